This design comes from an exercise in tuning for small area on the open sky130 flow, not from production work.
Function was checked by simulation only, so behaviour that the tests miss may differ from the original.
Order is by start time. A run may have started before the one above it ended, and the first run may already hold edits.
The series may have gaps, and a smaller design here may also do less where the tests do not look.
Power figures rest on the tool's default switching activity, not on a simulated workload.

--- design/flow/run.sh ---
#!/bin/bash
# synth_recipe.tcl (not shown) runs the flow's synth.tcl, then flattens the netlist and writes it again
# the make line also repeats each setting of config.mk as NAME=value (left out here)
make -C /OpenROAD-flow-scripts/flow DESIGN_CONFIG=/design/flow/config.mk WORK_HOME=/design/flow/orfs CLKGATE_MAP_FILE= SYNTH_SCRIPT=/design/flow/synth_recipe.tcl finish
--- design/flow/config.mk ---
export PLATFORM = sky130hd
export DESIGN_NAME = uart
export DESIGN_NICKNAME = uart
export VERILOG_FILES = /design/flow/design.v
export SDC_FILE = /design/flow/constraint.sdc
export NUM_CORES = 4
export LEC_CHECK = 0
export CAP_MARGIN = 20
export CORE_MARGIN = 2
export CORE_UTILIZATION = 40
export PLACE_DENSITY = 0.6
export SLEW_MARGIN = 20
--- design/flow/constraint.sdc ---
create_clock -name core_clock -period 10.0 [get_ports {i_clk}]
set_input_delay 2.0000 -clock core_clock [delete_from_list [all_inputs] [get_ports {i_clk}]]
set_output_delay 2.0000 -clock core_clock [all_outputs]
set_load 0.01 [all_outputs]
--- design/flow/design.v ---
module parity_checker(
              i_clk,
              i_rst_n,  
              i_parity_mode_0,
              i_parity_en,
              i_frame_size,
              i_frame,
              o_parity_check
            );
input                 i_clk;
input                 i_rst_n;
input                 i_parity_mode_0;  
input                 i_parity_en; 
input   [2:0]         i_frame_size;     
input   [8:0]         i_frame;          
output  reg           o_parity_check;   
always @(*) begin: parity_check_block
    case (i_frame_size)   
          3'b000: o_parity_check = (^i_frame[4:0])^i_parity_mode_0;
          3'b001: o_parity_check = (^i_frame[5:0])^i_parity_mode_0;
          3'b010: o_parity_check = (^i_frame[6:0])^i_parity_mode_0;
          3'b011: o_parity_check = (^i_frame[7:0])^i_parity_mode_0;
          3'b111: o_parity_check = (^i_frame[8:0])^i_parity_mode_0;
          default: o_parity_check = i_parity_mode_0;
        endcase     
end
endmodule       
module fsm_tx ( 
				i_clk,
				i_tick,
				i_rst_n,
				i_data_in_udr,
				i_last_bit_sent,
				i_upm1,
				i_usbs,
				o_start_bit_insert,
				o_parity_generate,
    			o_reg_wr_or_shift,
    			o_rewr_or_count,
    			o_data_transmit,
    			o_parity_insert,
    			o_stop_bit,
    			o_transmit_complete
              );
parameter 					IDLE 				= 0, 
							START_TRANSMISSION	= 1,
							SEND_DATA			= 2,
							PARITY_INSERT		= 3,
							STOP_BIT			= 4;
input 					i_clk;		 
input 					i_tick;	 
input 					i_rst_n;		 
input 					i_data_in_udr;	 
input 					i_last_bit_sent;	   
input 					i_upm1;			 
input 					i_usbs; 		 
output  reg 			o_start_bit_insert;  
output  reg 			o_data_transmit; 	 
output  reg 			o_parity_generate;  
output	reg				o_reg_wr_or_shift;  
output  reg 			o_rewr_or_count;    
output  reg 			o_parity_insert;    
output 	reg 			o_stop_bit;		    
output 	reg 			o_transmit_complete;  
reg		[2:0]			state, next_state; 	 
always @(posedge i_clk or negedge i_rst_n) begin : fsm_state_change_block
	if(~i_rst_n) begin : fsm_state_change_reset
		state <= IDLE;
	end else if (i_tick) begin : fsm_state_change_operation
		state <= next_state;
	end
end
always @(posedge i_clk or negedge i_rst_n) begin : fsm_output_logic_block
	if(~i_rst_n) begin : fsm_output_logic_reset
		o_start_bit_insert  <= 0;
		o_parity_generate 	<= 0;
		o_reg_wr_or_shift 	<= 0;
		o_rewr_or_count	  	<= 0;
		o_parity_insert   	<= 0;
		o_stop_bit		  	<= 0;
		o_transmit_complete	<= 1;
		o_data_transmit		<= 0;
	end else if (i_tick) begin : fsm_output_logic_operation
		o_start_bit_insert  <= 0;
		o_parity_generate 	<= 0;
		o_reg_wr_or_shift 	<= 0;
		o_rewr_or_count	  	<= 0;
		o_parity_insert   	<= 0;
		o_stop_bit		  	<= 0;
		o_transmit_complete	<= 0;
		o_data_transmit 	<= 0;
		case(next_state)
			IDLE: 	begin : idle_state_operation
						o_stop_bit 			<= 1;
						o_transmit_complete	<= 1;
					end
			START_TRANSMISSION:
					begin : start_transmissiom_operation
						o_reg_wr_or_shift 		<= 1;
						o_rewr_or_count	  		<= 1;
						o_parity_generate 		<= 1;
						o_start_bit_insert 		<= 1;
					end
			SEND_DATA:
					begin : send_data_operation
						o_data_transmit <= 1;
						if (i_last_bit_sent) o_parity_insert <= 1;
					end
			PARITY_INSERT:
					begin : parity_insert
						o_parity_insert <= 1;
					end
			STOP_BIT:
					begin : STOP_BIT_operation
						o_stop_bit		<= 1;
					end
		endcase
	end
end
always @(*) begin : fsm_state_change_logic_block
	case (state)
		IDLE: 	if(i_data_in_udr) begin
					next_state = START_TRANSMISSION;
				end else begin
					next_state = IDLE;
				end
		START_TRANSMISSION:
					next_state = SEND_DATA;
		SEND_DATA:
				if (i_last_bit_sent) begin
					if (i_upm1) next_state = PARITY_INSERT;
					else begin
						if(i_usbs) 	next_state = STOP_BIT;
						else next_state = IDLE;
					end
				end else begin
					next_state = SEND_DATA;
				end
		PARITY_INSERT:
				if(i_usbs) next_state = STOP_BIT;
				else next_state = IDLE;
		STOP_BIT:
				next_state = IDLE;
		default: next_state = IDLE;
	endcase  
end  
endmodule
module fsm_rx (
				i_clk,
				i_tick,
				i_rst_n,
				i_edge_detect,
				i_start_bit,
				i_data_recovery,
				i_end_frame,
				i_upm1,
				o_start_bit_wait,
				o_data_bit_wait,
				o_sampling_en,
				o_bit_counter_load_en,
				o_parity_check,
				o_stop_bit_wait,
				o_receive_complete
				);
parameter 					IDLE_RESET 		= 5,
							IDLE 			= 0,
							START_BIT		= 1,
							DATA_RECEIVE	= 2,
							PARITY_CHECK 	= 3,
							STOP_BIT 		= 4;
input 						i_clk;	 
input 						i_tick;	 
input 						i_rst_n;	 
input 						i_edge_detect;	 
input 						i_start_bit;	 
input 						i_data_recovery;  
input 						i_end_frame;	 
input 						i_upm1;	 
output reg					o_sampling_en;	 
output reg 					o_bit_counter_load_en;  
output reg					o_stop_bit_wait;	 
output reg 					o_parity_check;  
output reg 					o_receive_complete;  
output reg 					o_start_bit_wait;  
output reg 					o_data_bit_wait;	 
reg 	[2:0]				state, next_state;  
always @(posedge i_clk or negedge i_rst_n) begin : fsm_state_change_block
	if(~i_rst_n) begin : fsm_state_change_reset
		state <= IDLE_RESET;
	end else if (i_tick) begin : fsm_state_change_operation
		state <= next_state;
	end
end
always @(posedge i_clk or negedge i_rst_n) begin : fsm_output_logic_block
	if(~i_rst_n) begin : fsm_output_logic_reset
		o_sampling_en 		  <= 0;
		o_bit_counter_load_en <= 0;
		o_stop_bit_wait 	  <= 0;
		o_parity_check		  <= 0;
		o_receive_complete	  <= 0;
		o_start_bit_wait	  <= 0;
		o_data_bit_wait 	  <= 0;
	end else if (i_tick) begin : fsm_output_logic_operation
		o_sampling_en 		  <= 1;
		o_bit_counter_load_en <= 0;
		o_stop_bit_wait		  <= 0;
		o_parity_check		  <= 0;
		o_receive_complete 	  <= 0;
		o_start_bit_wait	  <= 0;
		o_data_bit_wait 	  <= 0;
		 case(next_state)
		 	IDLE_RESET:
					begin : idle_reset_operation
						o_sampling_en 		<= 0;
					end
		 	IDLE:	begin : idle_state_operation
		 				o_sampling_en		<= 0;
		 				o_receive_complete	<= 1;
		 			end
		 	START_BIT:
		 			begin : start_bit_operation
		 				o_bit_counter_load_en <= 1;
		 				o_start_bit_wait	  <= 1;
		 				if(o_stop_bit_wait) o_receive_complete 	<=	1;
		 			end
		 	DATA_RECEIVE:
		 			begin : data_receive_operation
		 				o_data_bit_wait <= 1;
		 			end
		 	PARITY_CHECK:
		 			begin : parity_check_operation
		 				if (i_data_recovery)
		 					o_parity_check <= 1;
		 			end
		 	STOP_BIT:
		 			begin : stop_bit_1_operation
		 				o_stop_bit_wait  	  <= 1;
		 				if (i_data_recovery)
		 					o_receive_complete 	<=	1;	 					
		 			end
		 endcase  
	end
end
always @(*) begin : fsm_state_chage_logic_block
	case(state)
		IDLE_RESET: 
				if (i_edge_detect) 	
					next_state = START_BIT;
				else 	
					next_state = IDLE_RESET;
		IDLE: 	if (i_edge_detect) 	
					next_state = START_BIT;
				else 	
					next_state = IDLE;
		START_BIT:
				if (i_start_bit)
					next_state = DATA_RECEIVE;
				else 
					if(i_data_recovery) 
						next_state = IDLE;
					else 
						next_state = START_BIT;	
		DATA_RECEIVE:
				case(1'b1)
					i_upm1 & i_end_frame: next_state = PARITY_CHECK;
					i_end_frame	:		  next_state = STOP_BIT;
					default: 			  next_state = DATA_RECEIVE;
				endcase
		PARITY_CHECK:
				if(o_parity_check) 	
						next_state = STOP_BIT;
				else 	next_state = PARITY_CHECK;
		STOP_BIT:
				case (1'b1)
					i_edge_detect & i_data_recovery:
								 				next_state = START_BIT;
					i_data_recovery: 			next_state = IDLE;
					default: 					next_state = STOP_BIT;
				endcase
		default: next_state = IDLE;
	endcase
end
endmodule
module transmitter	(
					i_clk,
					i_tick,
					i_rst_n,	
					i_tx_data,
					i_tx_data_9bit,
					i_tx_data_en,
					i_ucz,
					i_upm,
					i_usbs,
					o_tx,
					o_transmit_complete,
					o_data_read_from_udr
					);
input 					i_clk; 		 
input 					i_tick;	 
input 					i_rst_n;		 
input 	[7:0]			i_tx_data;		 
input 					i_tx_data_9bit;	 
input 					i_tx_data_en; 	 
input 	[2:0]			i_ucz;			 
input 	[1:0]			i_upm;			 
input 					i_usbs; 		 
output					o_transmit_complete;	 
output  reg 			o_tx;					 
output 					o_data_read_from_udr;
reg		[8:0]			shift_register;  
reg 	[3:0]			counter;
wire 					fsm_start_bit; 		   
wire					fsm_rewrite_or_shift;  
wire 					fsm_counter_en;		   
wire					fsm_parity_generate;   
wire 					fsm_parity_insert;	   
wire 					fsm_stop_bit_insert;   
wire 					fsm_transmit_complete; 
wire  					fsm_data_transmit;	   
wire 					last_bit_flag;			   
wire					parity_bit;			   
reg 					parity_bit_reg; 	  
wire 					tx;
reg 					data_read_from_udr;
parity_checker  parity_check1 (
				              	.i_clk 				(i_clk),
				              	.i_rst_n			(i_rst_n),  
				              	.i_parity_mode_0	(i_upm[0]),
				              	.i_parity_en		(fsm_parity_generate),
				              	.i_frame_size		(i_ucz),
				              	.i_frame 			({i_tx_data_9bit, i_tx_data}),
				              	.o_parity_check		(parity_bit)
				              );
fsm_tx 	transmitter1_fsm1	( 
								.i_clk				(i_clk),
								.i_tick				(i_tick), 
								.i_rst_n				(i_rst_n),
								.i_data_in_udr			(i_tx_data_en),
								.i_last_bit_sent		(last_bit_flag),
								.i_upm1					(i_upm[1]),
								.i_usbs					(i_usbs),
								.o_start_bit_insert		(fsm_start_bit),
								.o_parity_generate		(fsm_parity_generate),
				    			.o_reg_wr_or_shift		(fsm_rewrite_or_shift),
				    			.o_rewr_or_count		(fsm_counter_en),
				    			.o_data_transmit		(fsm_data_transmit),
				    			.o_parity_insert		(fsm_parity_insert),
				    			.o_stop_bit				(fsm_stop_bit_insert),
				    			.o_transmit_complete	(fsm_transmit_complete)
				              );
assign  o_data_read_from_udr = data_read_from_udr;
assign 	last_bit_flag	=	(counter == 1);
assign 	o_transmit_complete = fsm_transmit_complete;
assign  tx 				= shift_register[0];
always @(posedge i_clk or negedge i_rst_n) begin : shift_register_load_block
	if(~i_rst_n) begin : shift_register_reset
		shift_register <= 0;
		data_read_from_udr <= 0;
	end else if (i_tick) begin : shift_register_operation
		if (fsm_rewrite_or_shift) begin	
			shift_register <= {i_tx_data_9bit, i_tx_data};
			data_read_from_udr <= 1;
		end else begin
			data_read_from_udr <= 0;
			shift_register <= {1'b0, shift_register[8:1]};
		end
	end
end  
always @(posedge i_clk or negedge i_rst_n) begin : proc_
	if(~i_rst_n) begin
		parity_bit_reg <= 0;
	end else if (i_tick) begin
		if (fsm_parity_generate) 
			parity_bit_reg <= parity_bit;
	end
end
always @(posedge i_clk or negedge i_rst_n) begin : counter_block
	if(~i_rst_n) begin : counter_reset
		counter <= 0;
	end else if (i_tick) begin : counter_operation
		if (fsm_counter_en|!fsm_data_transmit) begin
			case(i_ucz)
				3'b000:		counter <= 5;  
				3'b001:		counter <= 6;  
				3'b010:		counter <= 7;  
				3'b011:		counter <= 8;  
				3'b111:		counter <= 9;  
				default:	counter <= 0;  
			endcase  
		end else begin
			counter <= counter - 1;
		end
	end
end
always @(posedge i_clk or negedge i_rst_n) begin : tx_line_block
	if(~i_rst_n) begin
		o_tx <= 1;
	end else if (i_tick) begin
		if (fsm_parity_insert)	o_tx <= parity_bit_reg;
		else begin
			if (fsm_stop_bit_insert) 		o_tx <= 1;
			else begin
				if (fsm_start_bit) 			o_tx <= 0;
				else begin
					if (fsm_data_transmit) 	o_tx <= tx;
					else 					o_tx <= 1;
				end
			end
		end
	end
end  
endmodule
module receiver (
					i_clk,
					i_tick,
					i_rst_n,
					i_rx,
					i_upm,
					i_ucsz,
					i_udr_valid,
					i_receive_buffer_valid,
					i_mpcm,
					i_u2x,
					i_umsel,
					o_shift_register,
					o_frame_error,
					o_data_overrun,
					o_parity_error,
					o_shift_register_valid
				);
input 				i_clk;  
input 				i_tick;	 
input 				i_rst_n;  
input 				i_rx;	  
input 	[1:0]		i_upm;	  
input 	[2:0]		i_ucsz;	 
input 				i_mpcm;  
input 				i_u2x;	 
input 				i_umsel;  
input 				i_receive_buffer_valid;  
input 				i_udr_valid;
output  reg	[8:0]	o_shift_register;	 
output  reg			o_frame_error;		 
output 	reg 		o_data_overrun;		 
output  reg 		o_parity_error;		 
output 	reg 		o_shift_register_valid;	 
reg			[8:0]	shift_register;		 
reg 				input_ff;	 
reg 		[3:0]	sample_counter;		 
reg 		[2:0] 	vote_sample;  
reg 		[3:0]	bit_counter;  
reg 				mpcm_address_receive_bit;  
wire 				high_to_low_transition;  
wire 				recovery_bit;  
wire 				start_bit;  
wire 				recovery_ready;  
wire                fsm_sample_count_en;  
wire 				shift_register_we;  
wire 				fsm_bit_couter_load_en; 	 
wire 				fsm_stop_bit_wait;	 
wire 				parity_bit;			 
wire 				fsm_receive_complete;	 
wire 				fsm_wait_start_bit;	 
wire 				stop_bit;			 
wire 				fsm_data_bit_wait;	 
wire 				data_overrun_error;	 
wire 				sync_recovery;  
wire 				frame_end_sync;
wire 				fsm_frame_end;
wire 				fsm_parity_check;
wire 				frame_end;
wire 				smp_4, smp_5, smp_6, smp_7, smp_8, smp_9, smp_10, smp_11;
parity_checker  parity_check2 (
				              	.i_clk 				(i_clk),
				              	.i_rst_n			(i_rst_n),  
				              	.i_parity_mode_0	(i_upm[0]),
				              	.i_parity_en		(1'b1),
				              	.i_frame_size		(i_ucsz),
				              	.i_frame 			(shift_register),
				              	.o_parity_check		(parity_bit)
				              );
fsm_rx receiver1_fsm1	(
							.i_clk					(i_clk),
								.i_tick					(i_tick),
							.i_rst_n					(i_rst_n),
							.i_edge_detect				(high_to_low_transition),
							.i_start_bit				(start_bit),
							.i_data_recovery			(recovery_ready),
							.i_end_frame				(fsm_frame_end),
							.i_upm1						(i_upm[1]),
							.o_sampling_en				(fsm_sample_count_en),
							.o_start_bit_wait			(fsm_wait_start_bit),
							.o_data_bit_wait			(fsm_data_bit_wait),
							.o_bit_counter_load_en		(fsm_bit_couter_load_en),
							.o_parity_check				(fsm_parity_check),
							.o_stop_bit_wait			(fsm_stop_bit_wait),
							.o_receive_complete			(fsm_receive_complete)
						);
assign	high_to_low_transition = input_ff & ! i_rx;
assign  sync_recovery = (sample_counter == 0);
assign  smp_4 = (sample_counter == 3); 
assign  smp_5 = (sample_counter == 4);
assign  smp_6 = (sample_counter == 5);
assign  smp_7 = (sample_counter == 6);
assign  smp_8 = (sample_counter == 7);
assign  smp_9 = (sample_counter == 8);
assign  smp_10 = (sample_counter == 9);
assign	smp_11 = (sample_counter == 10);
assign  recovery_bit = (i_umsel) ? (input_ff):
						(vote_sample[0] & vote_sample[1]) | 
							(vote_sample[0] & vote_sample[2]) | 
								(vote_sample[1] & vote_sample[2]); 
assign	recovery_ready = (i_umsel)?	(sync_recovery)	: ((i_u2x) ? (smp_7) : (smp_11));
assign	start_bit = recovery_ready & !recovery_bit & fsm_wait_start_bit;
assign 	frame_end = (bit_counter == 0);
assign  shift_register_we = recovery_ready & fsm_data_bit_wait & !frame_end;	
assign  frame_end_sync = (bit_counter == 1);
assign  fsm_frame_end = (i_umsel) ? (frame_end | frame_end_sync) : (frame_end);
assign 	stop_bit = fsm_stop_bit_wait & recovery_ready;
assign 	data_overrun_error = i_receive_buffer_valid & i_udr_valid;
always @(posedge i_clk or negedge i_rst_n) begin : edge_detector_block
	if(~i_rst_n) begin
		input_ff <= 1;
	end else if (i_tick) begin
		input_ff <= i_rx;
	end
end
always @(posedge i_clk or negedge i_rst_n) begin : sample_counter_block
	if(~i_rst_n) begin : sample_counter_reset
		sample_counter <= 0;
	end else if (i_tick) begin : sample_counter_operation
		if (fsm_sample_count_en) begin
			if (stop_bit) begin
				sample_counter <= 0;
			end
			else begin
				if (i_u2x & smp_8 | i_umsel)
					sample_counter <= 0;
				else 
					sample_counter <= sample_counter + 1;
			end
		end	
	end
end
always @(posedge i_clk or negedge i_rst_n) begin : vote_samples_block
	if(~i_rst_n) begin
		vote_sample <= 0;
	end else if (i_tick) begin
		if (!i_u2x) begin
			if(smp_8) 	vote_sample[0] <= input_ff;
			if(smp_9) 	vote_sample[1] <= input_ff;
			if(smp_10)	vote_sample[2] <= input_ff;
		end else begin 
			if(smp_4) 	vote_sample[0] <= input_ff;
			if(smp_5) 	vote_sample[1] <= input_ff;
			if(smp_6) 	vote_sample[2] <= input_ff;
		end
	end
end
always @(posedge i_clk or negedge i_rst_n) begin : shift_register_block
	if(~i_rst_n) begin : shift_register_reset
		shift_register <= 0;
	end else if (i_tick) begin : shift_register_operation
		if (shift_register_we) begin 	
			shift_register 		<= shift_register << 1;
			shift_register[0] 	<= recovery_bit;
		end
	end
end
always @(posedge i_clk or negedge i_rst_n) begin : bit_counter_block
	if(~i_rst_n) begin : bit_counter_reset
		bit_counter <= 0;
	end else if (i_tick) begin : bit_counter_operation
		if (fsm_bit_couter_load_en) begin
			case(i_ucsz)
				3'b000:		bit_counter <= 5;  
				3'b001:		bit_counter <= 6;  
				3'b010:		bit_counter <= 7;  
				3'b011:		bit_counter <= 8;  
				3'b111:		bit_counter <= 9;  
				default:	bit_counter <= 0;  
			endcase  
		end else begin
			if (shift_register_we)
				bit_counter <= bit_counter - 1;
		end
	end
end
always @(posedge i_clk or negedge i_rst_n) begin : parity_error_block
	if(~i_rst_n) begin : parity_error_reset
		o_parity_error <= 0;
	end else if (i_tick) begin : parity_error_operation
		if (fsm_parity_check)
			o_parity_error <= !(parity_bit == recovery_bit);
	end
end
always @(posedge i_clk or negedge i_rst_n) begin : frame_error_block
	if(~i_rst_n) begin : frame_error_reset
		o_frame_error <= 0;
	end else if (i_tick) begin : frame_error_operation
		if (stop_bit)
			o_frame_error <= !recovery_bit;
	end
end
always @(posedge i_clk or negedge i_rst_n) begin : data_overrun_error_block
	if(~i_rst_n) begin : data_overrun_error_reset
		o_data_overrun <= 0;
	end else if (i_tick) begin : data_overrun_error_operation
		if (start_bit)
			o_data_overrun <= data_overrun_error;
		else begin
			if(!i_receive_buffer_valid)
				o_data_overrun <= 0;
		end
	end
end
always @(*) begin : valid_bit_block
	if (i_mpcm)
		o_shift_register_valid = fsm_receive_complete & shift_register[0]; 
	else 
		o_shift_register_valid = fsm_receive_complete;
end
always @(*) begin  
	o_shift_register   = shift_register;
end
endmodule
module fifo(  
			  i_clk,
			  i_rst_n,
              i_shift_register,
              i_shift_register_valid,
              i_frame_error,
              i_data_overrun,
              i_parity_error,
              i_mcu_read,
              o_udr,
              o_rxb8,
              o_udr_valid,
              o_receive_buffer_valid,
              o_parity_error_flag,
              o_frame_error_flag,
              o_data_overrun_flag
            );
input 				i_clk; 		 
input 				i_rst_n;	 
input 	[8:0]		i_shift_register;	 
input 				i_shift_register_valid;  
input 				i_data_overrun;	 
input 				i_parity_error;  
input 				i_frame_error;	 
input 				i_mcu_read;		 
output reg 	[7:0]	o_udr; 		
output reg 			o_rxb8;		
output reg 			o_udr_valid;
output reg 			o_receive_buffer_valid;
output reg 			o_parity_error_flag;
output reg 			o_frame_error_flag;
output reg 			o_data_overrun_flag;
reg 	[8:0]		receive_buffer;
reg 				frame_error_0;
reg 				parity_error_0;
reg 				udr_valid;
reg 				receive_buffer_valid;
reg 				shift_reg_read;
wire 				shift_reg_valid;
assign 	shift_reg_valid = i_shift_register_valid & !shift_reg_read;
always @(posedge i_clk or negedge i_rst_n) begin : receive_buffer_block
	if(~i_rst_n) begin : receive_buffer_reset
		receive_buffer 		 <= 0;
		frame_error_0		 <= 0;
		parity_error_0 		 <= 0;
		shift_reg_read 		 <= 0;
	end else begin : receive_buffer_operation
		if (!receive_buffer_valid & i_shift_register_valid | i_mcu_read) begin
			receive_buffer 	<=	i_shift_register;
			shift_reg_read  <=	1;
			frame_error_0 	<= 	i_frame_error;
			parity_error_0	<= 	i_parity_error;
		end
		if (!i_shift_register_valid)
			shift_reg_read 	<=  0;
	end
end
always @(posedge i_clk or negedge i_rst_n) begin : receive_buffer_valid_bit_block
	if(~i_rst_n) begin : receive_buffer_valid_bit_reset
		receive_buffer_valid <= 0; 
	end else begin : receive_buffer_valid_bit_operation
		if(i_mcu_read | !receive_buffer_valid | !udr_valid) begin
			receive_buffer_valid <= i_shift_register_valid;
		end
		if(i_shift_register_valid & shift_reg_read) 
			receive_buffer_valid <= 0;
	end
end
always @(*) begin : o_receive_buffer_valid_block
	o_receive_buffer_valid = receive_buffer_valid;
end
always @(posedge i_clk or negedge i_rst_n) begin : udr_block
	if(~i_rst_n) begin : udr_reset
		o_udr 	<=	0;
		o_rxb8	<=	0;
		o_parity_error_flag	<=	0;
		o_frame_error_flag	<=	0;
		o_data_overrun_flag	<=	0;
	end else begin : udr_operation
		if (i_mcu_read | !udr_valid) begin
			o_udr 	<=	receive_buffer[7:0];
			o_rxb8 	<=	receive_buffer[8];
			o_parity_error_flag	<=	parity_error_0;
			o_frame_error_flag 	<= 	frame_error_0;
			o_data_overrun_flag <= 	i_data_overrun;
		end
	end
end
always @(posedge i_clk or negedge i_rst_n) begin : udr_valid_block
	if(~i_rst_n) begin : udr_valid_reset
		udr_valid <= 0;
	end else begin : udr_valid_operation
		if (i_mcu_read | !udr_valid) 
			udr_valid 	<= 	receive_buffer_valid;
	end
end
always @(*) begin : o_udr_valid_block
	o_udr_valid = udr_valid;
end
endmodule
module clock_generator (  
              i_clk,
              i_rst_n,
              i_ubrrl_new,
              i_ubrr,
              i_xcki,
              i_ddr_xck,
              i_ucpol,
              i_umsel,
              i_u2x,
              i_txen,
              i_rxen,
              i_transmit_complete,
              o_txtick,
              o_rxtick,
              o_xcko
            );
input                     	i_clk;       
input                     	i_rst_n;     
input                     	i_xcki;      
input                     	i_ddr_xck;   
input   [11:0]		i_ubrr; 	 
input   					i_ubrrl_new; 
input 						i_ucpol;	 
input 						i_umsel; 	 
input 						i_u2x;		 
input 						i_rxen;		 
input 						i_txen;		 
input             i_transmit_complete;  
output                  o_txtick;    
output                  o_rxtick;    
output                  o_xcko;      
wire                      	baud_rate_clock_en;  
wire 						edge_detect;		 
wire 						rising_edge;		 
wire 						falling_edge;		 
wire 						sync_mode_clock; 	 
wire 						ux_u2x_clock;		 
wire 						txclk;				 
wire 						rxclk_sync;			 
reg     [11:0]			  	down_counter;
reg 						divide_by_2;		 
reg 	[1:0]				divide_by_8;		 
reg 						divide_by_16;		 
reg 	[1:0]				sync_register;		 
reg 						edge_detection_ff;	 
reg 						txclk_prev;			 
reg 						rxclk_sync_prev;	 
wire 						d2_rise, d4_rise, d8_rise;
assign baud_rate_clock_en   =  (down_counter == 0);
assign rising_edge			=  sync_register[1] & ~edge_detection_ff;
assign falling_edge			= ~sync_register[1] & edge_detection_ff;
assign edge_detect 			= (i_ucpol) ? (rising_edge) : (falling_edge);
assign o_xcko				= divide_by_2;
assign sync_mode_clock 		= (i_ddr_xck) ? (divide_by_2) : (edge_detect); 
assign ux_u2x_clock			= (i_u2x)	? (divide_by_8[1]) : (divide_by_16);
assign txclk				= (i_umsel) ? (sync_mode_clock) : (ux_u2x_clock);
assign rxclk_sync			= sync_mode_clock;
assign d2_rise				= baud_rate_clock_en & ~divide_by_2;
assign d4_rise				= d2_rise & ~divide_by_8[0];
assign d8_rise				= d4_rise & ~divide_by_8[1];
assign o_txtick				= txclk & ~txclk_prev & (i_txen | !i_transmit_complete);
assign o_rxtick				= i_rxen & ((i_umsel) ? (rxclk_sync & ~rxclk_sync_prev)
												  : (baud_rate_clock_en));
always @(posedge i_clk, negedge i_rst_n) begin: down_counter_block
    if(!i_rst_n)  begin: down_counter_reset
      down_counter <= 0;
    end  
    else begin: down_counter_operation
      if (i_ubrrl_new || baud_rate_clock_en) begin: down_counter_new_ubrr
        down_counter <= i_ubrr;
      end  
      else begin: down_counter_counting
        down_counter <= down_counter - 1;
      end  
    end  
end  
always @(posedge i_clk or negedge i_rst_n) begin : divider_block
	if(~i_rst_n) begin: divider_reset 
		divide_by_2 <= 0;
		divide_by_8 <= 0;
		divide_by_16 <= 0;
	end else begin: divider_operation
		if (baud_rate_clock_en) divide_by_2 <= ~divide_by_2;
		if (d2_rise) divide_by_8[0] <= ~divide_by_8[0];
		if (d4_rise) divide_by_8[1] <= ~divide_by_8[1];
		if (d8_rise) divide_by_16 <= ~divide_by_16;
	end
end  
always @(posedge i_clk or negedge i_rst_n) begin : sync_register_block
	if(~i_rst_n) begin: sync_register_reset
		sync_register <= 0;
	end else begin
		sync_register[0] <= i_xcki;
		sync_register[1] <= sync_register[0];
	end
end  
always @(posedge i_clk or negedge i_rst_n) begin : edge_detection_block
	if(~i_rst_n) begin
		edge_detection_ff <= 0;
	end else begin
		edge_detection_ff <= sync_register[1];
	end
end  
always @(posedge i_clk or negedge i_rst_n) begin : clock_level_block
	if(~i_rst_n) begin
		txclk_prev <= 0;
		rxclk_sync_prev <= 0;
	end else begin
		txclk_prev <= txclk;
		rxclk_sync_prev <= rxclk_sync;
	end
end  
endmodule
module uart_module(  
              i_clk,
              i_rst_n,
              i_we,
              i_udr_select,
              i_ubrrh_ucsrc_select,
              i_ucsra_select,
              i_ucsrb_select,
              i_ubrrl_select,
              i_ddr_xck,
              i_udr,
              i_rx,
              i_xcki,
              i_ubrrh_ucsrc,
              i_ubrrl,
              i_ucsra,
              i_ucsrb,
              o_ubrrh_ucsrc,
              o_ubrrl,
              o_ucsra,
              o_ucsrb,
              o_udr,
              o_tx,
              o_xcko
            );
parameter WIDTH = 8;
input                 i_clk;     
input                 i_rst_n;   
input   [WIDTH-1:0]   i_udr;     
input   			  i_rx;      
input 				  i_we;		 
input                 i_xcki;    
input 				  i_ddr_xck;  
input 					i_udr_select; 
input 	              	i_ubrrh_ucsrc_select; 
input 	              	i_ucsra_select;
input 	              	i_ucsrb_select;
input 	              	i_ubrrl_select;
input   [WIDTH-1:0]   i_ubrrh_ucsrc;   
input   [WIDTH-1:0]   i_ubrrl;         
input   [WIDTH-1:0]   i_ucsra;         
input   [WIDTH-1:0]   i_ucsrb;         
output   [WIDTH-1:0]   o_ubrrh_ucsrc;   
output   [WIDTH-1:0]   o_ubrrl;         
output   [WIDTH-1:0]   o_ucsra;         
output   [WIDTH-1:0]   o_ucsrb;         
output  [WIDTH-1:0]   o_udr;     
output  			  o_tx;      
output  reg           o_xcko;     
reg     [WIDTH-1:0]   ubrrh;     
reg     [WIDTH-1:0]   ubrrl;     
reg     [WIDTH-1:0]   ucsra;     
reg     [WIDTH-1:0]   ucsrb;     
reg     [WIDTH-1:0]   ucsrc;     
reg     [WIDTH-1:0]   udr_tx;              
reg 				  udr_tx_data_en; 	   
reg                   ubrrh_ucsrc_read_access;   
wire 				  txtick, rxtick;  
wire 				  transmit_complete ;  
wire 				  xclko;  
wire [8:0]				shift_reg;
reg [8:0]				shift_reg_re_order;
wire 					shift_reg_valid;
wire 					frame_err;
wire 					data_overrun_err;
wire 					parity_err;
wire 					receive_buffer_valid;
wire 					udr_valid;
wire [7:0]				udr_receiver1;
wire 					tx;
wire 					parity_error_flag;
wire 					data_overrun_flag;
wire 					frame_error_flag;
wire 					ucsrb_1;
wire 					udr_empty;
wire 					fifo_read;
integer 				i; 	 
clock_generator clock_generator1_inst1(  
              							.i_clk					(i_clk),
              							.i_rst_n				(i_rst_n),
              							.i_ubrrl_new			(i_ubrrl_select),
              							.i_ubrr 				({ubrrh[3:0], ubrrl}),
              							.i_xcki					(i_xcki),
              							.i_ddr_xck				(i_ddr_xck),
              							.i_ucpol				(ucsrc[0]),				
              							.i_umsel				(ucsrc[6]),
              							.i_u2x					(ucsra[1]),
              							.i_txen					(ucsrb[3]),
              							.i_rxen					(ucsrb[4]),
              							.i_transmit_complete	(transmit_complete),
              							.o_txtick				(txtick),
              							.o_rxtick				(rxtick),
              							.o_xcko					(xclko)
            						);
transmitter	transmitter1_inst1		(
										.i_clk					(i_clk),
										.i_tick					(txtick),
										.i_rst_n				(i_rst_n),	
										.i_tx_data 				(udr_tx),
										.i_tx_data_9bit 		(ucsrb[0]),
										.i_tx_data_en 			(udr_tx_data_en),
										.i_ucz					({ucsrb[2],ucsrc[2:1]}),
										.i_upm 					(ucsrc[5:4]),
										.i_usbs 				(ucsrc[3]),
										.o_tx 					(tx),
										.o_transmit_complete	(transmit_complete),
										.o_data_read_from_udr 	(udr_empty)
									);  
receiver receiver1_inst1 			(
										.i_clk					(i_clk),
										.i_tick					(rxtick),
										.i_rst_n				(i_rst_n),
										.i_rx 					(i_rx),
										.i_upm 					(ucsrc[5:4]),
										.i_ucsz					({ucsrb[2],ucsrc[2:1]}),
										.i_udr_valid 			(udr_valid),
										.i_receive_buffer_valid	(receive_buffer_valid),
										.i_mpcm					(ucsra[0]),
										.i_u2x					(ucsra[1]),
										.i_umsel				(ucsrc[6]),
										.o_shift_register 		(shift_reg),
										.o_frame_error 			(frame_err),
										.o_data_overrun			(data_overrun_err),
										.o_parity_error			(parity_err),
										.o_shift_register_valid	(shift_reg_valid)
									);  
fifo fifo1_inst1 					(  
										.i_clk 					(i_clk),
										.i_rst_n 				(i_rst_n),
							            .i_shift_register 		(shift_reg_re_order),
							            .i_shift_register_valid (shift_reg_valid),
							            .i_frame_error 			(frame_err),
							            .i_data_overrun			(data_overrun_err),
							            .i_parity_error 		(parity_err),
							            .i_mcu_read 			(fifo_read),
							            .o_udr 					(udr_receiver1),
							            .o_rxb8 				(ucsrb_1),
							            .o_udr_valid 			(udr_valid),
							            .o_receive_buffer_valid	(receive_buffer_valid),
							            .o_parity_error_flag	(parity_error_flag),
							            .o_frame_error_flag		(frame_error_flag),
							            .o_data_overrun_flag	(data_overrun_flag)
							        );      
assign 	  o_tx = tx;
assign 	  fifo_read = i_udr_select& !i_we;
assign    o_ucsra =  ucsra;
assign    o_ucsrb =  {ucsrb[7:2], ucsrb_1, ucsrb[0]};
assign    o_ubrrh_ucsrc =  ubrrh_ucsrc_read_access ? ucsrc : ubrrh;  
assign    o_ubrrl =  ubrrl; 
assign    o_udr    =  udr_receiver1;
always @(posedge i_clk or negedge i_rst_n) begin 
	if(~i_rst_n) begin
		udr_tx <= 0;
		udr_tx_data_en <= 0;
	end else begin
		case (1'b1)
			i_we & i_udr_select: begin
				udr_tx <= i_udr;
				udr_tx_data_en <= 1;
			end
			udr_empty: 
				udr_tx_data_en <= 0;
		endcase 
	end
end
always @(posedge i_clk or negedge i_rst_n) begin : ucsra_block
	if(~i_rst_n) begin
		ucsra <= 0;
		ucsra[5] <= 1;
	end else begin
		if (i_ucsra_select & i_we) begin : mcu_write_to_ucsra
			ucsra[1:0]	<= 	i_ucsra[1:0];
		end	else begin : usart_write_to_ucsra
			ucsra[7]	<=	udr_valid;
			ucsra[6]	<=	transmit_complete;
			ucsra[5]	<=  !udr_tx_data_en & !udr_empty;
			ucsra[4]	<=	frame_error_flag;
			ucsra[3]	<=	data_overrun_flag;
			ucsra[2]	<=	parity_error_flag;
		end
	end
end
always @(posedge i_clk or negedge i_rst_n) begin : ucsrb_block
	if(~i_rst_n) begin
		ucsrb <= 0;
	end else begin
		if(i_ucsrb_select & i_we) begin
			ucsrb[7:2] 	<= i_ucsrb[7:2];
			ucsrb[0]	<= i_ucsrb[0];
		end
	end
end
always @(posedge i_clk or negedge i_rst_n) begin : ucsrc_ubrrh_block
	if(~i_rst_n) begin
		ucsrc <= 8'b10000110;
		ubrrh <= 0;
	end else begin
		if (i_ubrrh_ucsrc[7] & i_we & i_ubrrh_ucsrc_select) begin
			ucsrc <= i_ubrrh_ucsrc;
		end else begin
			if (!i_ubrrh_ucsrc[7] & i_we & i_ubrrh_ucsrc_select) begin
				ubrrh[7] <= i_ubrrh_ucsrc[7];
				ubrrh[3:0] <= i_ubrrh_ucsrc[3:0];
			end
		end
	end
end
always @(posedge i_clk or negedge i_rst_n) begin : ucsrc_ubrrh_access_block
	if(~i_rst_n) begin
		ubrrh_ucsrc_read_access <= 0;
	end else begin
		if (i_ubrrh_ucsrc_select & !i_we) begin
			ubrrh_ucsrc_read_access <= ~ubrrh_ucsrc_read_access;
		end
	end
end
always @(posedge i_clk or negedge i_rst_n) begin : ubrrl_block
	if(~i_rst_n) begin
		ubrrl <= 0;
	end else begin
		if (i_we & i_ubrrl_select)
			ubrrl <= i_ubrrl;
	end
end
always @(*) begin : xclko_block
	o_xcko = xclko;
end
always @(*) begin : shift_reg_data_reorder_block
	shift_reg_re_order = 9'b0;
	case({ucsrb[2],ucsrc[2:1]})  
		3'b000:  
			begin
				for (i = 0; i < 5; i = i + 1) begin
					shift_reg_re_order[i] = shift_reg[4-i];
				end
			end
		3'b001:	 
			begin
				for (i = 0; i < 6; i = i + 1) begin
					shift_reg_re_order[i] = shift_reg[5-i];
				end
			end	
		3'b010:	 
			begin
				for (i = 0; i < 7; i = i + 1) begin
					shift_reg_re_order[i] = shift_reg[6-i];
				end
			end	
		3'b011:	 
			begin
				for (i = 0; i < 8; i = i + 1) begin
					shift_reg_re_order[i] = shift_reg[7-i];
				end
			end	
		3'b111:	 
			begin
				for (i = 0; i < 9; i = i + 1) begin
					shift_reg_re_order[i] = shift_reg[8-i];
				end
			end		
	endcase
end
endmodule
module uart	(
					i_clk,
					i_rst_n,
					i_we,
					i_address,
					i_data,
					i_rx,
					i_xcki,
					i_ddr_xck,
					o_xcko,
					o_tx,
					o_data
				);
	input 				i_clk;
	input 				i_rst_n;
	input 				i_we;
	input 	[7:0] 		i_address;
	input 	[7:0] 		i_data;
	input      			i_rx;
	input 				i_xcki;
	input 				i_ddr_xck;
	output  reg [7:0]	o_data;
	output 				o_tx;
	output 				o_xcko;
	reg 				ubrrh_ucsrc_select,
						ucsra_select,
						ucsrb_select,
						ubrrl_select,
						udr_select;
	wire 	[7:0]		ubrrh_ucsrc,
						ucsra,
						ucsrb,
						ubrrl,
						udr;
	uart_module uart_module_inst1 	(  
						              .i_clk					(i_clk),
						              .i_rst_n					(i_rst_n),
						              .i_we						(i_we),
						              .i_udr_select				(udr_select),
						              .i_ubrrh_ucsrc_select		(ubrrh_ucsrc_select),
						              .i_ucsra_select			(ucsra_select),
						              .i_ucsrb_select			(ucsrb_select),
						              .i_ubrrl_select			(ubrrl_select),
						              .i_ddr_xck				(i_ddr_xck),
						              .i_udr 					(i_data),
						              .i_rx 					(i_rx),
						              .i_xcki					(i_xcki),
						              .i_ubrrh_ucsrc 			(i_data),
						              .i_ubrrl 					(i_data),
						              .i_ucsra 					(i_data),
						              .i_ucsrb 					(i_data),
						              .o_ubrrh_ucsrc 			(ubrrh_ucsrc),
						              .o_ubrrl 					(ubrrl),
						              .o_ucsra 					(ucsra),
						              .o_ucsrb 					(ucsrb),
						              .o_udr 					(udr),
						              .o_tx 					(o_tx),
						              .o_xcko 					(o_xcko)
            						);
	always @(*) begin : address_block
		ucsra_select 		= 0;
		ucsrb_select 		= 0;
		ubrrh_ucsrc_select  = 0;
		ubrrl_select 		= 0;
		udr_select 			= 0;
		case(i_address)
			8'h00: 
					begin
						ucsra_select = 1;
					end
			8'h01:
					begin
						ucsrb_select = 1;
					end
			8'h02:
					begin
						ubrrh_ucsrc_select = 1;
					end
			8'h03:
					begin
						ubrrl_select = 1;
					end
			8'h04:
					begin
						udr_select = 1;
					end
		endcase  
	end
	always @(*) begin  
		o_data = 8'h00;
		case(1'b1)
			ucsra_select:			o_data = ucsra;
			ucsrb_select:			o_data = ucsrb;
			ubrrh_ucsrc_select:		o_data = ubrrh_ucsrc;
			ubrrl_select:			o_data = ubrrl;
			udr_select:				o_data = udr;
		endcase  
	end
endmodule  
==> qor.txt, run 1 <==
outcome - finished clean
FF/Latch Area - 3760 um2
hold_buf cts - 0
port bufs - 31
Root Buffer - clkbuf_16
crit path DAT - 5.08 ns
syn_nets - 801
largest net degree at the start of global routing - 100
worst slack at placement - 2.92 ns
vias in the first global route - 5440
Max-Cap Viols - 0
Netlist Area Pre-Place - 7880 um2
Worst R2R Setup Slack - 7.11 ns
Leakage Power - 3.93 nW
Crit path largest cell delay - 0.77 ns
Setup CP Type - in2out
Worst Skew - 0.00685 ns
global-route wire length before repair - 30100 um
total wire length - 18800 um
maximum fanout along the worst path - 20
post-layout minimum cycle time - 7.08 ns
Slew Limit Fails - 0
Tcrit/Tclk final - 0.708
Final #Nets - 811
DR vias - 5754
Post-DRT Antenna Nets - 0
final setup violation count - 0
Rows - 51
Hold Crit Class - reg2reg
CTS Sinks - 150
post-synthesis sequential area ratio - 0.478
CTS tree - built
Routed WL per cell - 17.8 um
placed wire-length estimate - 13300 um
H-tree level count - 4
Die Y - 144 um
DR vias/cell - 5.44
most used flip-flop cell after synthesis - dfrtp_1
CP Data Required Time - 8.00 ns
Initial DRT Pass Iterations - 4
IO Count - 32
worst skew pair latency - 0.43 ns
initial antenna violation count - 1
CTS Buf Count - 17
routability congestion estimate - 0.827
Avg Cell Area, Syn - 10.2 um2
Slew @ Worst Pin - 0.916 ns
critical-path cell list - clkdlybuf4s50_1 > nor2b_1 > or4b_1 > nor2_1 > a22oi_1 > nor2_1 > a2bb2oi_1 > clkdlybuf4s50_1
worst reg2reg path depth - 8
share of layout cells above drive strength 1 - 0.158
Ant. Diodes - 0
Worst slew margin - 0.389
Slowest cell on crit path - clkdlybuf4s50_1
Worst setup SP type - primary input
max reg flops - 12
Synth Register Bits - 150
Hold Path Depth - 0
Sum Neg Setup Slack - 0 ns
RSZ-0062 raised after global routing - false
initial DRC count - 371
final setup margin - 2.92 ns
CP endpoint kind - output pin
Max Clock Freq - 0.141 GHz
Clk pin slew, worst setup/hold paths - 0.06 ns
Initial Utilization - 0.406
Peak VDD IR - 109 uV
YS warnings - 9
multi-input logic area - 3810 um2
Pwr Density - 175 nW/um2
final hold vios - 0
DIE AREA - 20800 um2
Syn-to-layout area delta - 13.8%
Core Area - 19400 um2
CTS resizes - 0
asr flop ratio synth - 1.00
EDFF count, synth - 0
Post-Syn Instances - 770
Biggest register - uart_module_inst1.clock_generator1_inst1.down_counter
Netlist cell types - 71
setup bufs post-CTS - 0
GRT Residual Overflow - 0
clk buf depth - 2
Total GRT Usage - 0.189
Die Wd - 144 um
number of fill cells - 1871
R2R Path End - uart_module_inst1.receiver1_inst1.vote_sample[1]
drt drc - 0
## cells in the mapped netlist, types with 12 or more instances
cell	instances	share of area
a211oi_1	12	0.011
inv_1	34	0.016
mux2_2	68	0.097
dfrtp_1	141	0.45
o21ai_0	55	0.035
nor2_1	36	0.017
nor3_1	12	0.0076
xnor2_1	15	0.017
nand3_1	21	0.013
a21oi_1	34	0.022
nor2b_1	14	0.011
nand2_1	91	0.043
clkbuf_1	29	0.014
mux2i_1	24	0.031
## worst max-delay path by stage
stage,from,endpoint,slack (ns),depth (start not counted)
2_1_floorplan,i_address[3],o_data[6],4.24,7
3_3_place_gp,i_address[0],o_data[6],2.94,8
3_5_place_dp,i_address[0],o_data[6],2.92,8
4_1_cts,i_address[0],o_data[6],2.91,8
5_1_grt,i_address[0],o_data[6],2.69,8
6_report,i_address[0],o_data[6],2.92,8
## area by class of cell
| class | instances | share of cell area |
|---|---|---|
| clock buffers | 18 | 0.0490 |
| inverters | 34 | 0.0142 |
| repair buffers | 34 | 0.0373 |
| multi-input cells | 543 | 0.425 |
| clock inverters | 14 | 0.0169 |
| well taps | 265 | 0.0370 |
| flip-flops and latches | 150 | 0.420 |
## cell usage in the layout (no fill, tap or decap), drive strengths merged, types with 4 or more instances in the layout
cell / n
nor2b: 14
a221oi: 7
a211oi: 12
a21boi: 6
xnor3: 4
o41ai: 4
nor4: 6
and2: 5
clkbuf: 18
nand2b: 9
inv: 36
o22ai: 7
dfstp: 9
xor2: 8
nand4: 7
clkinvlp: 5
a21oi: 34
clkinv: 5
nor3b: 6
nor2: 36
dfrtp: 141
nand2: 91
clkdlybuf4s50: 30
mux2: 72
mux2i: 24
nand3: 21
a21o: 4
o21ai: 58
nand3b: 4
and3: 7
nor3: 12
buf: 4
xnor2: 15
ha: 9
o31ai: 10
## cell families (layout without fill, tap and decap cells)
logic type               count (synthesis)  in the layout  share of synthesized area
AO/OA/AOI/OAI                          175            175                      0.144
XOR/XNOR                                28             28                     0.0400
flip-flops                             150            150                      0.478
multiplexers                            97             97                      0.138
adder cells (fa/ha/maj)                 10             10                     0.0156
buffers and inverters                   77            100                     0.0383
AND/OR/NAND/NOR                        233            233                      0.146
## metal layers
layer | vias up | share of wire | wire [um] | GRT usage
met5 | - | 0.00069 | 13 | 0
met4 | 2 | 0.025 | 478 | 0.0654
met3 | 28 | 0.039 | 734 | 0.0411
met2 | 98 | 0.46 | 8560 | 0.290
met1 | 2849 | 0.48 | 9010 | 0.264
li1 | 2777 | - | - | -
## power by group
part           internal [mW]  leakage (nW)  switching (mW)
clock network          0.375         0.275           0.264
registers              0.673          1.97          0.0732
logic                 0.0892          1.68          0.0914
## through the flow
stage	util	cell area (um2)	hold WS (ns)	power (mW)	std cells
6_report	0.462	8960	0.350	1.57	1058
4_1_cts	0.462	8960	0.352	1.58	1058
3_3_place_gp	0.431	8370	0.332	0.935	1026
3_5_place_dp	0.431	8370	0.339	0.938	1026
2_1_floorplan	-	7880	0.331	0.862	770
5_1_grt	0.462	8960	0.355	1.64	1058
## worst max-delay path: cells and delay by family
family / cells / cell delay, ns
buf+inv: 2 / 1.38
simple gates: 4 / 1.28
compound gates: 2 / 0.43
==> run 2: changes to the inputs <==
==> design/flow/design.v (replaced) <==
module uart (
	input            i_clk,
	input            i_rst_n,
	input            i_we,
	input      [7:0] i_address,
	input      [7:0] i_data,
	input            i_rx,
	input            i_xcki,
	input            i_ddr_xck,
	output           o_xcko,
	output reg       o_tx,
	output reg [7:0] o_data
);
wire sel0 = (i_address == 8'd0);
wire sel1 = (i_address == 8'd1);
wire sel2 = (i_address == 8'd2);
wire sel3 = (i_address == 8'd3);
wire sel4 = (i_address == 8'd4);
wire mcu_read = sel4 & ~i_we;
reg  [1:0] ucsra_l;    
reg  [7:2] ucsra_h;    
reg  [7:2] ucsrb_h;    
reg        txb8;
reg  [6:0] ucsrc;      
reg  [3:0] ubrrh;
reg  [7:0] ubrrl;
reg        rd_ucsrc;   
reg  [7:0] udr_tx;     
reg        tx_pend;
wire       u2x   = ucsra_l[1];
wire       mpcm  = ucsra_l[0];
wire       rxen  = ucsrb_h[4];
wire       txen  = ucsrb_h[3];
wire [2:0] ucsz  = {ucsrb_h[2], ucsrc[2:1]};
wire       umsel = ucsrc[6];
wire [1:0] upm   = ucsrc[5:4];
wire       usbs  = ucsrc[3];
wire       ucpol = ucsrc[0];
reg  [7:0] udr_rx;
reg        rxb8;
reg        udr_valid;
reg        pe_flag, fe_flag, dor_flag;
reg  [2:0] ts;
localparam T_IDLE = 3'b000, T_START = 3'b001, T_STOP = 3'b010, T_PAR = 3'b011;
wire t_idle  = (ts == T_IDLE);
wire t_start = (ts == T_START);
wire t_par   = (ts == T_PAR);
wire t_send  = ts[2];
wire udr_empty = ts[2] & ~ts[0];
always @(*) begin
	o_data = 8'h00;
	case (1'b1)
		sel0: o_data = {ucsra_h, ucsra_l};
		sel1: o_data = {ucsrb_h, rxb8, txb8};
		sel2: o_data = rd_ucsrc ? {1'b1, ucsrc} : {4'b0000, ubrrh};
		sel3: o_data = ubrrl;
		sel4: o_data = udr_rx;
	endcase
end
always @(posedge i_clk or negedge i_rst_n) begin
	if (~i_rst_n) begin
		ucsra_l <= 2'b00;
		ucsra_h <= 6'b001000;
	end else if (sel0 & i_we) begin
		ucsra_l <= i_data[1:0];
	end else begin
		ucsra_h <= {udr_valid, t_idle, ~tx_pend & ~udr_empty, fe_flag, dor_flag, pe_flag};
	end
end
always @(posedge i_clk or negedge i_rst_n) begin
	if (~i_rst_n) begin
		ucsrb_h <= 6'b0;
		txb8    <= 1'b0;
	end else if (sel1 & i_we) begin
		ucsrb_h <= i_data[7:2];
		txb8    <= i_data[0];
	end
end
always @(posedge i_clk or negedge i_rst_n) begin
	if (~i_rst_n) begin
		ucsrc <= 7'b0000110;
		ubrrh <= 4'b0;
	end else if (sel2 & i_we) begin
		if (i_data[7]) ucsrc <= i_data[6:0];
		else           ubrrh <= i_data[3:0];
	end
end
always @(posedge i_clk or negedge i_rst_n) begin
	if (~i_rst_n)          rd_ucsrc <= 1'b0;
	else if (sel2 & ~i_we) rd_ucsrc <= ~rd_ucsrc;
end
always @(posedge i_clk or negedge i_rst_n) begin
	if (~i_rst_n)         ubrrl <= 8'b0;
	else if (sel3 & i_we) ubrrl <= i_data;
end
always @(posedge i_clk) begin
	if (sel4 & i_we) udr_tx <= i_data;
end
always @(posedge i_clk or negedge i_rst_n) begin
	if (~i_rst_n)         tx_pend <= 1'b0;
	else if (sel4 & i_we) tx_pend <= 1'b1;
	else if (udr_empty)   tx_pend <= 1'b0;
end
reg  [11:0] dc;
reg  [3:0]  div;        
reg  [2:0]  xs;         
reg         txclk_prev, rxclk_prev;
wire bz = (dc == 12'd0);
always @(posedge i_clk or negedge i_rst_n) begin
	if (~i_rst_n)       dc <= 12'd0;
	else if (sel3 | bz) dc <= {ubrrh, ubrrl};
	else                dc <= dc - 12'd1;
end
always @(posedge i_clk or negedge i_rst_n) begin
	if (~i_rst_n) div <= 4'd0;
	else if (bz)  div <= div - 4'd1;
end
always @(posedge i_clk or negedge i_rst_n) begin
	if (~i_rst_n) xs <= 3'b0;
	else          xs <= {xs[1:0], i_xcki};
end
wire xedge   = ucpol ? (xs[1] & ~xs[2]) : (~xs[1] & xs[2]);
wire syncclk = i_ddr_xck ? div[0] : xedge;
wire txclk   = umsel ? syncclk : (u2x ? div[2] : div[3]);
always @(posedge i_clk or negedge i_rst_n) begin
	if (~i_rst_n) begin
		txclk_prev <= 1'b0;
		rxclk_prev <= 1'b0;
	end else begin
		txclk_prev <= txclk;
		rxclk_prev <= syncclk;
	end
end
wire txtick = txclk & ~txclk_prev & (txen | ~t_idle);
wire rxtick = rxen & (umsel ? (syncclk & ~rxclk_prev) : bz);
assign o_xcko = div[0];
reg [3:0] nbits;
always @(*) begin
	case (ucsz)
		3'b000:  nbits = 4'd5;
		3'b001:  nbits = 4'd6;
		3'b010:  nbits = 4'd7;
		3'b011:  nbits = 4'd8;
		3'b111:  nbits = 4'd9;
		default: nbits = 4'd0;
	endcase
end
wire ucsz_rsvd = ucsz[2] & ~(ucsz[1] & ucsz[0]);
reg  [8:0] tsr;         
reg  [3:0] tcnt;        
reg        tpar;        
wire tlast = (tcnt == 4'd1);
always @(posedge i_clk or negedge i_rst_n) begin
	if (~i_rst_n) begin
		ts   <= T_IDLE;
		o_tx <= 1'b1;
	end else if (txtick) begin
		o_tx <= t_par ? tpar : t_start ? 1'b0 : t_send ? tsr[0] : 1'b1;
		case (ts)
			T_IDLE:  ts <= tx_pend ? T_START : T_IDLE;
			T_START: ts <= {1'b1, ucsz_rsvd, 1'b0};
			T_PAR:   ts <= usbs ? T_STOP : T_IDLE;
			T_STOP:  ts <= T_IDLE;
			default: ts <= ~tlast ? {1'b1, ts[1], 1'b1} :
			               upm[1] ? T_PAR : usbs ? T_STOP : T_IDLE;
		endcase
	end
end
always @(posedge i_clk) begin
	if (txtick) begin
		if (t_start) tsr <= {txb8, udr_tx};
		else         tsr <= {1'b0, tsr[8:1]};
		if (t_send)  tcnt <= tcnt - 4'd1;
		else         tcnt <= nbits;
		if (t_start)                tpar <= upm[0];
		else if (t_send & ~ts[1])   tpar <= tpar ^ tsr[0];
	end
end
reg        rin;         
reg  [3:0] sc;          
reg  [2:0] vote;
reg  [8:0] rsr;         
reg  [3:0] bc;          
reg        perr, ferr, dor;
reg  [2:0] rs;
reg        rc;          
localparam R_IDLE = 3'd0, R_START = 3'd1, R_DATA = 3'd2, R_STOP = 3'd3,
           R_PAR0 = 3'd4, R_PAR1 = 3'd5;
wire r_idle  = (rs == R_IDLE);
wire r_start = (rs == R_START);
wire r_data  = (rs == R_DATA);
wire r_stop  = (rs == R_STOP);
wire r_par1  = (rs == R_PAR1);
wire hl    = rin & ~i_rx;
wire rr    = umsel ? (sc == 4'd0) : (u2x ? (sc == 4'd6) : (sc == 4'd10));
wire rbit  = umsel ? rin : ((vote[0] & vote[1]) | (vote[0] & vote[2]) | (vote[1] & vote[2]));
wire startbit = rr & ~rbit & r_start;
wire fend  = (bc == 4'd0) | (umsel & (bc == 4'd1));
wire swe   = rr & r_data & (bc != 4'd0);
wire stopbit = r_stop & rr;
reg rpar;
always @(*) begin
	case (ucsz)
		3'b000:  rpar = ^rsr[4:0];
		3'b001:  rpar = ^rsr[5:0];
		3'b010:  rpar = ^rsr[6:0];
		3'b011:  rpar = ^rsr[7:0];
		3'b111:  rpar = ^rsr[8:0];
		default: rpar = 1'b0;
	endcase
end
reg [8:0] rdat;
integer i;
always @(*) begin
	rdat = 9'b0;
	case (ucsz)
		3'b000: for (i = 0; i < 5; i = i + 1) rdat[i] = rsr[4-i];
		3'b001: for (i = 0; i < 6; i = i + 1) rdat[i] = rsr[5-i];
		3'b010: for (i = 0; i < 7; i = i + 1) rdat[i] = rsr[6-i];
		3'b011: for (i = 0; i < 8; i = i + 1) rdat[i] = rsr[7-i];
		3'b111: for (i = 0; i < 9; i = i + 1) rdat[i] = rsr[8-i];
		default: ;
	endcase
end
wire rb_valid;
always @(posedge i_clk or negedge i_rst_n) begin
	if (~i_rst_n) begin
		rin  <= 1'b1;
		sc   <= 4'd0;
		vote <= 3'b0;
		rsr  <= 9'b0;
		perr <= 1'b0;
		ferr <= 1'b0;
		dor  <= 1'b0;
		rs   <= R_IDLE;
		rc   <= 1'b0;
	end else if (rxtick) begin
		rin <= i_rx;
		if (~r_idle) begin
			if (stopbit | (u2x & (sc == 4'd7)) | umsel) sc <= 4'd0;
			else                                        sc <= sc + 4'd1;
		end
		if (~u2x) begin
			if (sc == 4'd7) vote[0] <= rin;
			if (sc == 4'd8) vote[1] <= rin;
			if (sc == 4'd9) vote[2] <= rin;
		end else begin
			if (sc == 4'd3) vote[0] <= rin;
			if (sc == 4'd4) vote[1] <= rin;
			if (sc == 4'd5) vote[2] <= rin;
		end
		if (swe) rsr <= {rsr[7:0], rbit};
		if (r_par1) perr <= (rpar ^ upm[0]) ^ rbit;
		if (stopbit) ferr <= ~rbit;
		if (startbit)       dor <= rb_valid & udr_valid;
		else if (~rb_valid) dor <= 1'b0;
		case (rs)
			R_IDLE: begin
				if (hl) begin rs <= R_START; rc <= 1'b0; end
			end
			R_START: begin
				if (startbit)  begin rs <= R_DATA; rc <= 1'b0; end
				else if (rr)   begin rs <= R_IDLE; rc <= 1'b1; end
				else           begin rs <= R_START; rc <= 1'b0; end
			end
			R_DATA: begin
				if (fend) begin
					if (upm[1]) begin rs <= rr ? R_PAR1 : R_PAR0; rc <= 1'b0; end
					else        begin rs <= R_STOP; rc <= rr; end
				end else begin
					rc <= 1'b0;
				end
			end
			R_PAR0: begin
				rs <= rr ? R_PAR1 : R_PAR0; rc <= 1'b0;
			end
			R_PAR1: begin
				rs <= R_STOP; rc <= rr;
			end
			R_STOP: begin
				if (rr) begin rs <= hl ? R_START : R_IDLE; rc <= 1'b1; end
				else    begin rc <= 1'b0; end
			end
			default: begin rs <= R_IDLE; rc <= 1'b1; end
		endcase
	end
end
always @(posedge i_clk) begin
	if (rxtick) begin
		if (r_start)  bc <= nbits;
		else if (swe) bc <= bc - 4'd1;
	end
end
wire srv = rc & (~mpcm | rsr[0]);
reg  [8:0] rb;
reg        fe0, pe0, srd, rbv;
assign rb_valid = rbv;
always @(posedge i_clk or negedge i_rst_n) begin
	if (~i_rst_n) begin
		rb  <= 9'b0;
		fe0 <= 1'b0;
		pe0 <= 1'b0;
		srd <= 1'b0;
	end else begin
		if (~rbv & srv | mcu_read) begin
			rb  <= rdat;
			srd <= 1'b1;
			fe0 <= ferr;
			pe0 <= perr;
		end
		if (~srv) srd <= 1'b0;
	end
end
always @(posedge i_clk or negedge i_rst_n) begin
	if (~i_rst_n) rbv <= 1'b0;
	else begin
		if (mcu_read | ~rbv | ~udr_valid) rbv <= srv;
		if (srv & srd) rbv <= 1'b0;
	end
end
always @(posedge i_clk or negedge i_rst_n) begin
	if (~i_rst_n) begin
		udr_rx    <= 8'b0;
		rxb8      <= 1'b0;
		pe_flag   <= 1'b0;
		fe_flag   <= 1'b0;
		dor_flag  <= 1'b0;
		udr_valid <= 1'b0;
	end else if (mcu_read | ~udr_valid) begin
		udr_rx    <= rb[7:0];
		rxb8      <= rb[8];
		pe_flag   <= pe0;
		fe_flag   <= fe0;
		dor_flag  <= dor;
		udr_valid <= rbv;
	end
end
endmodule
--- a/design/flow/config.mk
+++ b/design/flow/config.mk
@@ -5,6 +5,7 @@
 export SDC_FILE = /design/flow/constraint.sdc
 export NUM_CORES = 4
 export LEC_CHECK = 0
+export ABC_AREA = 1
 export CAP_MARGIN = 20
 export CORE_MARGIN = 2
 export CORE_UTILIZATION = 40
==> qor.txt, run 2 <==
outcome - finished clean (unchanged)
placed wire-length estimate - 12400 um (was 13300 um)
Sum Neg Setup Slack - 0 ns (unchanged)
Routed WL per cell - 15.4 um (was 17.8 um)
CP Data Required Time - 8.00 ns (about the same)
vias in the first global route - 5255 (was 5440)
post-synthesis compound-gate area fraction - 0.146 (was 0.144)
CTS resizes - 0 (unchanged)
Root Buffer - clkbuf_16 (unchanged)
Biggest register - dc (was uart_module_inst1.clock_generator1_inst1.down_counter)
Avg Cell Area, Syn - 8.44 um2 (was 10.2 um2)
Tcrit/Tclk final - 0.632 (was 0.708)
worst skew pair latency - 0.42 ns (was 0.43 ns)
Worst Skew - 0.00635 ns (was 0.00685 ns)
Slew @ Worst Pin - 0.836 ns (was 0.916 ns)
largest net degree at the start of global routing - 58 (was 100)
Worst R2R Setup Slack - 7.53 ns (was 7.11 ns)
Synth Register Bits - 137 (was 150)
Max-Cap Viols - 0 (unchanged)
Worst setup SP type - primary input (unchanged)
Synth Area in Adders - 0.0216 (was 0.0156)
CP endpoint kind - output pin (unchanged)
post-layout minimum cycle time - 6.32 ns (was 7.08 ns)
initial DRC count - 458 (was 371)
post-synth top area share - 0.381 (was 0.448)
port bufs - 31 (unchanged)
EDFF count, synth - 26 (was 0)
Synth area leaders - dfrtp_1 38%, nand2_1 12%, edfxtp_1 11% (was dfrtp_1 45%, mux2_2 9.7%, nand2_1 4.3%)
global-route wire length before repair - 27800 um (was 30100 um)
initial antenna violation count - 0 (was 1)
Worst slew margin - 0.440 (was 0.389)
Die Wd - 136 um (was 144 um)
asr flop ratio synth - 0.810 (was 1.00)
Commonest cells post-synth - 214 x nand2_1, 106 x dfrtp_1, 102 x inv_1 (was 141 x dfrtp_1, 91 x nand2_1, 68 x mux2_2)
Leakage Power - 3.58 nW (was 3.93 nW)
Slew Limit Fails - 0 (unchanged)
DIE AREA - 18500 um2 (was 20800 um2)
hold_buf cts - 0 (unchanged)
post-synthesis sequential area ratio - 0.512 (was 0.478)
GRT Residual Overflow - 0 (unchanged)
maximum fanout along the worst path - 7 (was 20)
DR vias/cell - 5.03 (was 5.44)
Post-DRT Antenna Nets - 0 (unchanged)
Post-Synth Simple-Gate Area - 0.217 (was 0.146)
largest area contributor in the netlist - dfrtp_1 (unchanged)
count leader, synth - nand2_1 (was dfrtp_1)
Core Area - 17200 um2 (was 19400 um2)
Max Clock Freq - 0.158 GHz (was 0.141 GHz)
Setup CP Type - in2out (unchanged)
CTS Sinks - 137 (was 150)
share of layout cells above drive strength 1 - 0.0973 (was 0.158)
drt drc - 0 (unchanged)
H-tree level count - 4 (unchanged)
Hold Crit Class - reg2reg (unchanged)
max reg flops - 12 (unchanged)
Clk pin slew, worst setup/hold paths - 0.06 ns (about the same)
mux contribution to synthesized area - 0.00970 (was 0.138)
Hold WS - 0.349 ns (was 0.350 ns)
Initial Utilization - 0.405 (was 0.406)
RSZ-0062 raised after global routing - false (unchanged)
final hold vios - 0 (unchanged)
Post-Syn Instances - 825 (was 770)
most common cell after layout, fill and taps aside - nand2_1 (was dfrtp_1)
XOR/XNOR Fraction of Synth Area - 0.0226 (was 0.0400)
commonest cells after routing, fill and taps aside - 214 x nand2_1, 106 x dfrtp_1, 102 x inv_1, 95 x o21ai_0, 60 x nor2_1 (was 141 x dfrtp_1, 91 x nand2_1, 68 x mux2_2, 55 x o21ai_0, 36 x nor2_1)
Syn-to-layout area delta - 16.4% (was 13.8%)
Pwr Density - 198 nW/um2 (was 175 nW/um2)
Tot Pwr - 1.61 mW (was 1.57 mW)
YS warnings - 1 (was 9)
DR vias - 5533 (was 5754)
syn_nets - 859 (was 801)
total wire length - 16900 um (was 18800 um)
crit path DAT - 4.32 ns (was 5.08 ns)
Rows - 48 (was 51)
final setup violation count - 0 (unchanged)
Peak VDD IR - 150 uV (was 109 uV)
Ant. Diodes - 0 (unchanged)
Netlist Area Pre-Place - 6960 um2 (was 7880 um2)
Total GRT Usage - 0.198 (was 0.189)
clk buf depth - 2 (unchanged)
IO Count - 32 (unchanged)
CTS Buf Count - 17 (unchanged)
Initial DRT Pass Iterations - 8 (was 4)
largest family of logic cells by synthesized area - simple AND/OR/NAND/NOR gates (unchanged)
Netlist cell types - 46 (was 71)
most used flip-flop cell after synthesis - dfrtp_1 (unchanged)
Die Y - 136 um (was 144 um)
setup bufs post-CTS - 0 (unchanged)
routability congestion estimate - 0.893 (was 0.827)
Final #Nets - 895 (was 811)
CTS tree - built (unchanged)
run 2: final timing paths:
kind	to	cells past startpoint	from
worst max-delay path	o_data[6]	11	i_address[3]
worst min-delay path	xs[1]	0	xs[0]
worst max register to register	bc[1]	10	dc[0]
worst min register to register	xs[1]	0	xs[0]
max in group asynchronous	sc[0]	2	i_rst_n
min in group asynchronous	xs[0]	1	i_rst_n
run 2: worst max-delay path, cell delays in order:
cell             delay [ns]
clkdlybuf4s50_1        0.44
inv_1                  0.07
nand2_1                0.13
inv_2                  0.09
nand3_1                0.11
nor2_2                 0.25
inv_1                  0.20
o22ai_1                0.16
a31oi_1                0.07
o211ai_1               0.18
clkdlybuf4s50_1        0.61
run 2: cells by family (layout without fill, tap and decap cells):
kind of cell | count (synthesis) | count (layout)
AND/OR/NAND/NOR | 350 | 350
AO/OA/AOI/OAI | 175 | 175
flip-flops | 137 | 137
buffers and inverters | 127 | 176
XOR/XNOR | 18 | 18
adder cells (fa/ha/maj) | 12 | 12
multiplexers | 6 | 6
run 2: through the flow:
step	utilization	std cells	setup slack (ns)	instance area (um2)
finish	0.472	1099	3.68	8100
global route	0.472	1099	3.51	8100
CTS	0.472	1099	3.72	8100
global placement	0.436	1067	3.77	7490
detailed placement	0.436	1067	3.74	7490
floorplan	-	825	5.01	6960
run 2: metal layers:
layer  vias up  global-route usage  routed length (um)
li1       2786                   -                   -
met1      2618               0.270                8030
met2       107               0.309                7900
met3        22              0.0447                 640
met4         0              0.0712                 312
met5         -                   0                   0
run 2: area by class of cell:
cell class,count,area [um2]
well taps,225,282
multi-input cells,561,2900
inverters,111,419
clock inverters,9,138
fillers,1697,9070
clock buffers,23,478
flip-flops and latches,137,3560
repair buffers,33,323
run 2: where the power goes:
| group | internal, mW | switching, mW |
|---|---|---|
| clock | 0.414 | 0.241 |
| sequential | 0.648 | 0.0518 |
| combinational | 0.0951 | 0.157 |
| total | 1.16 | 0.449 |
==> run 3: changes to the inputs <==
==> design/flow/flow/run.sh (new file) <==
#!/bin/bash
# Own layout flow: the standard ORFS flow, with port buffers of the
# smallest buffer cell and a clock tree without dummy loads.
set -euo pipefail
CTS="-sink_clustering_enable -repair_clock_nets -dont_use_dummy_load -buf_list sky130_fd_sc_hd__clkbuf_8 -sink_clustering_size 20"
bash standard.sh \
  "BUFFER_PORTS_ARGS=-buffer_cell sky130_fd_sc_hd__buf_1" \
  "CTS_ARGS=$CTS" \
  finish > standard_flow.log 2>&1
==> design/flow/standard.sh (new file) <==
#!/bin/bash
# synth_recipe.tcl (not shown) runs the flow's synth.tcl, then flattens the netlist and writes it again
# the make line also repeats each setting of config.mk as NAME=value (left out here)
make -C /OpenROAD-flow-scripts/flow DESIGN_CONFIG=/design/flow/config.mk WORK_HOME=/design/flow/orfs CLKGATE_MAP_FILE= SYNTH_SCRIPT=/design/flow/synth_recipe.tcl "${@:-finish}"
removed: design/flow/run.sh
==> qor.txt, run 3 <==
outcome - finished clean (unchanged)
post-layout minimum cycle time - 5.58 ns (was 6.32 ns)
clk buf depth - 2 (unchanged)
Slew @ Worst Pin - 0.917 ns (was 0.836 ns)
CP endpoint kind - output pin (unchanged)
maximum fanout along the worst path - 7 (unchanged)
IO Count - 32 (unchanged)
Sum Neg Setup Slack - 0 ns (unchanged)
final instance area - 7530 um2 (was 8100 um2)
Tcrit/Tclk final - 0.558 (was 0.632)
Slowest cell on crit path - nor2_2 (was clkdlybuf4s50_1)
asr flop ratio synth - 0.810 (unchanged)
worst skew pair latency - 0.45 ns (was 0.42 ns)
global-route wire length before repair - 27000 um (was 27800 um)
final setup violation count - 0 (unchanged)
max reg flops - 12 (unchanged)
CTS resizes - 0 (unchanged)
post-synth top area share - 0.381 (unchanged)
Netlist Area Pre-Place - 6960 um2 (unchanged)
DR vias/cell - 5.10 (was 5.03)
YS warnings - 1 (unchanged)
CP Data Required Time - 8.00 ns (about the same)
port bufs - 31 (unchanged)
CTS Sinks - 137 (unchanged)
Routed WL per cell - 15.2 um (was 15.4 um)
syn_nets - 859 (unchanged)
P_sw - 0.390 mW (was 0.449 mW)
Max-Cap Viols - 0 (unchanged)
post-layout util - 0.439 (was 0.472)
Clk pwr share - 0.262 (was 0.408)
RSZ-0062 raised after global routing - false (unchanged)
Initial DRT Pass Iterations - 5 (was 8)
routability congestion estimate - 0.846 (was 0.893)
total wire length - 16500 um (was 16900 um)
Max Clock Freq - 0.179 GHz (was 0.158 GHz)
final hold vios - 0 (unchanged)
Worst setup SP type - primary input (unchanged)
CTS Buf Count - 17 (unchanged)
initial antenna violation count - 0 (unchanged)
Final #Nets - 895 (unchanged)
Clk pin slew, worst setup/hold paths - 0.08 ns (was 0.06 ns)
Ant. Diodes - 0 (unchanged)
Synth Register Bits - 137 (unchanged)
DR vias - 5524 (was 5533)
Tot Pwr - 1.27 mW (was 1.61 mW)
commonest cells after routing, fill and taps aside - 214 x nand2_1, 106 x dfrtp_1, 102 x inv_1, 95 x o21ai_0, 60 x nor2_1 (unchanged)
GRT Residual Overflow - 0 (unchanged)
DIE AREA - 18500 um2 (unchanged)
most common cell after layout, fill and taps aside - nand2_1 (unchanged)
Post-Syn Instances - 825 (unchanged)
final setup margin - 4.42 ns (was 3.68 ns)
Total GRT Usage - 0.191 (was 0.198)
post-synthesis sequential area ratio - 0.512 (unchanged)
final std cells w/o fill - 1084 (was 1099)
hold_buf cts - 0 (unchanged)
Rows - 48 (unchanged)
Sequential Power Share - 0.549 (was 0.435)
Biggest register - dc (unchanged)
vias in the first global route - 5216 (was 5255)
switch share - 0.307 (was 0.280)
initial DRC count - 487 (was 458)
drt drc - 0 (unchanged)
Worst slew margin - 0.387 (was 0.440)
Initial Utilization - 0.405 (unchanged)
largest area contributor in the netlist - dfrtp_1 (unchanged)
Worst Skew - 0.0258 ns (was 0.00635 ns)
share of layout cells above drive strength 1 - 0.0850 (was 0.0973)
setup bufs post-CTS - 0 (unchanged)
placed wire-length estimate - 12200 um (was 12400 um)
Die Y - 136 um (unchanged)
Hold Path Depth - 0 (unchanged)
Internal Power - 0.882 mW (was 1.16 mW)
Netlist cell types - 46 (unchanged)
Core Area - 17200 um2 (unchanged)
Commonest cells post-synth - 214 x nand2_1, 106 x dfrtp_1, 102 x inv_1 (unchanged)
Root Buffer - clkbuf_8 (was clkbuf_16)
Post-DRT Antenna Nets - 0 (unchanged)
most used flip-flop cell after synthesis - dfrtp_1 (unchanged)
EDFF count, synth - 26 (unchanged)
H-tree level count - 4 (unchanged)
Peak VDD IR - 85.8 uV (was 150 uV)
placed inst area - 7300 um2 (was 7490 um2)
largest net degree at the start of global routing - 63 (was 58)
DP Cell Count - 1067 (unchanged)
critical-path cell list - buf_1 > inv_1 > nand2_1 > inv_2 > nand3_1 > nor2_2 > inv_1 > o22ai_1 > a31oi_1 > o211ai_1 > buf_1 (was clkdlybuf4s50_1 > inv_1 > nand2_1 > inv_2 > nand3_1 > nor2_2 > inv_1 > o22ai_1 > a31oi_1 > o211ai_1 > clkdlybuf4s50_1)
Avg Cell Area, Syn - 8.44 um2 (unchanged)
Die Wd - 136 um (unchanged)
Comb pwr share - 0.189 (was 0.157)
Syn-to-layout area delta - 8.18% (was 16.4%)
Hold WS - 0.354 ns (was 0.349 ns)
Leakage Power - 3.33 nW (was 3.58 nW)
crit path DAT - 3.58 ns (was 4.32 ns)
Hold Crit Class - reg2reg (unchanged)
worst slack at placement - 4.47 ns (was 3.74 ns)
Synth area leaders - dfrtp_1 38%, nand2_1 12%, edfxtp_1 11% (unchanged)
Crit path largest cell delay - 0.26 ns (was 0.61 ns)
Pwr Density - 169 nW/um2 (was 198 nW/um2)
Slew Limit Fails - 0 (unchanged)
count leader, synth - nand2_1 (unchanged)
Setup CP Type - in2out (unchanged)
CTS tree - built (unchanged)
worst reg2reg path depth - 10 (unchanged)
## run 3: cell families after synthesis
kind of cell / after synthesis / synth area share
and+or+nand+nor: 350 / 0.217
AOI/OAI and AO/OA: 175 / 0.146
DFF: 137 / 0.512
buffers and inverters: 127 / 0.0719
xor gates and xnor gates: 18 / 0.0226
adders and majority gates: 12 / 0.0216
muxes: 6 / 0.00970
## run 3: layout make-up
class,count,area (um2)
flip-flops and latches,137,3560
inverters,111,419
multi-input cells,561,2900
well taps,225,282
fillers,1753,9640
clock buffers,17,234
repair buffers,33,135
## run 3: metal layers
layer | vias up | global-route usage | wire length [um] | part of all wire
met5 | - | 0 | 0 | 0
met4 | 0 | 0.0694 | 369 | 0.022
met3 | 31 | 0.0466 | 683 | 0.041
met2 | 121 | 0.296 | 7510 | 0.46
met1 | 2609 | 0.261 | 7900 | 0.48
li1 | 2763 | - | - | -
## run 3: worst paths after layout
path                        endpoint          from  slack, ns
setup / recovery           o_data[6]  i_address[2]       4.42
hold / removal                 xs[1]         xs[0]       0.35
setup reg to reg               bc[0]         dc[0]       7.47
hold reg to reg                xs[1]         xs[0]       0.35
max in group asynchronous    vote[0]       i_rst_n       7.10
min in group asynchronous   ubrrl[4]       i_rst_n       1.60
## run 3: critical path, delay by kind of cell
family / cells / cell delay [ns]
buffers and inverters: 5 / 0.64
AO/OA/AOI/OAI: 3 / 0.42
AND/OR/NAND/NOR: 3 / 0.51
## run 3: power by group through the flow
stage                     combinational (mW)  sequential [mW]  clock (mW)
after floorplan                        0.183            0.696           0
after global placement                 0.240            0.708           0
after detailed placement               0.244            0.708           0
after CTS                              0.245            0.699       0.346
after global routing                   0.282            0.706       0.369
final                                  0.240            0.699       0.334
==> run 4: changes to the inputs <==
==> design/flow/flow/run.sh (replaced) <==
#!/bin/bash
# Own layout flow: the standard ORFS flow, with port buffers of the
# smallest buffer cell and a clock tree without dummy loads.
set -euo pipefail
CTS="-sink_clustering_enable -repair_clock_nets -dont_use_dummy_load -buf_list sky130_fd_sc_hd__clkbuf_4 -sink_clustering_size 20"
bash standard.sh \
  "BUFFER_PORTS_ARGS=-buffer_cell sky130_fd_sc_hd__buf_1" \
  "CTS_ARGS=$CTS" \
  finish > standard_flow.log 2>&1
--- a/design/flow/config.mk
+++ b/design/flow/config.mk
@@ -8,6 +8,6 @@
 export ABC_AREA = 1
 export CAP_MARGIN = 20
 export CORE_MARGIN = 2
-export CORE_UTILIZATION = 40
-export PLACE_DENSITY = 0.6
+export CORE_UTILIZATION = 65
+export PLACE_DENSITY = 0.75
 export SLEW_MARGIN = 20
==> qor.txt, run 4 <==
maximum fanout along the worst path - 7 (unchanged)
DIE AREA - 11600 um2 (was 18500 um2)
CP Data Required Time - 8.00 ns (about the same)
total wire length - 16400 um (was 16500 um)
IO Count - 32 (unchanged)
met1 usage - 0.390 (was 0.261)
Clk pin slew, worst setup/hold paths - 0.09 ns (was 0.08 ns)
Worst Skew - 0.0393 ns (was 0.0258 ns)
syn_nets - 859 (unchanged)
max reg flops - 12 (unchanged)
Max-Cap Viols - 0 (unchanged)
routability congestion estimate - 0.928 (was 0.846)
worst reg2reg path depth - 10 (unchanged)
EDFF count, synth - 26 (unchanged)
RSZ-0062 raised after global routing - false (unchanged)
share of layout cells above drive strength 1 - 0.0850 (unchanged)
CTS Buf Count - 17 (unchanged)
setup bufs post-CTS - 0 (unchanged)
Root Buffer - clkbuf_4 (was clkbuf_8)
Leakage Power - 3.29 nW (was 3.33 nW)
final hold vios - 0 (unchanged)
count leader, synth - nand2_1 (unchanged)
Syn-to-layout area delta - 5.09% (was 8.18%)
Most Used Layer, Global Route - met2 (unchanged)
Slew @ Worst Pin - 0.804 ns (was 0.917 ns)
Total GRT Usage - 0.307 (was 0.191)
origin of the worst min-delay path - xs[0] (unchanged)
Core Area - 10400 um2 (was 17200 um2)
largest area contributor in the netlist - dfrtp_1 (unchanged)
P_sw - 0.381 mW (was 0.390 mW)
CP endpoint kind - output pin (unchanged)
final setup violation count - 0 (unchanged)
hold_buf cts - 0 (unchanged)
met2 track demand over resource - 0.505 (was 0.296)
Slowest cell on crit path - nor2_2 (unchanged)
asr flop ratio synth - 0.810 (unchanged)
Rows - 37 (was 48)
post-synth top area share - 0.381 (unchanged)
outcome - finished clean (unchanged)
Worst slew margin - 0.464 (was 0.387)
Synth area leaders - dfrtp_1 38%, nand2_1 12%, edfxtp_1 11% (unchanged)
Post-DRT Antenna Nets - 0 (unchanged)
Die Y - 108 um (was 136 um)
Pwr Density - 163 nW/um2 (was 169 nW/um2)
Biggest register - dc (unchanged)
Initial DRT Pass Iterations - 7 (was 5)
global-route wire length before repair - 27000 um (about the same)
commonest cells after routing, fill and taps aside - 214 x nand2_1, 106 x dfrtp_1, 102 x inv_1, 95 x o21ai_0, 60 x nor2_1 (unchanged)
DR vias/cell - 5.78 (was 5.10)
clk buf depth - 2 (unchanged)
most used flip-flop cell after synthesis - dfrtp_1 (unchanged)
Max Clock Freq - 0.180 GHz (was 0.179 GHz)
FF-to-FF Start - dc[0] (unchanged)
number of fill cells - 841 (was 1753)
Comb pwr share - 0.208 (was 0.189)
vias in the first global route - 5623 (was 5216)
largest net degree at the start of global routing - 64 (was 63)
Initial Utilization - 0.671 (was 0.405)
Die Wd - 108 um (was 136 um)
initial antenna violation count - 1 (was 0)
worst skew pair latency - 0.55 ns (was 0.45 ns)
Routed WL per cell - 16.4 um (was 15.2 um)
GRT Residual Overflow - 0 (unchanged)
Clk pwr share - 0.206 (was 0.262)
DR vias - 5761 (was 5524)
critical-path cell list - buf_1 > inv_1 > nand2_1 > inv_2 > nand3_1 > nor2_2 > inv_1 > o22ai_1 > a31oi_1 > o211ai_1 > buf_1 (unchanged)
Netlist Area Pre-Place - 6960 um2 (unchanged)
Internal Power - 0.811 mW (was 0.882 mW)
worst path bufs/invs - 5 (unchanged)
Peak VDD IR - 99.1 uV (was 85.8 uV)
crit path DAT - 3.56 ns (was 3.58 ns)
H-tree level count - 4 (unchanged)
post-synthesis sequential area ratio - 0.512 (unchanged)
Sum Neg Setup Slack - 0 ns (unchanged)
port bufs - 31 (unchanged)
Final #Nets - 895 (unchanged)
post-layout minimum cycle time - 5.56 ns (was 5.58 ns)
Tcrit/Tclk final - 0.556 (was 0.558)
most common cell after layout, fill and taps aside - nand2_1 (unchanged)
CTS tree - built (unchanged)
Slew Limit Fails - 0 (unchanged)
hold endpoint - xs[1] (unchanged)
Setup CP Type - in2out (unchanged)
Crit path largest cell delay - 0.25 ns (was 0.26 ns)
Commonest cells post-synth - 214 x nand2_1, 106 x dfrtp_1, 102 x inv_1 (unchanged)
CTS Sinks - 137 (unchanged)
Netlist cell types - 46 (unchanged)
placed wire-length estimate - 12100 um (was 12200 um)
drt drc - 0 (unchanged)
Hold Path Depth - 0 (unchanged)
Worst setup SP type - primary input (unchanged)
GR Layer Usage met3 - 0.0642 (was 0.0466)
Post-Syn Instances - 825 (unchanged)
Sequential Power Share - 0.587 (was 0.549)
R2R Path End - bc[1] (was bc[0])
CP top delay family - buffers and inverters (unchanged)
CTS resizes - 0 (unchanged)
Hold Crit Class - reg2reg (unchanged)
Avg Cell Area, Syn - 8.44 um2 (unchanged)
initial DRC count - 467 (was 487)
post-layout util - 0.706 (was 0.439)
switch share - 0.320 (was 0.307)
Synth Register Bits - 137 (unchanged)
Worst R2R Setup Slack - 7.52 ns (was 7.47 ns)
YS warnings - 1 (unchanged)
[run 4: worst max path at each step]
stage                      start         to  slack (ns)  cells after the start
detailed placement  i_address[2]  o_data[5]        4.49                     11
global route        i_address[2]  o_data[5]        4.32                     11
floorplan           i_address[2]  o_data[5]        5.01                      9
global placement    i_address[2]  o_data[5]        4.61                     11
CTS                 i_address[2]  o_data[5]        4.48                     11
finish              i_address[2]  o_data[5]        4.44                     11
[run 4: cell families after synthesis]
kind of cell | Yosys count | share of synthesized area
AOI/OAI and AO/OA | 175 | 0.146
xor gates and xnor gates | 18 | 0.0226
adders and majority gates | 12 | 0.0216
buffers and inverters | 127 | 0.0719
DFF | 137 | 0.512
muxes | 6 | 0.00970
and+or+nand+nor | 350 | 0.217
[run 4: per-stage QoR]
stage	setup slack, ns	std cells	area [um2]	hold WS, ns	power, mW
floorplan	5.01	825	6960	0.331	0.878
global placement	4.61	978	7190	0.346	0.941
detailed placement	4.49	978	7190	0.347	0.956
CTS	4.48	995	7310	0.361	1.20
global route	4.32	996	7320	0.379	1.26
finish	4.44	996	7320	0.358	1.19
[run 4: power by group through the flow]
stage / Clock, mW / Sequential [mW] / Combinational [mW]
finish: 0.245 / 0.699 / 0.248
CTS: 0.250 / 0.698 / 0.249
global route: 0.272 / 0.708 / 0.284
detailed placement: 0 / 0.709 / 0.247
global placement: 0 / 0.707 / 0.234
floorplan: 0 / 0.696 / 0.183
[run 4: layer usage]
metal / wire [um] / vias up / part of all wire
met4: 662 / 0 / 0.040
li1: - / 2774 / -
met3: 897 / 55 / 0.055
met2: 7910 / 216 / 0.48
met5: 0 / - / 0
met1: 6890 / 2716 / 0.42
[run 4: layout make-up]
class / instances / area [um2] / area share
well taps: 136 / 170 / 0.0233
clock buffers: 17 / 128 / 0.0174
multi-input cells: 561 / 2900 / 0.396
repair buffers: 33 / 135 / 0.0185
flip-flops and latches: 137 / 3560 / 0.487
diodes: 1 / 2.50 / 0.000342
inverters: 111 / 419 / 0.0573
==> run 5: changes to the inputs <==
--- a/design/flow/design.v
+++ b/design/flow/design.v
@@ -122,14 +122,9 @@
 wire xedge   = ucpol ? (xs[1] & ~xs[2]) : (~xs[1] & xs[2]);
 wire syncclk = i_ddr_xck ? div[0] : xedge;
 wire txclk   = umsel ? syncclk : (u2x ? div[2] : div[3]);
-always @(posedge i_clk or negedge i_rst_n) begin
-	if (~i_rst_n) begin
-		txclk_prev <= 1'b0;
-		rxclk_prev <= 1'b0;
-	end else begin
-		txclk_prev <= txclk;
-		rxclk_prev <= syncclk;
-	end
+always @(posedge i_clk) begin
+	txclk_prev <= txclk;
+	rxclk_prev <= syncclk;
 end
 wire txtick = txclk & ~txclk_prev & (txen | ~t_idle);
 wire rxtick = rxen & (umsel ? (syncclk & ~rxclk_prev) : bz);
==> design/flow/flow/run.sh (replaced) <==
#!/bin/bash
# Own layout flow: the standard ORFS flow (standard.sh) with three changes:
#  - synthesis maps the logic with an area-only ABC script (flow/abc_min_area.script);
#    everything else in synthesis, including the registers and their names, is unchanged
#  - port buffers use the smallest buffer cell
#  - the clock tree is built without dummy loads
# Each tool's output goes to standard_flow.log (make) and the ORFS logs under orfs/logs.
set -euo pipefail
W=$(pwd)
ABC_SCRIPT="$W/flow/abc_min_area.script"
{
  echo 'proc abc {args} {'
  echo '  set i [lsearch -exact $args -script]'
  echo "  if {\$i >= 0} { lset args [expr {\$i + 1}] $ABC_SCRIPT }"
  echo '  yosys abc {*}$args'
  echo '}'
  cat "$W/synth_recipe.tcl"
} > "$W/own_synth.tcl"
CTS="-sink_clustering_enable -repair_clock_nets -dont_use_dummy_load -buf_list sky130_fd_sc_hd__clkbuf_8 -sink_clustering_size 20"
bash standard.sh \
  "SYNTH_SCRIPT=$W/own_synth.tcl" \
  "BUFFER_PORTS_ARGS=-buffer_cell sky130_fd_sc_hd__buf_1" \
  "CTS_ARGS=$CTS" \
  finish > standard_flow.log 2>&1
==> design/flow/flow/abc_min_area.script (new file) <==
strash; dch; amap -F 5 -A 5 -m; topo
--- a/design/flow/config.mk
+++ b/design/flow/config.mk
@@ -8,6 +8,6 @@
 export ABC_AREA = 1
 export CAP_MARGIN = 20
 export CORE_MARGIN = 2
-export CORE_UTILIZATION = 65
-export PLACE_DENSITY = 0.75
+export CORE_UTILIZATION = 40
+export PLACE_DENSITY = 0.6
 export SLEW_MARGIN = 20
==> qor.txt, run 5 <==
Die Wd - 130 um (was 108 um)
Syn-to-layout area delta - 10.5% (was 5.09%)
CTS Buf Count - 17 (unchanged)
Clk pin slew, worst setup/hold paths - 0.07 ns (was 0.09 ns)
Peak VDD IR - 126 uV (was 99.1 uV)
Synth Register Bits - 137 (unchanged)
Leakage Power - 2.49 nW (was 3.29 nW)
maximum fanout along the worst path - 7 (unchanged)
Initial Utilization - 0.413 (was 0.671)
asr flop ratio synth - 0.796 (was 0.810)
hold_buf cts - 0 (unchanged)
global-route wire length before repair - 26200 um (was 27000 um)
outcome - finished clean (unchanged)
H-tree level count - 4 (unchanged)
worst skew pair latency - 0.44 ns (was 0.55 ns)
CP most frequent cell - buf_1
post-layout minimum cycle time - 6.13 ns (was 5.56 ns)
largest net degree at the start of global routing - 78 (was 64)
commonest cells after routing, fill and taps aside - 132 x clkinv_1, 104 x dfrtp_1, 99 x o22ai_1, 44 x nor2_1 (was 214 x nand2_1, 106 x dfrtp_1, 102 x inv_1, 95 x o21ai_0, 60 x nor2_1)
Commonest cells post-synth - 132 x clkinv_1, 104 x dfrtp_1, 99 x o22ai_1 (was 214 x nand2_1, 106 x dfrtp_1, 102 x inv_1)
number of fill cells - 1502 (was 841)
Final #Nets - 732 (was 895)
Synth area leaders - dfrtp_1 41%, edfxtp_1 12%, o22ai_1 9.8% (was dfrtp_1 38%, nand2_1 12%, edfxtp_1 11%)
Slew Limit Fails - 0 (unchanged)
FF/Latch Area - 3550 um2 (was 3560 um2)
CP endpoint kind - output pin (unchanged)
total wire length - 16200 um (was 16400 um)
Ant. Diodes - 0 (was 1)
share of layout cells above drive strength 1 - 0.0417 (was 0.0850)
CP Data Required Time - 8.00 ns (about the same)
worst slack at placement - 3.54 ns (was 4.49 ns)
FF-to-FF Start - dc[6] (was dc[0])
clk buf depth - 2 (unchanged)
IO Count - 32 (unchanged)
CTS tree - built (unchanged)
CTS resizes - 0 (unchanged)
Sum Neg Setup Slack - 0 ns (unchanged)
Post-DRT Antenna Nets - 0 (unchanged)
Total GRT Usage - 0.205 (was 0.307)
DR vias/cell - 5.81 (was 5.78)
Initial DRT Pass Iterations - 5 (was 7)
count leader, synth - clkinv_1 (was nand2_1)
DR vias - 5273 (was 5761)
setup bufs post-CTS - 0 (unchanged)
DIE AREA - 16800 um2 (was 11600 um2)
Netlist Area Pre-Place - 6320 um2 (was 6960 um2)
post-synth top area share - 0.412 (was 0.381)
crit path DAT - 4.13 ns (was 3.56 ns)
vias in the first global route - 4999 (was 5623)
Routed WL per cell - 17.8 um (was 16.4 um)
syn_nets - 677 (was 859)
worst path bufs/invs - 3 (was 5)
drt drc - 0 (unchanged)
EDFF count, synth - 26 (unchanged)
Hold Crit Class - reg2reg (unchanged)
origin of the worst min-delay path - xs[0] (unchanged)
Worst Skew - 0.0217 ns (was 0.0393 ns)
placed inst area - 6740 um2 (was 7190 um2)
placed wire-length estimate - 12000 um (was 12100 um)
multi-input logic area - 2270 um2 (was 2900 um2)
Hold WS - 0.358 ns (about the same)
Pwr Density - 224 nW/um2 (was 163 nW/um2)
Rows - 45 (was 37)
Netlist cell types - 37 (was 46)
final hold vios - 0 (unchanged)
CTS Sinks - 137 (unchanged)
Setup CP Type - in2out (unchanged)
CP top delay family - simple AND/OR/NAND/NOR gates (was buffers and inverters)
Slew @ Worst Pin - 0.994 ns (was 0.804 ns)
post-layout util - 0.456 (was 0.706)
DP Cell Count - 890 (was 978)
Core Area - 15300 um2 (was 10400 um2)
initial antenna violation count - 0 (was 1)
port bufs - 31 (unchanged)
final std cells w/o fill - 907 (was 996)
Max-Cap Viols - 0 (unchanged)
max reg flops - 12 (unchanged)
most used flip-flop cell after synthesis - dfrtp_1 (unchanged)
RSZ-0062 raised after global routing - false (unchanged)
post-synthesis sequential area ratio - 0.563 (was 0.512)
Max Clock Freq - 0.163 GHz (was 0.180 GHz)
Crit path largest cell delay - 0.61 ns (was 0.25 ns)
most common cell after layout, fill and taps aside - clkinv_1 (was nand2_1)
GRT Residual Overflow - 0 (unchanged)
Tot Pwr - 1.56 mW (was 1.19 mW)
Die Y - 130 um (was 108 um)
Post-Syn Instances - 643 (was 825)
Slowest cell on crit path - or4_1 (was nor2_2)
Avg Cell Area, Syn - 9.83 um2 (was 8.44 um2)
final setup margin - 3.87 ns (was 4.44 ns)
Worst slew margin - 0.335 (was 0.464)
final setup violation count - 0 (unchanged)
critical-path cell list - buf_1 > or4_1 > nor4_2 > clkinv_1 > o22ai_1 > a31oi_1 > o221ai_1 > buf_1 (was buf_1 > inv_1 > nand2_1 > inv_2 > nand3_1 > nor2_2 > inv_1 > o22ai_1 > a31oi_1 > o211ai_1 > buf_1)
Biggest register - dc (unchanged)
Tcrit/Tclk final - 0.613 (was 0.556)
largest area contributor in the netlist - dfrtp_1 (unchanged)
crit path from - i_address[4] (was i_address[2])
final instance area - 6980 um2 (was 7320 um2)
YS warnings - 1 (unchanged)
initial DRC count - 542 (was 467)
routability congestion estimate - 0.929 (was 0.928)
Root Buffer - clkbuf_8 (was clkbuf_4)
Worst setup SP type - primary input (unchanged)
run 5: changes by cell type in the layout (fill, tap and decap cells not counted), moves of 17 or more:
cell | previous run | this run
clkinv_1 | 0 | 132
o21ai_0 | 95 | 32
clkbuf_4 | 18 | 1
nor3_1 | 6 | 24
inv_1 | 102 | 0
nand2_1 | 214 | 32
o22ai_1 | 17 | 99
nand3_1 | 39 | 8
clkbuf_8 | 0 | 17
run 5: cell families after synthesis:
family	synth area share
buffers and inverters	0.0784
flip-flops	0.563
adder cells (fa/ha/maj)	0.0238
AND/OR/NAND/NOR	0.0923
AO/OA/AOI/OAI	0.238
multiplexers	0.00178
XOR/XNOR	0.00277
run 5: layer usage:
metal | track usage | routed length (um) | up-vias
met5 | 0 | 0 | -
met4 | 0.0677 | 351 | 0
met2 | 0.325 | 7690 | 187
met1 | 0.276 | 7270 | 2550
li1 | - | - | 2510
met3 | 0.0524 | 863 | 26
run 5: path summary, 6_finish.rpt:
check | endpoint | slack (ns) | cells after the start
min reg2reg | xs[1] | 0.36 | 0
max | o_data[6] | 3.87 | 8
max reg2reg | rs[2] | 5.70 | 12
min | xs[1] | 0.36 | 0
min in group asynchronous | rb[3] | 1.54 | 1
max in group asynchronous | dc[9] | 7.14 | 2
run 5: power breakdown:
group          switching, mW  internal, mW
sequential            0.0861         0.696
combinational          0.285         0.174
clock                  0.175         0.149
run 5: worst reg2reg max path: cells and delay by family, from the launching register on:
| kind | cells | cell delay (ns) |
|---|---|---|
| DFF | 1 | 0.41 |
| AOI/OAI and AO/OA | 5 | 1.53 |
| and+or+nand+nor | 4 | 1.67 |
| buffers and inverters | 3 | 0.59 |
run 5: cell type report:
type,count,area share
Sequential cell,137,0.509
Inverter,132,0.0710
Timing Repair Buffer,36,0.0226
Multi-Input combinational cell,374,0.326
Tap cell,211,0.0378
Clock buffer,17,0.0335
==> run 6: changes to the inputs <==
--- a/design/flow/flow/run.sh
+++ b/design/flow/flow/run.sh
@@ -2,6 +2,7 @@
 # Own layout flow: the standard ORFS flow (standard.sh) with three changes:
 #  - synthesis maps the logic with an area-only ABC script (flow/abc_min_area.script);
 #    everything else in synthesis, including the registers and their names, is unchanged
+#  - synthesis does not map adders to half/full-adder cells (ADDER_MAP_FILE empty)
 #  - port buffers use the smallest buffer cell
 #  - the clock tree is built without dummy loads
 # Each tool's output goes to standard_flow.log (make) and the ORFS logs under orfs/logs.
@@ -19,6 +20,7 @@
 CTS="-sink_clustering_enable -repair_clock_nets -dont_use_dummy_load -buf_list sky130_fd_sc_hd__clkbuf_8 -sink_clustering_size 20"
 bash standard.sh \
   "SYNTH_SCRIPT=$W/own_synth.tcl" \
+  "ADDER_MAP_FILE=" \
   "BUFFER_PORTS_ARGS=-buffer_cell sky130_fd_sc_hd__buf_1" \
   "CTS_ARGS=$CTS" \
   finish > standard_flow.log 2>&1
==> design/flow/flow/abc_min_area.script (replaced) <==
strash; &get -n; &deepsyn -T 30; &put; dch; amap -F 5 -A 5 -m; topo
==> qor.txt, run 6 <==
post-layout minimum cycle time - 5.91 ns (was 6.13 ns)
Worst R2R Setup Slack - 5.13 ns (was 5.70 ns)
Biggest register - dc (unchanged)
drt drc - 0 (unchanged)
Clk pin slew, worst setup/hold paths - 0.07 ns (about the same)
Avg Cell Area, Syn - 9.51 um2 (was 9.83 um2)
FF/Latch Area - 3550 um2 (unchanged)
Pwr Density - 230 nW/um2 (was 224 nW/um2)
CTS Buf Count - 17 (unchanged)
Die Wd - 127 um (was 130 um)
IO Count - 32 (unchanged)
port bufs - 31 (unchanged)
Hold Crit Class - reg2reg (unchanged)
Routed WL per cell - 17.3 um (was 17.8 um)
Max-Cap Viols - 0 (unchanged)
Initial DRT Pass Iterations - 7 (was 5)
Worst Skew - 0.0131 ns (was 0.0217 ns)
syn_nets - 656 (was 677)
placed wire-length estimate - 11100 um (was 12000 um)
CP Data Required Time - 8.00 ns (about the same)
Slew Limit Fails - 0 (unchanged)
H-tree level count - 4 (unchanged)
Sum Neg Setup Slack - 0 ns (unchanged)
post-synthesis sequential area ratio - 0.590 (was 0.563)
Initial Utilization - 0.412 (was 0.413)
Post-Syn Instances - 634 (was 643)
post-synth top area share - 0.432 (was 0.412)
largest net degree at the start of global routing - 74 (was 78)
Netlist cell types - 34 (was 37)
crit path DAT - 3.91 ns (was 4.13 ns)
EDFF count, synth - 26 (unchanged)
Syn-to-layout area delta - 10.3% (was 10.5%)
Netlist Area Pre-Place - 6030 um2 (was 6320 um2)
hold_buf cts - 0 (unchanged)
Ant. Diodes - 0 (unchanged)
final setup violation count - 0 (unchanged)
CTS Sinks - 137 (unchanged)
Post-DRT Antenna Nets - 0 (unchanged)
clk buf depth - 2 (unchanged)
R2R Path End - bc[3] (was rs[2])
YS warnings - 1 (unchanged)
largest area contributor in the netlist - dfrtp_1 (unchanged)
Leakage Power - 2.58 nW (was 2.49 nW)
DR vias/cell - 5.61 (was 5.81)
Root Buffer - clkbuf_8 (unchanged)
Setup CP Type - in2out (unchanged)
Commonest cells post-synth - 104 x dfrtp_1, 103 x clkinv_1, 83 x nor2_1 (was 132 x clkinv_1, 104 x dfrtp_1, 99 x o22ai_1)
GRT Residual Overflow - 0 (unchanged)
CTS tree - built (unchanged)
Tot Pwr - 1.53 mW (was 1.56 mW)
worst reg2reg path depth - 15 (was 12)
final hold vios - 0 (unchanged)
outcome - finished clean (unchanged)
share of layout cells above drive strength 1 - 0.0408 (was 0.0417)
number of fill cells - 1407 (was 1502)
max reg flops - 12 (unchanged)
Max Clock Freq - 0.169 GHz (was 0.163 GHz)
initial DRC count - 310 (was 542)
crit path from - i_address[4] (unchanged)
CTS resizes - 0 (unchanged)
worst skew pair latency - 0.45 ns (was 0.44 ns)
FF-to-FF Start - dc[1] (was dc[6])
most common cell after layout, fill and taps aside - dfrtp_1 (was clkinv_1)
Slew @ Worst Pin - 0.976 ns (was 0.994 ns)
total wire length - 15100 um (was 16200 um)
Total GRT Usage - 0.196 (was 0.205)
Synth Register Bits - 137 (unchanged)
global-route wire length before repair - 24400 um (was 26200 um)
Die Y - 127 um (was 130 um)
Tcrit/Tclk final - 0.591 (was 0.613)
multi-input logic area - 2090 um2 (was 2270 um2)
vias in the first global route - 4785 (was 4999)
DR vias - 4884 (was 5273)
final std cells w/o fill - 871 (was 907)
commonest cells after routing, fill and taps aside - 104 x dfrtp_1, 103 x clkinv_1, 83 x nor2_1, 67 x nand2_1, 63 x o21ai_0 (was 132 x clkinv_1, 104 x dfrtp_1, 99 x o22ai_1, 44 x nor2_1)
maximum fanout along the worst path - 6 (was 7)
Worst slew margin - 0.344 (was 0.335)
DIE AREA - 16100 um2 (was 16800 um2)
Synth area leaders - dfrtp_1 43%, edfxtp_1 13%, clkinv_1 6.4% (was dfrtp_1 41%, edfxtp_1 12%, o22ai_1 9.8%)
CP endpoint kind - output pin (unchanged)
Core Area - 14600 um2 (was 15300 um2)
Peak VDD IR - 103 uV (was 126 uV)
setup bufs post-CTS - 0 (unchanged)
routability congestion estimate - 0.908 (was 0.929)
DP Cell Count - 854 (was 890)
CP endpoint - o_data[6] (unchanged)
initial antenna violation count - 0 (unchanged)
RSZ-0062 raised after global routing - false (unchanged)
Rows - 44 (was 45)
Final #Nets - 711 (was 732)
count leader, synth - dfrtp_1 (was clkinv_1)
placed inst area - 6420 um2 (was 6740 um2)
most used flip-flop cell after synthesis - dfrtp_1 (unchanged)
origin of the worst min-delay path - xs[0] (unchanged)
final instance area - 6650 um2 (was 6980 um2)
asr flop ratio synth - 0.796 (unchanged)
Worst setup SP type - primary input (unchanged)
## run 6: cell count changes after synthesis, sizes merged, moves of 7 or more
cell    previous run  this run
o21a               0         7
nor2              44        83
nand2             32        67
a222oi             7        16
o22ai             99        47
clkinv           132       103
ha                12         0
o21ai             32        63
nor3              24        12
## run 6: worst min path at each step
stage	cells past startpoint	endpoint	slack [ns]
final	0	xs[1]	0.35
after CTS	0	xs[1]	0.36
after detailed placement	0	xs[1]	0.34
after global placement	0	xs[1]	0.34
after floorplan	0	xs[1]	0.33
after global routing	0	xs[1]	0.36
## run 6: kinds of logic after synthesis
kind of cell    after synthesis  share of synthesized area
compound gates              206                      0.217
buf+inv                     103                     0.0641
flops                       137                      0.590
simple gates                188                      0.129
## run 6: per-stage QoR
step	hold WS [ns]	utilization	setup WS (ns)
after CTS	0.356	0.454	4.11
after detailed placement	0.340	0.438	4.08
after global placement	0.336	0.438	4.19
after floorplan	0.331	-	4.63
final	0.351	0.454	4.09
after global routing	0.358	0.454	3.91
## run 6: final cells by class
class	instances	area share
Clock buffer	17	0.0352
Inverter	103	0.0581
Tap cell	184	0.0346
Multi-Input combinational cell	394	0.314
Sequential cell	137	0.534
Timing Repair Buffer	36	0.0237
## run 6: worst max-delay path, stage by stage
cell and delay, ns:
buf_1 0.07, nor3_1 0.23, nand3b_1 0.14, or3_1 0.39
nor2_1 0.38, clkinv_1 0.21, o221ai_1 0.29, buf_1 0.21
## run 6: power by group
part	total, mW	switching (mW)	internal [mW]
Clock	0.334	0.185	0.149
Sequential	0.792	0.0858	0.706
Combinational	0.407	0.252	0.155
## run 6: routing by layer
layer	vias to the layer above	wire, um	global-route usage	share of wire
met2	130	6820	0.305	0.45
met5	-	0	0	0
met4	0	484	0.0924	0.032
met1	2350	7190	0.266	0.48
met3	32	589	0.0388	0.039
li1	2372	-	-	-
==> run 7: changes to the inputs <==
--- a/design/flow/flow/run.sh
+++ b/design/flow/flow/run.sh
@@ -17,7 +17,7 @@
   echo '}'
   cat "$W/synth_recipe.tcl"
 } > "$W/own_synth.tcl"
-CTS="-sink_clustering_enable -repair_clock_nets -dont_use_dummy_load -buf_list sky130_fd_sc_hd__clkbuf_8 -sink_clustering_size 20"
+CTS="-sink_clustering_enable -repair_clock_nets -dont_use_dummy_load -buf_list sky130_fd_sc_hd__clkbuf_4 -sink_clustering_size 20"
 bash standard.sh \
   "SYNTH_SCRIPT=$W/own_synth.tcl" \
   "ADDER_MAP_FILE=" \
--- a/design/flow/config.mk
+++ b/design/flow/config.mk
@@ -8,6 +8,6 @@
 export ABC_AREA = 1
 export CAP_MARGIN = 20
 export CORE_MARGIN = 2
-export CORE_UTILIZATION = 40
-export PLACE_DENSITY = 0.6
+export CORE_UTILIZATION = 55
+export PLACE_DENSITY = 0.7
 export SLEW_MARGIN = 20
==> qor.txt, run 7 <==
DR vias/cell - 5.96 (was 5.61)
H-tree level count - 4 (unchanged)
EDFF count, synth - 26 (unchanged)
total wire length - 14000 um (was 15100 um)
Worst setup SP type - primary input (unchanged)
Hold Crit Class - reg2reg (unchanged)
DIE AREA - 11800 um2 (was 16100 um2)
Peak VDD IR - 104 uV (was 103 uV)
maximum fanout along the worst path - 6 (unchanged)
vias in the first global route - 4651 (was 4785)
Clk pin slew, worst setup/hold paths - 0.09 ns (was 0.07 ns)
commonest cells after routing, fill and taps aside - 104 x dfrtp_1, 103 x clkinv_1, 82 x nor2_1, 67 x nand2_1, 63 x o21ai_0 (was 104 x dfrtp_1, 103 x clkinv_1, 83 x nor2_1, 67 x nand2_1, 63 x o21ai_0)
hold_buf cts - 0 (unchanged)
worst path bufs/invs - 3 (unchanged)
CP Data Required Time - 8.00 ns (about the same)
global-route wire length before repair - 22600 um (was 24400 um)
Netlist Area Pre-Place - 6030 um2 (unchanged)
port bufs - 31 (unchanged)
final hold vios - 0 (unchanged)
Worst R2R Setup Slack - 5.01 ns (was 5.13 ns)
count leader, synth - dfrtp_1 (unchanged)
most common cell after layout, fill and taps aside - dfrtp_1 (unchanged)
initial antenna violation count - 0 (unchanged)
Post-Syn Instances - 634 (unchanged)
post-layout minimum cycle time - 5.93 ns (was 5.91 ns)
Max-Cap Viols - 0 (unchanged)
crit path DAT - 3.93 ns (was 3.91 ns)
Worst Skew - 0.0321 ns (was 0.0131 ns)
Avg Cell Area, Syn - 9.51 um2 (unchanged)
Root Buffer - clkbuf_4 (was clkbuf_8)
share of layout cells above drive strength 1 - 0.0394 (was 0.0408)
Total GRT Usage - 0.257 (was 0.196)
CP top delay family - simple AND/OR/NAND/NOR gates (unchanged)
Most Used Layer, Global Route - met2 (unchanged)
Sum Neg Setup Slack - 0 ns (unchanged)
Rows - 38 (was 44)
initial DRC count - 425 (was 310)
worst reg2reg path depth - 14 (was 15)
Final #Nets - 709 (was 711)
Post-DRT Antenna Nets - 0 (unchanged)
Hold Path Depth - 0 (unchanged)
asr flop ratio synth - 0.796 (unchanged)
Core Area - 10700 um2 (was 14600 um2)
Pwr Density - 221 nW/um2 (was 230 nW/um2)
final setup margin - 4.07 ns (was 4.09 ns)
Synth Register Bits - 137 (unchanged)
met2 track demand over resource - 0.408 (was 0.305)
CTS resizes - 0 (unchanged)
outcome - finished clean (unchanged)
GR Layer Usage met3 - 0.0699 (was 0.0388)
stages on the worst setup path - 8 (unchanged)
RSZ-0062 raised after global routing - false (unchanged)
Initial Utilization - 0.561 (was 0.412)
post-synth top area share - 0.432 (unchanged)
routability congestion estimate - 0.954 (was 0.908)
CP endpoint kind - output pin (unchanged)
placed wire-length estimate - 10500 um (was 11100 um)
post-synthesis sequential area ratio - 0.590 (unchanged)
Tot Pwr - 1.43 mW (was 1.53 mW)
CTS Sinks - 137 (unchanged)
Initial DRT Pass Iterations - 8 (was 7)
Slowest cell on crit path - or3_1 (unchanged)
clk buf depth - 2 (unchanged)
Ant. Diodes - 0 (unchanged)
syn_nets - 656 (unchanged)
Max Clock Freq - 0.169 GHz (about the same)
Netlist cell types - 34 (unchanged)
Worst slew margin - 0.345 (was 0.344)
Setup CP Type - in2out (unchanged)
worst skew pair latency - 0.54 ns (was 0.45 ns)
IO Count - 32 (unchanged)
final setup violation count - 0 (unchanged)
met1 usage - 0.333 (was 0.266)
CP most frequent cell - buf_1 (unchanged)
DR vias - 4914 (was 4884)
Leakage Power - 2.52 nW (was 2.58 nW)
Slew @ Worst Pin - 0.983 ns (was 0.976 ns)
Die Wd - 109 um (was 127 um)
drt drc - 0 (unchanged)
YS warnings - 1 (unchanged)
largest net degree at the start of global routing - 79 (was 74)
Die Y - 109 um (was 127 um)
GRT Residual Overflow - 0 (unchanged)
max reg flops - 12 (unchanged)
largest area contributor in the netlist - dfrtp_1 (unchanged)
most used flip-flop cell after synthesis - dfrtp_1 (unchanged)
setup bufs post-CTS - 0 (unchanged)
Syn-to-layout area delta - 7.43% (was 10.3%)
Routed WL per cell - 17.0 um (was 17.3 um)
Slew Limit Fails - 0 (unchanged)
Biggest register - dc (unchanged)
CTS Buf Count - 17 (unchanged)
Tcrit/Tclk final - 0.593 (was 0.591)
critical-path cell list - buf_1 > nor3_1 > nand3b_1 > or3_1 > nor2_1 > clkinv_1 > o221ai_1 > buf_1 (unchanged)
Synth area leaders - dfrtp_1 43%, edfxtp_1 13%, clkinv_1 6.4% (unchanged)
CTS tree - built (unchanged)
Commonest cells post-synth - 104 x dfrtp_1, 103 x clkinv_1, 83 x nor2_1 (unchanged)
Crit path largest cell delay - 0.38 ns (was 0.39 ns)
worst slack at placement - 4.13 ns (was 4.08 ns)
==> run 7: cell count changes in the layout (fill, tap and decap cells not counted) <==
cell      before  now
nor2_1        83   82
nor2_2         0    1
clkbuf_4       1   18
clkbuf_8      17    0
buf_4          5    3
==> run 7: layout make-up <==
cell class	instances	area (um2)
timing repair buffer	34	143
fill	938	4270
clock buffer	17	128
multi-input combinational	394	2090
inverter	103	387
sequential	137	3550
tap	140	175
==> run 7: logic make-up after synthesis <==
kind of cell | count (synthesis) | share of synthesized area
and+or+nand+nor | 188 | 0.129
AOI/OAI and AO/OA | 206 | 0.217
buffers and inverters | 103 | 0.0641
DFF | 137 | 0.590
==> run 7: worst paths after layout <==
kind                               from         to
hold / removal                    xs[0]      xs[1]
max in group asynchronous       i_rst_n       ferr
hold reg to reg                   xs[0]      xs[1]
setup / recovery           i_address[4]  o_data[6]
setup reg to reg                  dc[0]      bc[1]
min in group asynchronous       i_rst_n  udr_rx[2]
==> run 7: report_power, final <==
part / internal (mW) / total [mW] / switching, mW
combinational: 0.155 / 0.402 / 0.247
sequential: 0.705 / 0.791 / 0.0867
clock: 0.0774 / 0.238 / 0.161
total: 0.937 / 1.43 / 0.494
==> run 7: layer usage <==
layer	routed length (um)	up-vias
met2	6620	183
li1	-	2376
met3	838	42
met4	459	0
met1	6110	2313
met5	0	-
==> run 7: metrics by stage <==
| stage | util | instances | hold slack, ns | area [um2] |
|---|---|---|---|---|
| after floorplan | - | 634 | 0.331 | 6030 |
| after global placement | 0.591 | 808 | 0.334 | 6350 |
| after detailed placement | 0.591 | 808 | 0.337 | 6350 |
| after CTS | 0.603 | 825 | 0.358 | 6480 |
| after global routing | 0.603 | 825 | 0.362 | 6480 |
| final | 0.603 | 825 | 0.356 | 6480 |
==> run 8: changes to the inputs <==
--- a/design/flow/flow/run.sh
+++ b/design/flow/flow/run.sh
@@ -17,7 +17,7 @@
   echo '}'
   cat "$W/synth_recipe.tcl"
 } > "$W/own_synth.tcl"
-CTS="-sink_clustering_enable -repair_clock_nets -dont_use_dummy_load -buf_list sky130_fd_sc_hd__clkbuf_4 -sink_clustering_size 20"
+CTS="-sink_clustering_enable -repair_clock_nets -dont_use_dummy_load -buf_list sky130_fd_sc_hd__clkbuf_4 -sink_clustering_size 10"
 bash standard.sh \
   "SYNTH_SCRIPT=$W/own_synth.tcl" \
   "ADDER_MAP_FILE=" \
==> qor.txt, run 8 <==
outcome - finished clean (unchanged)
CP top delay family - simple AND/OR/NAND/NOR gates (unchanged)
Initial DRT Pass Iterations - 8 (unchanged)
CTS tree - built (unchanged)
GRT Residual Overflow - 0 (unchanged)
Slowest cell on crit path - or3_1 (unchanged)
worst path bufs/invs - 3 (unchanged)
Hold Crit Class - reg2reg (unchanged)
Root Buffer - clkbuf_4 (unchanged)
setup bufs post-CTS - 0 (unchanged)
Routed WL per cell - 17.0 um (unchanged)
largest net degree at the start of global routing - 79 (unchanged)
total wire length - 14000 um (unchanged)
crit path from - i_address[4] (unchanged)
Synth area leaders - dfrtp_1 43%, edfxtp_1 13%, clkinv_1 6.4% (unchanged)
Sum Neg Setup Slack - 0 ns (unchanged)
Worst Skew - 0.0321 ns (unchanged)
Die Wd - 109 um (unchanged)
DR vias - 4914 (unchanged)
R2R Path End - bc[1] (unchanged)
drt drc - 0 (unchanged)
most used flip-flop cell after synthesis - dfrtp_1 (unchanged)
Synth Register Bits - 137 (unchanged)
IO Count - 32 (unchanged)
syn_nets - 656 (unchanged)
DIE AREA - 11800 um2 (unchanged)
H-tree level count - 4 (unchanged)
count leader, synth - dfrtp_1 (unchanged)
Slew Limit Fails - 0 (unchanged)
final instance area - 6480 um2 (unchanged)
Worst setup SP type - primary input (unchanged)
Tcrit/Tclk final - 0.593 (unchanged)
Commonest cells post-synth - 104 x dfrtp_1, 103 x clkinv_1, 83 x nor2_1 (unchanged)
Post-DRT Antenna Nets - 0 (unchanged)
Pwr Density - 221 nW/um2 (unchanged)
Netlist cell types - 34 (unchanged)
Worst slew margin - 0.345 (unchanged)
Core Area - 10700 um2 (unchanged)
final setup margin - 4.07 ns (unchanged)
worst skew pair latency - 0.54 ns (about the same)
most common cell after layout, fill and taps aside - dfrtp_1 (unchanged)
Hold Path Depth - 0 (unchanged)
CP most frequent cell - buf_1 (unchanged)
Initial Utilization - 0.561 (unchanged)
CTS Sinks - 137 (unchanged)
origin of the worst min-delay path - xs[0] (unchanged)
asr flop ratio synth - 0.796 (unchanged)
largest area contributor in the netlist - dfrtp_1 (unchanged)
Avg Cell Area, Syn - 9.51 um2 (unchanged)
worst reg2reg path depth - 14 (unchanged)
DP Cell Count - 808 (unchanged)
post-synth top area share - 0.432 (unchanged)
global-route wire length before repair - 22600 um (unchanged)
DR vias/cell - 5.96 (unchanged)
Biggest register - dc (unchanged)
crit path DAT - 3.93 ns (about the same)
Ant. Diodes - 0 (unchanged)
Max-Cap Viols - 0 (unchanged)
Die Y - 109 um (unchanged)
maximum fanout along the worst path - 6 (unchanged)
CTS Buf Count - 17 (unchanged)
routability congestion estimate - 0.954 (unchanged)
Total GRT Usage - 0.257 (unchanged)
post-layout minimum cycle time - 5.93 ns (unchanged)
vias in the first global route - 4651 (unchanged)
Crit path largest cell delay - 0.38 ns (about the same)
port bufs - 31 (unchanged)
Post-Syn Instances - 634 (unchanged)
max reg flops - 12 (unchanged)
initial antenna violation count - 0 (unchanged)
Final #Nets - 709 (unchanged)
placed wire-length estimate - 10500 um (unchanged)
post-layout util - 0.603 (unchanged)
Syn-to-layout area delta - 7.43% (unchanged)
Max Clock Freq - 0.169 GHz (unchanged)
EDFF count, synth - 26 (unchanged)
hold_buf cts - 0 (unchanged)
Netlist Area Pre-Place - 6030 um2 (unchanged)
CP endpoint kind - output pin (unchanged)
worst slack at placement - 4.13 ns (unchanged)
Leakage Power - 2.52 nW (unchanged)
post-synthesis sequential area ratio - 0.590 (unchanged)
clk buf depth - 2 (unchanged)
placed inst area - 6350 um2 (unchanged)
Clk pin slew, worst setup/hold paths - 0.09 ns (about the same)
critical-path cell list - buf_1 > nor3_1 > nand3b_1 > or3_1 > nor2_1 > clkinv_1 > o221ai_1 > buf_1 (unchanged)
Slew @ Worst Pin - 0.983 ns (unchanged)
CP Data Required Time - 8.00 ns (about the same)
final hold vios - 0 (unchanged)
final std cells w/o fill - 825 (unchanged)
CTS resizes - 0 (unchanged)
Rows - 38 (unchanged)
YS warnings - 1 (unchanged)
initial DRC count - 425 (unchanged)
Worst R2R Setup Slack - 5.01 ns (about the same)
FF-to-FF Start - dc[0] (unchanged)
Setup CP Type - in2out (unchanged)
Peak VDD IR - 104 uV (unchanged)
commonest cells after routing, fill and taps aside - 104 x dfrtp_1, 103 x clkinv_1, 82 x nor2_1, 67 x nand2_1, 63 x o21ai_0 (unchanged)
RSZ-0062 raised after global routing - false (unchanged)
hold endpoint - xs[1] (unchanged)
share of layout cells above drive strength 1 - 0.0394 (unchanged)
final setup violation count - 0 (unchanged)
run 8: cell counts in the layout (fill, tap and decap cells not counted):
Identical to the previous run, type by type.
run 8: power by group:
group | total (mW) | leakage (nW) | switching [mW] | internal, mW
Combinational | 0.402 | 0.966 | 0.247 | 0.155
Sequential | 0.791 | 1.48 | 0.0867 | 0.705
Clock | 0.238 | 0.0782 | 0.161 | 0.0774
run 8: per-layer routing:
layer | share of wire | GRT usage | wire length (um)
met5 | 0 | 0 | 0
met2 | 0.47 | 0.408 | 6620
met3 | 0.060 | 0.0699 | 838
met4 | 0.033 | 0.112 | 459
met1 | 0.44 | 0.333 | 6110
run 8: area by class of cell:
cell class,count,area [um2]
inverters,103,387
clock buffers,17,128
flip-flops and latches,137,3550
repair buffers,34,143
fillers,938,4270
multi-input cells,394,2090
well taps,140,175
run 8: cell families (layout without fill, tap and decap cells):
logic type / after synthesis / after routing / synth area share
compound gates: 206 / 206 / 0.217
simple gates: 188 / 188 / 0.129
buf+inv: 103 / 154 / 0.0641
flops: 137 / 137 / 0.590
run 8: how the worst max path moves through the flow:
stage                endpoint  slack, ns  depth (start not counted)
finish              o_data[6]       4.07                          8
global route        o_data[6]       3.88                          8
CTS                 o_data[6]       4.12                          8
detailed placement  o_data[6]       4.13                          8
global placement    o_data[6]       4.25                          8
floorplan           o_data[6]       4.63                          6
run 8: worst register-to-register path: stages (launching register included):
cell,delay (ns)
dfrtp_1,0.41
or3_1,0.40
or3_1,0.40
or3_1,0.41
or3_1,0.41
nor2_1,0.15
clkinv_1,0.14
nor3_1,0.60
a21oi_1,0.17
nor2_1,0.31
nand4_1,0.17
a211oi_1,0.24
buf_4,0.23
clkinv_1,0.27
o21ai_0,0.33
run 8: stage by stage:
step | power [mW] | hold WS [ns]
floorplan | 1.08 | 0.331
global placement | 1.18 | 0.334
detailed placement | 1.20 | 0.337
CTS | 1.44 | 0.358
global route | 1.53 | 0.362
finish | 1.43 | 0.356
==> run 9: changes to the inputs <==
--- a/design/flow/flow/run.sh
+++ b/design/flow/flow/run.sh
@@ -17,7 +17,7 @@
   echo '}'
   cat "$W/synth_recipe.tcl"
 } > "$W/own_synth.tcl"
-CTS="-sink_clustering_enable -repair_clock_nets -dont_use_dummy_load -buf_list sky130_fd_sc_hd__clkbuf_4 -sink_clustering_size 10"
+CTS="-sink_clustering_enable -repair_clock_nets -dont_use_dummy_load -buf_list sky130_fd_sc_hd__clkbuf_4 -root_buf sky130_fd_sc_hd__clkbuf_8 -sink_clustering_size 20"
 bash standard.sh \
   "SYNTH_SCRIPT=$W/own_synth.tcl" \
   "ADDER_MAP_FILE=" \
==> qor.txt, run 9 <==
post-synth top area share - 0.432 (unchanged)
YS warnings - 1 (unchanged)
GRT Residual Overflow - 0 (unchanged)
total wire length - 14000 um (about the same)
most common cell after layout, fill and taps aside - dfrtp_1 (unchanged)
largest family of logic cells by synthesized area - compound AO/OA/AOI/OAI gates (unchanged)
post-synthesis sequential area ratio - 0.590 (unchanged)
number of fill cells - 936 (was 938)
Leakage Power - 2.53 nW (was 2.52 nW)
largest net degree at the start of global routing - 79 (unchanged)
Worst slew margin - 0.346 (was 0.345)
Worst setup SP type - primary input (unchanged)
CTS Buf Count - 17 (unchanged)
Tot Pwr - 1.44 mW (was 1.43 mW)
Slew @ Worst Pin - 0.981 ns (was 0.983 ns)
hold endpoint - xs[1] (unchanged)
most used flip-flop cell after synthesis - dfrtp_1 (unchanged)
final setup violation count - 0 (unchanged)
switch share - 0.343 (was 0.345)
Hold Path Depth - 0 (unchanged)
P_sw - 0.493 mW (was 0.494 mW)
Sequential Power Share - 0.551 (was 0.553)
Avg Cell Area, Syn - 9.51 um2 (unchanged)
FF-to-FF Start - dc[0] (unchanged)
asr flop ratio synth - 0.796 (unchanged)
Pwr Density - 221 nW/um2 (about the same)
outcome - finished clean (unchanged)
DR vias - 4924 (was 4914)
Comb pwr share - 0.279 (was 0.281)
Ant. Diodes - 0 (unchanged)
global-route wire length before repair - 22600 um (about the same)
CP endpoint kind - output pin (unchanged)
clk buf depth - 2 (unchanged)
Rows - 38 (unchanged)
CTS resizes - 0 (unchanged)
Hold WS - 0.355 ns (was 0.356 ns)
initial antenna violation count - 0 (unchanged)
DR vias/cell - 5.97 (was 5.96)
Sum Neg Setup Slack - 0 ns (unchanged)
mux contribution to synthesized area - 0 (unchanged)
RSZ-0062 raised after global routing - false (unchanged)
origin of the worst min-delay path - xs[0] (unchanged)
vias in the first global route - 4638 (was 4651)
Root Buffer - clkbuf_8 (was clkbuf_4)
Post-Synth Simple-Gate Area - 0.129 (unchanged)
routability congestion estimate - 0.954 (unchanged)
final hold vios - 0 (unchanged)
final instance area - 6480 um2 (about the same)
Clk pin slew, worst setup/hold paths - 0.09 ns (about the same)
post-synthesis compound-gate area fraction - 0.217 (unchanged)
Syn-to-layout area delta - 7.53% (was 7.43%)
H-tree level count - 4 (unchanged)
port bufs - 31 (unchanged)
placed inst area - 6350 um2 (unchanged)
Synth Register Bits - 137 (unchanged)
Post-DRT Antenna Nets - 0 (unchanged)
Die Y - 109 um (unchanged)
Total GRT Usage - 0.257 (about the same)
share of layout cells above drive strength 1 - 0.0394 (unchanged)
Routed WL per cell - 17.0 um (about the same)
DIE AREA - 11800 um2 (unchanged)
Synth area leaders - dfrtp_1 43%, edfxtp_1 13%, clkinv_1 6.4% (unchanged)
Clk pwr share - 0.170 (was 0.166)
max reg flops - 12 (unchanged)
CTS tree - built (unchanged)
Peak VDD IR - 104 uV (about the same)
maximum fanout along the worst path - 6 (unchanged)
CP Data Required Time - 8.00 ns (about the same)
Max-Cap Viols - 0 (unchanged)
final setup margin - 4.09 ns (was 4.07 ns)
drt drc - 0 (unchanged)
CTS Sinks - 137 (unchanged)
IO Count - 32 (unchanged)
commonest cells after routing, fill and taps aside - 104 x dfrtp_1, 103 x clkinv_1, 82 x nor2_1, 67 x nand2_1, 63 x o21ai_0 (unchanged)
largest area contributor in the netlist - dfrtp_1 (unchanged)
Netlist cell types - 34 (unchanged)
Biggest register - dc (unchanged)
Core Area - 10700 um2 (unchanged)
Hold Crit Class - reg2reg (unchanged)
Post-Syn Instances - 634 (unchanged)
Max Clock Freq - 0.169 GHz (about the same)
syn_nets - 656 (unchanged)
post-layout util - 0.603 (about the same)
DP Cell Count - 808 (unchanged)
R2R Path End - bc[1] (unchanged)
Commonest cells post-synth - 104 x dfrtp_1, 103 x clkinv_1, 83 x nor2_1 (unchanged)
placed wire-length estimate - 10500 um (unchanged)
hold_buf cts - 0 (unchanged)
worst reg2reg path depth - 14 (unchanged)
worst slack at placement - 4.13 ns (unchanged)
Worst Skew - 0.0328 ns (was 0.0321 ns)
final std cells w/o fill - 825 (unchanged)
Final #Nets - 709 (unchanged)
Internal Power - 0.943 mW (was 0.937 mW)
Synth Area in Adders - 0 (unchanged)
initial DRC count - 406 (was 425)
Slew Limit Fails - 0 (unchanged)
post-layout minimum cycle time - 5.91 ns (was 5.93 ns)
Worst R2R Setup Slack - 4.99 ns (was 5.01 ns)
EDFF count, synth - 26 (unchanged)
count leader, synth - dfrtp_1 (unchanged)
XOR/XNOR Fraction of Synth Area - 0 (unchanged)
setup bufs post-CTS - 0 (unchanged)
Netlist Area Pre-Place - 6030 um2 (unchanged)
crit path DAT - 3.91 ns (was 3.93 ns)
worst skew pair latency - 0.42 ns (was 0.54 ns)
Initial DRT Pass Iterations - 6 (was 8)
Initial Utilization - 0.561 (unchanged)
Die Wd - 109 um (unchanged)
Tcrit/Tclk final - 0.591 (was 0.593)
Setup CP Type - in2out (unchanged)
## run 9: cell count changes in the layout (fill, tap and decap cells not counted)
cell | before | now
clkbuf_8 | 0 | 1
clkbuf_4 | 18 | 17
## run 9: cells by family (layout without fill, tap and decap cells)
logic type / count (synthesis) / in the layout
simple gates: 188 / 188
buf+inv: 103 / 154
flops: 137 / 137
compound gates: 206 / 206
## run 9: final cells by class
type	count	area [um2]	area share
clock buffer	17	134	0.0206
inverter	103	387	0.0596
multi-input combinational	394	2090	0.322
sequential	137	3550	0.548
tap	140	175	0.0270
timing repair buffer	34	143	0.0220
## run 9: worst max-delay path, cell delays in order
cell      delay (ns)
buf_1           0.07
nor3_1          0.24
nand3b_1        0.15
or3_1           0.38
nor2_1          0.35
clkinv_1        0.23
o221ai_1        0.29
buf_1           0.20
## run 9: worst max path at each step
stage                      start        end  cells past startpoint
global placement    i_address[4]  o_data[6]                      8
global route        i_address[4]  o_data[6]                      8
finish              i_address[4]  o_data[6]                      8
detailed placement  i_address[4]  o_data[6]                      8
floorplan           i_address[4]  o_data[6]                      6
CTS                 i_address[4]  o_data[6]                      8
## run 9: layer usage
| metal | wire length [um] | vias up | GRT usage |
|---|---|---|---|
| met5 | 0 | - | 0 |
| met4 | 448 | 0 | 0.112 |
| met3 | 922 | 36 | 0.0693 |
| met2 | 6670 | 183 | 0.408 |
| met1 | 6010 | 2328 | 0.333 |
| li1 | - | 2377 | - |
## run 9: power groups by stage
stage / clock, mW / combinational (mW) / sequential (mW)
floorplan: 0 / 0.303 / 0.774
global placement: 0 / 0.384 / 0.797
CTS: 0.254 / 0.402 / 0.790
global route: 0.275 / 0.459 / 0.805
finish: 0.244 / 0.400 / 0.792
detailed placement: 0 / 0.399 / 0.801
==> run 10: changes to the inputs <==
--- a/design/flow/flow/run.sh
+++ b/design/flow/flow/run.sh
@@ -17,7 +17,7 @@
   echo '}'
   cat "$W/synth_recipe.tcl"
 } > "$W/own_synth.tcl"
-CTS="-sink_clustering_enable -repair_clock_nets -dont_use_dummy_load -buf_list sky130_fd_sc_hd__clkbuf_4 -root_buf sky130_fd_sc_hd__clkbuf_8 -sink_clustering_size 20"
+CTS="-sink_clustering_enable -repair_clock_nets -dont_use_dummy_load -buf_list sky130_fd_sc_hd__clkbuf_4 -root_buf sky130_fd_sc_hd__clkbuf_8 -sink_clustering_size 20 -sink_clustering_max_diameter 40"
 bash standard.sh \
   "SYNTH_SCRIPT=$W/own_synth.tcl" \
   "ADDER_MAP_FILE=" \
==> design/flow/flow/abc_min_area.script (replaced) <==
strash; &get -n; &deepsyn -T 90; &put; dch; amap -F 5 -A 5 -m; topo
==> qor.txt, run 10 <==
crit path DAT - 3.91 ns (about the same)
Root Buffer - clkbuf_8 (unchanged)
Worst setup SP type - primary input (unchanged)
final setup violation count - 0 (unchanged)
Clk pin slew, worst setup/hold paths - 0.09 ns (about the same)
post-synth top area share - 0.432 (unchanged)
vias in the first global route - 4638 (unchanged)
CTS Buf Count - 17 (unchanged)
worst path bufs/invs - 3 (unchanged)
Final #Nets - 709 (unchanged)
largest net degree at the start of global routing - 79 (unchanged)
Initial Utilization - 0.561 (unchanged)
drt drc - 0 (unchanged)
worst skew pair latency - 0.42 ns (about the same)
CP endpoint kind - output pin (unchanged)
Clk pwr share - 0.170 (about the same)
Initial DRT Pass Iterations - 6 (unchanged)
Synth area leaders - dfrtp_1 43%, edfxtp_1 13%, clkinv_1 6.4% (unchanged)
CP Data Required Time - 8.00 ns (about the same)
Max Clock Freq - 0.169 GHz (unchanged)
DR vias/cell - 5.97 (unchanged)
Rows - 38 (unchanged)
most used flip-flop cell after synthesis - dfrtp_1 (unchanged)
hold_buf cts - 0 (unchanged)
commonest cells after routing, fill and taps aside - 104 x dfrtp_1, 103 x clkinv_1, 82 x nor2_1, 67 x nand2_1, 63 x o21ai_0 (unchanged)
Post-Syn Instances - 634 (unchanged)
CP top delay family - simple AND/OR/NAND/NOR gates (unchanged)
placed inst area - 6350 um2 (unchanged)
Slew Limit Fails - 0 (unchanged)
setup bufs post-CTS - 0 (unchanged)
Worst Skew - 0.0328 ns (unchanged)
Worst R2R Setup Slack - 4.99 ns (about the same)
Ant. Diodes - 0 (unchanged)
Sequential Power Share - 0.551 (about the same)
post-synthesis sequential area ratio - 0.590 (unchanged)
H-tree level count - 4 (unchanged)
Synth Register Bits - 137 (unchanged)
outcome - finished clean (unchanged)
Hold Path Depth - 0 (unchanged)
Die Wd - 109 um (unchanged)
R2R Path End - bc[1] (unchanged)
DP Cell Count - 808 (unchanged)
Syn-to-layout area delta - 7.53% (unchanged)
port bufs - 31 (unchanged)
CTS Sinks - 137 (unchanged)
Internal Power - 0.943 mW (unchanged)
max reg flops - 12 (unchanged)
share of layout cells above drive strength 1 - 0.0394 (unchanged)
Comb pwr share - 0.279 (about the same)
Total GRT Usage - 0.257 (unchanged)
RSZ-0062 raised after global routing - false (unchanged)
final instance area - 6480 um2 (unchanged)
Core Area - 10700 um2 (unchanged)
Pwr Density - 221 nW/um2 (unchanged)
Peak VDD IR - 104 uV (unchanged)
FF-to-FF Start - dc[0] (unchanged)
Worst slew margin - 0.346 (unchanged)
maximum fanout along the worst path - 6 (unchanged)
origin of the worst min-delay path - xs[0] (unchanged)
P_sw - 0.493 mW (unchanged)
Max-Cap Viols - 0 (unchanged)
placed wire-length estimate - 10500 um (unchanged)
CP most frequent cell - buf_1 (unchanged)
Biggest register - dc (unchanged)
Leakage Power - 2.53 nW (unchanged)
Crit path largest cell delay - 0.38 ns (about the same)
Post-DRT Antenna Nets - 0 (unchanged)
routability congestion estimate - 0.954 (unchanged)
critical-path cell list - buf_1 > nor3_1 > nand3b_1 > or3_1 > nor2_1 > clkinv_1 > o221ai_1 > buf_1 (unchanged)
Netlist Area Pre-Place - 6030 um2 (unchanged)
Hold Crit Class - reg2reg (unchanged)
initial antenna violation count - 0 (unchanged)
Netlist cell types - 34 (unchanged)
YS warnings - 1 (unchanged)
CTS resizes - 0 (unchanged)
Tcrit/Tclk final - 0.591 (unchanged)
CTS tree - built (unchanged)
clk buf depth - 2 (unchanged)
worst reg2reg path depth - 14 (unchanged)
Slew @ Worst Pin - 0.981 ns (unchanged)
Setup CP Type - in2out (unchanged)
GRT Residual Overflow - 0 (unchanged)
Sum Neg Setup Slack - 0 ns (unchanged)
Avg Cell Area, Syn - 9.51 um2 (unchanged)
asr flop ratio synth - 0.796 (unchanged)
final std cells w/o fill - 825 (unchanged)
total wire length - 14000 um (unchanged)
count leader, synth - dfrtp_1 (unchanged)
switch share - 0.343 (unchanged)
global-route wire length before repair - 22600 um (unchanged)
DR vias - 4924 (unchanged)
number of fill cells - 936 (unchanged)
Slowest cell on crit path - or3_1 (unchanged)
DIE AREA - 11800 um2 (unchanged)
EDFF count, synth - 26 (unchanged)
Die Y - 109 um (unchanged)
final hold vios - 0 (unchanged)
initial DRC count - 406 (unchanged)
most common cell after layout, fill and taps aside - dfrtp_1 (unchanged)
hold endpoint - xs[1] (unchanged)
largest area contributor in the netlist - dfrtp_1 (unchanged)
Commonest cells post-synth - 104 x dfrtp_1, 103 x clkinv_1, 83 x nor2_1 (unchanged)
Routed WL per cell - 17.0 um (unchanged)
post-layout minimum cycle time - 5.91 ns (unchanged)
IO Count - 32 (unchanged)
syn_nets - 656 (unchanged)
## run 10: cell counts after synthesis
No cell type changed its count.
## run 10: worst max-delay path by stage
stage	from	end	slack, ns	cells after the start
3_5_place_dp	i_address[4]	o_data[6]	4.13	8
3_3_place_gp	i_address[4]	o_data[6]	4.25	8
5_1_grt	i_address[4]	o_data[6]	3.88	8
4_1_cts	i_address[4]	o_data[6]	4.12	8
2_1_floorplan	i_address[4]	o_data[6]	4.63	6
6_report	i_address[4]	o_data[6]	4.09	8
## run 10: routing by layer
metal	wire length, um	up-vias	track usage	share of wire
li1	-	2377	-	-
met1	6010	2328	0.333	0.43
met2	6670	183	0.408	0.47
met3	922	36	0.0693	0.066
met4	448	0	0.112	0.032
met5	0	-	0	0
## run 10: cell families (layout without fill, tap and decap cells)
kind of cell	after synthesis	after routing	share of synthesized area
AO/OA/AOI/OAI	206	206	0.217
flip-flops	137	137	0.590
buffers and inverters	103	154	0.0641
AND/OR/NAND/NOR	188	188	0.129
## run 10: per-stage QoR
stage	utilization	setup slack, ns	hold WS (ns)	total power, mW
2_1_floorplan	-	4.63	0.331	1.08
3_3_place_gp	0.591	4.25	0.334	1.18
3_5_place_dp	0.591	4.13	0.337	1.20
4_1_cts	0.603	4.12	0.357	1.45
5_1_grt	0.603	3.88	0.361	1.54
6_report	0.603	4.09	0.355	1.44
## run 10: worst register-to-register path: stages, from the launching register on
cell and delay (ns):
dfrtp_1 0.41, or3_1 0.40, or3_1 0.40, or3_1 0.41, or3_1 0.41, nor2_1 0.15
clkinv_1 0.15, nor3_1 0.61, a21oi_1 0.18, nor2_1 0.31, nand4_1 0.17, a211oi_1 0.24
buf_4 0.23, clkinv_1 0.27, o21ai_0 0.33
## run 10: power groups by stage
| stage | registers [mW] | clock network, mW | logic [mW] |
|---|---|---|---|
| floorplan | 0.774 | 0 | 0.303 |
| global placement | 0.797 | 0 | 0.384 |
| detailed placement | 0.801 | 0 | 0.399 |
| CTS | 0.790 | 0.254 | 0.402 |
| global route | 0.805 | 0.275 | 0.459 |
| finish | 0.792 | 0.244 | 0.400 |
## run 10: area by class of cell
class	count	area [um2]	area share
multi-input cells	394	2090	0.322
flip-flops and latches	137	3550	0.548
clock buffers	17	134	0.0206
repair buffers	34	143	0.0220
inverters	103	387	0.0596
well taps	140	175	0.0270

## afterwards: timing with drivers on the ports
No port has a modelled driver above. Below, the same layouts with a new extraction and two added sets of constraints.
Step 1 (the two cells are an assumption about what drives the block):
set clk [get_ports {i_clk}]
set_driving_cell -lib_cell sky130_fd_sc_hd__clkbuf_16 $clk
set_driving_cell -lib_cell sky130_fd_sc_hd__buf_2 [delete_from_list [all_inputs] $clk]
Step 2 moves the port delays by t, midway between the first and last clock arrival at a register: inputs arrive t later, outputs are due t later. That takes back most of the time a late clock gives input paths.
Three values: no drivers, after step 1, after step 2; two values: the first two.
run | t (ns) | slack for setup (ns) | worst setup path at the end
run 1 | 0.469 | 2.919 / 2.894 / 2.894 | input to output
run 2 | 0.460 | 3.682 / 3.653 / 3.653 | input to output
run 3 | 0.476 | 4.420 / 4.401 / 4.401 | input to output
run 4 | 0.565 | 4.438 / 4.419 / 4.419 | input to output
run 5 | 0.465 | 3.867 / 3.845 / 3.845 | input to output
run 6 | 0.476 | 4.094 / 4.073 / 4.073 | input to output
run 7 | 0.561 | 4.072 / 4.053 / 4.053 | input to output
run 8 | 0.561 | 4.072 / 4.053 / 4.053 | input to output
run 9 | 0.440 | 4.092 / 4.073 / 4.073 | input to output
run 10 | 0.440 | 4.092 / 4.073 / 4.073 | input to output
After both steps setup and hold are still met in every run listed. The setup slack of run 2, which loses most, moves by -0.029 ns with the drivers and by -0.029 ns with both steps.
